This design comes from an exercise in tuning for small area and a short achievable clock period on the open sky130 flow, not from production work. In this exercise RTL edits were held to simulation tests only and were not proved equivalent to the original. Runs are listed by start time; runs that overlapped did not see each other's results, and the first one shown may already differ from the original design. Not every run is shown, and edits may drop behaviour that the tests do not exercise. In runs 5 to 7 the design's own scripts or RTL, not TritonCTS, make the clock network. The clock port is modelled as an ideal driver, which makes a skipped or thinned clock tree look cheaper than it is; a real chip needs a root buffer or a tree. Power and IR drop assume default switching activity.

<file path="flow/config.mk">
export PLATFORM = sky130hd
export DESIGN_NAME = top
export DESIGN_NICKNAME = top
export VERILOG_FILES = /design/flow/design.v
export SDC_FILE = /design/flow/constraint.sdc
export NUM_CORES = 8
export LEC_CHECK = 0
export CAP_MARGIN = 20
export CORE_MARGIN = 2
export CORE_UTILIZATION = 40
export SETUP_SLACK_MARGIN = 4.0
export SLEW_MARGIN = 20
</file>
<file path="flow/constraint.sdc">
create_clock -name core_clock -period 10.0 [get_ports {hz100}]
set_input_delay 2.0000 -clock core_clock [delete_from_list [all_inputs] [get_ports {hz100}]]
set_output_delay 2.0000 -clock core_clock [all_outputs]
set_load 0.01 [all_outputs]
</file>
<file path="flow/design.v">
`default_nettype none
module top (
  input  logic hz100, reset,
  input  logic [20:0] pb,
  output logic [7:0] ss7, ss6, ss5, ss4, ss3, ss2, ss1, ss0,
  output logic red, green
);
  logic [3:0] shift;
  logic hzX;
  always_ff @(posedge hz100, posedge reset)
    if (reset)
      shift <= 4'b1;
    else
      shift <= {shift[2:0], shift[3]};
  assign hzX = shift[2];
  lunarlander #(16'h800, 16'h4500, 16'h0, 16'h5) ll (
    .hz100(hz100), .clk(hzX), .rst(reset), .in(pb[19:0]), .crash(red), .land(green),
    .ss({ss7, ss6, ss5, ss4, ss3, ss2, ss1, ss0})
  );
endmodule
module lunarlander #(
  parameter FUEL=16'h800,
  parameter ALTITUDE=16'h4500,
  parameter VELOCITY=16'h0,
  parameter THRUST=16'h5,
  parameter GRAVITY=16'h5
  )(
  input logic hz100, clk, rst,    
  input logic [19:0] in,
  output logic [63:0] ss,
  output logic crash, land
);
  logic [15:0] alt, vel, fuel, thrust, newalt, newvel, newfuel, manualthrust;
  bcdaddsub4 bas4(.a(alt), .b(vel), .op(1'b0), .s(newalt)); 
  logic [15:0] intval;
  bcdaddsub4 subtract(.a(vel), .b(GRAVITY), .op(1'b1), .s(intval));
  bcdaddsub4 add(.a(intval), .b(thrust), .op(1'b0), .s(newvel));
  bcdaddsub4 new_fuel(.a(fuel), .b(thrust), .op(1'b1), .s(newfuel));
  logic [4:0] keycode;
  logic strobe;
  scankey sk1 (.clk(hz100), .rst(rst), .in(in[19:0]), .strobe(strobe), .out(keycode));
  always_ff @(posedge hz100,  posedge rst)
    if (rst == 1'b1)
      manualthrust <= THRUST;
    else if (strobe)
      manualthrust <= {11'b0, keycode};
  typedef enum logic [2:0] {INIT=0, CALC=1, SET=2, CHK=3, HLT=4} flight_t;
  logic [2:0] flight;
  logic nland, ncrash;
  always_ff @ (posedge hz100, posedge rst) begin
    if(rst) begin
      flight <= INIT;
      crash <= 1'b0;
      land <= 1'b0;
      ncrash <= 1'b0;
      nland <= 1'b0;
      fuel <= FUEL;
      alt <= ALTITUDE;
      vel <= VELOCITY;
      thrust <= THRUST;
    end
    else if (clk) begin
      case(flight)
        INIT: flight <= CALC;
        CALC: flight <= SET;
        SET: begin begin if (newfuel[15] == 1)
                    fuel <= 0; 
                   else
                    fuel <= newfuel; 
                   alt <= newalt; 
                   vel <= newvel; end
                   if(newfuel <= 0 || fuel == 0)
                      thrust <= 0;
                   else 
                    thrust <= manualthrust;
                   flight <= CHK; end
        CHK: begin if ((newalt[15] == 1) && (thrust <= 5) && (newvel > 16'h9970)) begin
                    nland <= 1;
                    flight <= HLT; end
                    else if (newalt[15] == 1) begin
                      ncrash <= 1;
                      flight <= HLT; end
                    else 
                      flight <= CALC; end
        HLT: begin land <= nland; crash <= ncrash; alt <= 0; vel <= 0; end
      endcase
    end    
  end
  logic [23:0] lookupmsg [3:0];
  logic [1:0] sel;
  logic [15:0] val;
  always_comb begin
    lookupmsg[0] = 24'b011101110011100001111000;   
    lookupmsg[1] = 24'b001111100111100100111000;   
    lookupmsg[2] = 24'b011011110111011101101101;   
    lookupmsg[3] = 24'b011110000111011001010000;   
    case(sel)
      0: val = alt;
      1: val = vel;
      2: val = fuel;
      3: val = thrust;
    endcase
  end
  logic [63:0] valdisp;
  display_32_bit show_val (.in({16'b0, val}), .out(valdisp));
  always_comb begin
    ss = {lookupmsg[sel], 8'b0, valdisp[31:0]};
  end
  always_ff @(posedge hz100, posedge rst)
    if(rst)
       sel <= 0;
    else if (strobe) begin
      case (keycode)
        5'b10000: sel <= 3;
        5'b10001: sel <= 2;
        5'b10010: sel <= 1;
        5'b10011: sel <= 0;
      endcase
    end
endmodule
module bcdaddsub4 (input logic [15:0] a, b, input logic op, output logic [15:0]s);
    logic [3:0]out1, out2, out3, out4;
    logic [15:0]cin, bNew;
    bcd9comp1 cmp1(.in(b[3:0]), .out(out1));
    bcd9comp1 cmp2(.in(b[7:4]), .out(out2));
    bcd9comp1 cmp3(.in(b[11:8]), .out(out3));
    bcd9comp1 cmp4(.in(b[15:12]), .out(out4));
    assign cin = {out4, out3, out2, out1};
    assign bNew = op == 1 ? cin : b;
    bcdadd4 ba1(.a(a), .b(bNew), .ci(op), .co(), .s(s));
endmodule
module bcdadd4 (input logic [15:0] a, b, input logic ci, output logic co,output logic [15:0]s);
    logic co1, co2, co3;
    bcdadd1 ba1(.a(a[ 3: 0]), .b(b[ 3: 0]), .ci(ci ), .co(co1), .s(s[ 3: 0]));
    bcdadd1 ba2(.a(a[ 7: 4]), .b(b[ 7: 4]), .ci(co1), .co(co2), .s(s[ 7: 4]));
    bcdadd1 ba3(.a(a[11: 8]), .b(b[11: 8]), .ci(co2), .co(co3), .s(s[11: 8]));
    bcdadd1 ba4(.a(a[15:12]), .b(b[15:12]), .ci(co3), .co(co ), .s(s[15:12]));
endmodule
module bcd9comp1(input logic [3:0]in, output logic [3:0]out);
  always_comb
    case(in)
      4'b0000: out = 4'b1001;
      4'b0001: out = 4'b1000;
      4'b0010: out = 4'b0111;
      4'b0011: out = 4'b0110;
      4'b0100: out = 4'b0101;
      4'b0101: out = 4'b0100;
      4'b0110: out = 4'b0011;
      4'b0111: out = 4'b0010;
      4'b1000: out = 4'b0001;
      4'b1001: out = 4'b0000;
      default: out = 4'b0000;
    endcase
endmodule
module bcdadd1 (input logic [3:0]a, b, input logic ci, output logic co, output logic [3:0]s);
  logic [3:0]z, bNew;
  logic cout;
  fa4 f1(.a(a), .b(b), .ci(ci), .s(z), .co(cout));
  assign co = cout | z[3] & z[2] | z[3] & z[1];
  assign bNew = {1'b0, co, co, 1'b0};
  fa4 add(.a(bNew), .b(z), .ci(1'b0), .s(s), .co());
endmodule
module fa4(input logic [3:0]a, b, input logic ci, output logic [3:0] s, output logic co);
  logic co1, co2, co3;
  fa f1(.a(a[0]), .b(b[0]), .ci(ci), .s(s[0]), .co(co1));
  fa f2(.a(a[1]), .b(b[1]), .ci(co1), .s(s[1]), .co(co2));
  fa f3(.a(a[2]), .b(b[2]), .ci(co2), .s(s[2]), .co(co3));
  fa f4(.a(a[3]), .b(b[3]), .ci(co3), .s(s[3]), .co(co));
endmodule
module fa (input logic a, b, ci, output logic s, co);
  assign s = a ^ b ^ ci;
  assign co = a &b | a&ci | b&ci;
endmodule
module scankey(input logic clk, input logic rst, input logic [19:0] in, output logic [4:0] out, output logic strobe);
  assign out[0] = in[1] | in[3] | in[5] | in[7] | in[9]  | in[11] | in[13] | in[15] | in[17] | in[19];
  assign out[1] = in[2] | in[3] | in[6] | in[7] | in[10] | in[11] | in[14] | in[15] | in[18] | in[19];
  assign out[2] = in[4] | in[5] | in[6] | in[7] | in[12] | in[13] | in[14] | in[15];
  assign out[3] = in[8] | in[9] | in[10] | in[11] | in[12] | in[13] | in[14] | in[15];
  assign out[4] = in[16] | in[17] | in[18] | in[19];
  logic delay0, delay1;
  logic [3:0] next_out;
  always_ff @ (posedge clk, posedge rst) begin
    if(rst) begin
    delay0 <= 0;
    delay1 <= 0;
    end
    else begin
    delay0 <= |in[19:0];
    delay1 <= delay0;
    end
  end
  assign strobe = delay0 & ~delay1;    
endmodule
module display_32_bit (input logic [31:0] in, output logic [63:0] out);
  ssdec s0(.out(out[6:0]), .in(in[3:0]), .enable(1'b1));
  ssdec s1(.out(out[14:8]), .in(in[7:4]), .enable(|in[31:4]));
  ssdec s2(.out(out[22:16]), .in(in[11:8]), .enable(|in[31:8]));
  ssdec s3(.out(out[30:24]), .in(in[15:12]), .enable(|in[31:12]));
  ssdec s4(.out(out[38:32]), .in(in[19:16]), .enable(|in[31:16]));
  ssdec s5(.out(out[46:40]), .in(in[23:20]), .enable(|in[31:20]));
  ssdec s6(.out(out[54:48]), .in(in[27:24]), .enable(|in[31:24]));
  ssdec s7(.out(out[62:56]), .in(in[31:28]), .enable(|in[31:28]));
  assign out[7] = 0;
  assign out[15] = 0;
  assign out[23] = 0;
  assign out[31] = 0;
  assign out[39] = 0;
  assign out[47] = 0;
  assign out[55] = 0;
  assign out[63] = 0;
endmodule
module ssdec (input logic [3:0]in, output logic [6:0] out, input logic enable);
    logic [6:0] SEG7 [15:0];
    assign SEG7[4'h0] = enable == 1 ? 7'b0111111: 7'b0000000; 
    assign SEG7[4'h1] = enable == 1 ? 7'b0000110: 7'b0000000; 
    assign SEG7[4'h2] = enable == 1 ? 7'b1011011: 7'b0000000; 
    assign SEG7[4'h3] = enable == 1 ? 7'b1001111: 7'b0000000; 
    assign SEG7[4'h4] = enable == 1 ? 7'b1100110: 7'b0000000; 
    assign SEG7[4'h5] = enable == 1 ? 7'b1101101: 7'b0000000; 
    assign SEG7[4'h6] = enable == 1 ? 7'b1111101: 7'b0000000; 
    assign SEG7[4'h7] = enable == 1 ? 7'b0000111: 7'b0000000; 
    assign SEG7[4'h8] = enable == 1 ? 7'b1111111: 7'b0000000; 
    assign SEG7[4'h9] = enable == 1 ? 7'b1100111: 7'b0000000; 
    assign SEG7[4'ha] = enable == 1 ? 7'b1110111: 7'b0000000; 
    assign SEG7[4'hb] = enable == 1 ? 7'b1111100: 7'b0000000; 
    assign SEG7[4'hc] = enable == 1 ? 7'b0111001: 7'b0000000; 
    assign SEG7[4'hd] = enable == 1 ? 7'b1011110: 7'b0000000; 
    assign SEG7[4'he] = enable == 1 ? 7'b1111001: 7'b0000000; 
    assign SEG7[4'hf] = enable == 1 ? 7'b1110001: 7'b0000000; 
    assign {out[6:0]} = SEG7[in];
endmodule
</file>
<file path="flow/run.sh">
#!/bin/bash
# synth_recipe.tcl (not shown) runs the flow's synth.tcl, then flattens the netlist and writes it again
# the make line also repeats each setting of config.mk as NAME=value (left out here)
make -C /OpenROAD-flow-scripts/flow DESIGN_CONFIG=/design/flow/config.mk WORK_HOME=/design/flow/orfs CLKGATE_MAP_FILE= SYNTH_SCRIPT=/design/flow/synth_recipe.tcl finish
</file>
==> impl_metrics.csv, run 1 <==
group,metric,value,unit
drt,dr_wl_met3,943,um
global_route,gr-total-overflow,0,
timing,hold_viol,0,
timing,finalCritPeriodShare,0.778,
placement,dp_hpwl,11600,um
die,io_pins,89,
min_path,hold_path_class,"flip-flop to flip-flop",
layout,nNetsFinal,996,
timing,clock_skew,0.00579,ns
clocking,htreeDepth,3,
drt,drt_first_pass_iters,5,
layout,drive_gt1_frac,0.287,
synth,synthCells,751,
timing,relSlewSlack,0.364,
placement,gp_congestion,0.819,
setup_path,cp.required,10.22,ns
timing,drv_slew,0,
clocking,cts_buffer_depth,2,
setup_path,path_buf_inv,10,
die,start_util,0.413,
layout,antennaDiodeCount,0,
global_route,grt_pass1_wl,27900,um
drt,first_iter_violations,402,
drt,wirelength_met1,7920,um
drt,postRouteAntennaNets,0,
setup_path,cp_top_family,"adder cells",
clocking,clk_latency,0.33,ns
timing,tightest_slew,0.954,ns
setup_path,crit_top_cell,"fa_2",
drt,wl,18200,um
die,core,0.0160,mm2
timing,fin_crit,7.78,ns
run_status,status,"finished clean",
clocking,cts_buffers,9,
flow_run,timing.max_cap.violations,0,
timing,clock.fmax,128,MHz
synth,synth_flop_cell,"dfrtp_1",
clocking,hold_buffers,0,
synth,yosysSeqAreaShare,0.275,
setup_path,cpMaxStageDelayCell,"fa_1",
synth,yosysTopAreaCell,"dfrtp_1",
setup_path,critPathKind,"flip-flop to flip-flop",
setup_path,cp_slowest_stage_delay,0.55,ns
die,fp.dieW,132,um
die,die_area,0.0175,mm2
drt,met2_length,8900,um
layout,fillers,1355,
drt,wl_per_cell,16.7,um
synth,synth_area,0.00660,mm2
layout,layout_commonest_cell,"nand2_1",
timing,setup_viol,0,
clocking,cts_root_buffer,"clkbuf_16",
synth,avgSynthCellArea,8.79,um2
timing,setup_tns,0,ns
clocking,path_clk_slew,0.06,ns
placement,io_buffers,68,
setup_path,path_max_fanout,3,
global_route,grt_max_degree,73,
layout,final_cell_mix,"70 x nand2_1, 69 x inv_1, 68 x clkdlybuf4s50_1, 68 x buf_4, 60 x dfrtp_1",
drt,drc_errors,0,
clocking,clock_sinks,72,
synth,synth.top_cell.area_share,0.239,
drt,top_layer,"met4",
synth,synth-edff-count,0,
die,rows,46,
die,die_y,132,um
global_route,grt_pass1_vias,5806,
setup_path,worstPathArrival,8.00,ns
global_route,antenna_found_initial,0,
synth,synth-seq-cells,72,
timing,rsz0062_at_grt,"true",
drt,vias,5874,
setup_path,start_kind,"flip-flop",
synth,yosys_warnings,7,
synth,synthTopCellsByArea,"dfrtp_1 24%, ha_1 15%, fa_1 7.0%",
synth,synthArstFlopShare,1.00,
setup_path,end_kind,"flip-flop",
drt,via_per_inst,5.39,
layout,syn_to_final_growth,38.6,%
clocking,cts_tree,"built",
synth,ys_types,56,
global_route,grt_usage,0.196,
path summary, 6_finish.rpt:
| path | start | to | slack, ns | cells after the start |
|---|---|---|---|---|
| setup / recovery | ll.alt[0] | ll.flight[2] | 2.22 | 35 |
| hold / removal | shift[1] | shift[2] | 0.35 | 0 |
| setup reg to reg | ll.alt[0] | ll.flight[2] | 2.22 | 35 |
| hold reg to reg | shift[1] | shift[2] | 0.35 | 0 |
| max in group asynchronous | reset | ll.vel[0] | 7.05 | 3 |
| min in group asynchronous | reset | ll.fuel[14] | 2.29 | 3 |
sequential cells by signal, summed over array words and instances, names as in the netlist:
signal	flops
ll.alt	16
ll.vel	16
ll.fuel	15
ll.manualthrust	5
ll.thrust	5
shift	4
ll.flight	3
ll.sel	2
ll.crash	1
ll.land	1
ll.ncrash	1
ll.nland	1
ll.sk1.delay0	1
ll.sk1.delay1	1
timing repair:
item                                    4_1_cts  5_1_grt
resized for setup                            76       65
cloned                                        1        0
endpoints found under the hold margin         0        0
pin swaps                                    43       53
setup buffers                                46       23
endpoints found under the setup margin       37       41
stage by stage:
step	hold slack (ns)	cell area [um2]	cells	util	worst slack, ns
3_3_place_gp	0.336	7490	1004	0.468	2.08
4_1_cts	0.349	8590	1067	0.537	2.35
6_report	0.351	9150	1090	0.572	2.22
5_1_grt	0.358	9150	1090	0.572	1.90
3_5_place_dp	0.339	7490	1004	0.468	1.86
2_1_floorplan	0.331	6850	768	-	2.53
per-layer routing:
metal / global-route usage / vias to the layer above
met3: 0.0280 / 27
met1: 0.251 / 2841
met2: 0.337 / 207
met4: 0.0723 / 0
met5: 0 / -
li1: - / 2799
layout make-up:
class                           count  area (um2)  area share
Clock inverter                      6         115      0.0126
Sequential cell                    72        1820       0.199
Inverter                           96         363      0.0397
Timing Repair Buffer              144        1280       0.140
Multi-Input combinational cell    546        5060       0.554
Tap cell                          216         270      0.0295
Clock buffer                       10         239      0.0261
worst reg2reg max path: cells and delay by family, from the launching register on:
family,cells,cell delay [ns]
XOR/XNOR,1,0.26
flip-flops,1,0.36
AO/OA/AOI/OAI,5,0.91
AND/OR/NAND/NOR,2,0.26
buffers and inverters,10,0.64
adder cells (fa/ha/maj),17,5.25
logic make-up after synthesis:
| group | share of synthesized area |
|---|---|
| multiplexers | 0.0245 |
| flip-flops | 0.275 |
| buffers and inverters | 0.108 |
| adder cells (fa/ha/maj) | 0.223 |
| other | 0.00114 |
| XOR/XNOR | 0.0517 |
| AND/OR/NAND/NOR | 0.133 |
| AO/OA/AOI/OAI | 0.184 |
synth_stat cells (all sizes together), types with 5 or more instances:
cell	number
inv	96
ha	81
nand2	72
o21ai	66
dfrtp	63
buf	43
nor2	43
a21oi	23
fa	23
xnor2	23
a22o	22
nor4	16
xor2	16
a22oi	11
clkbuf	11
a211oi	9
dfstp	9
mux2	9
nand2b	9
or3	9
o21a	8
o31ai	8
a31oi	7
nand3	7
nor3	7
a21o	6
mux2i	6
o22ai	6
a222oi	5
Power of run 1 is not shown: the default activity estimate is doubtful for this run.
==> run 2, diff against run 1 <==
==> flow/design.v (replaced) <==
`default_nettype none
module top (
  input  logic hz100, reset,
  input  logic [20:0] pb,
  output logic [7:0] ss7, ss6, ss5, ss4, ss3, ss2, ss1, ss0,
  output logic red, green
);
  function automatic logic [4:0] dadd(input logic [3:0] a, input logic [3:0] b, input logic ci);
    logic [4:0] c;
    logic [3:0] z, s;
    logic co;
    c[0] = ci;
    for (int i = 0; i < 4; i++) begin
      z[i] = a[i] ^ b[i] ^ c[i];
      c[i+1] = (a[i] & b[i]) | (a[i] & c[i]) | (b[i] & c[i]);
    end
    co = c[4] | (z[3] & z[2]) | (z[3] & z[1]);
    s[0] = z[0];
    s[1] = z[1] ^ co;
    s[2] = z[2] ^ (co & ~z[1]);
    s[3] = z[3] ^ (co & (z[2] | z[1]));
    dadd = {co, s};
  endfunction
  function automatic logic [6:0] seg(input logic [3:0] d);
    case (d)
      4'h0: seg = 7'h3F; 4'h1: seg = 7'h06; 4'h2: seg = 7'h5B; 4'h3: seg = 7'h4F;
      4'h4: seg = 7'h66; 4'h5: seg = 7'h6D; 4'h6: seg = 7'h7D; 4'h7: seg = 7'h07;
      4'h8: seg = 7'h7F; 4'h9: seg = 7'h67; 4'hA: seg = 7'h77; 4'hB: seg = 7'h7C;
      4'hC: seg = 7'h39; 4'hD: seg = 7'h5E; 4'hE: seg = 7'h79; default: seg = 7'h71;
    endcase
  endfunction
  function automatic logic [6:0] segd(input logic [3:0] x);
    logic D, C, B, A;
    {D, C, B, A} = x;
    segd[0] = D | B | ~(C ^ A);
    segd[1] = ~C | ~(B ^ A);
    segd[2] = C | ~B | A;
    segd[3] = (~C & ~A) | (B & ~A) | (~C & B) | (C & ~B & A);
    segd[4] = ~A & (~C | B);
    segd[5] = D | (~B & ~A) | (C & ~B) | (C & ~A);
    segd[6] = D | (B ^ C) | (C & ~A);
  endfunction
  logic [1:0] ph;
  always_ff @(posedge hz100, posedge reset)
    if (reset) ph <= 2'b00;
    else       ph <= {ph[0], ~ph[1]};
  wire step = ph[1] & ph[0];
  wire [19:0] in = pb[19:0];
  wire [4:0] keycode;
  assign keycode[0] = in[1] | in[3] | in[5] | in[7] | in[9]  | in[11] | in[13] | in[15] | in[17] | in[19];
  assign keycode[1] = in[2] | in[3] | in[6] | in[7] | in[10] | in[11] | in[14] | in[15] | in[18] | in[19];
  assign keycode[2] = in[4] | in[5] | in[6] | in[7] | in[12] | in[13] | in[14] | in[15];
  assign keycode[3] = in[8] | in[9] | in[10] | in[11] | in[12] | in[13] | in[14] | in[15];
  assign keycode[4] = in[16] | in[17] | in[18] | in[19];
  logic d0, d1;
  always_ff @(posedge hz100, posedge reset)
    if (reset) begin d0 <= 1'b0; d1 <= 1'b0; end
    else begin d0 <= |in; d1 <= d0; end
  wire strobe = d0 & ~d1;
  logic [4:0] mt;    
  logic [1:0] sel;
  always_ff @(posedge hz100, posedge reset)
    if (reset) begin
      mt <= 5'd5;
      sel <= 2'd0;
    end else if (strobe) begin
      mt <= keycode;
      if (keycode[4:2] == 3'b100) sel <= ~keycode[1:0];
    end
  localparam logic [2:0] INIT = 3'd0, CALC = 3'd1, SET = 3'd2, CHK = 3'd3,
                         HLTL = 3'd4, HLTC = 3'd5, LAND = 3'd6, CRSH = 3'd7;
  logic [2:0] flight;
  logic [14:0] alt;       
  logic [11:0] vel;       
  logic vneg;             
  logic [11:0] fuel;      
  logic [4:0] thrust;     
  wire [4:0] a0 = dadd(alt[3:0], vel[3:0], 1'b0);
  wire [4:0] a1 = dadd(alt[7:4], vel[7:4], a0[4]);
  wire [4:0] a2 = dadd(alt[11:8], vel[11:8], a1[4]);
  wire alt15 = vneg ? (alt[14:12] == 3'd0 && !a2[4]) : (alt[14:12] == 3'd7 && a2[4]);
  wire [2:0] a3 = alt[14:12] + {2'b0, a2[4]} - {2'b0, vneg};    
  wire [14:0] newalt = {a3, a2[3:0], a1[3:0], a0[3:0]};
  wire [4:0] i0 = dadd(vel[3:0], 4'd4, 1'b1);
  wire [4:0] i1 = dadd(vel[7:4], 4'd9, i0[4]);
  wire [4:0] i2 = dadd(vel[11:8], 4'd9, i1[4]);
  wire [4:0] n0 = dadd(i0[3:0], thrust[3:0], 1'b0);
  wire [4:0] n1 = dadd(i1[3:0], {3'b0, thrust[4]}, n0[4]);
  wire [4:0] n2 = dadd(i2[3:0], 4'd0, n1[4]);
  wire newvneg = vneg ? !(i2[4] && n2[4]) : !(i2[4] || n2[4]);
  wire [11:0] newvel = {n2[3:0], n1[3:0], n0[3:0]};
  wire [3:0] td0 = (thrust[3] && (thrust[2] || thrust[1])) ? 4'd9 : thrust[3:0];
  wire [4:0] f0 = dadd(fuel[3:0], 4'd9 - td0, 1'b1);
  wire [4:0] f1 = dadd(fuel[7:4], {3'b100, !thrust[4]}, f0[4]);
  wire [4:0] f2 = dadd(fuel[11:8], 4'd9, f1[4]);
  wire fuelneg = !f2[4];                                    
  wire fuelhit = fuel[11:8] == 4'd0 && fuel[7:4] == {3'b0, thrust[4]} && fuel[3:0] == td0;   
  wire fuelzero = fuel == 12'd0;
  wire [11:0] newfuel = {f2[3:0], f1[3:0], f0[3:0]};
  wire landok = thrust <= 5'd5 && newvneg && n2[3:0] == 4'd9 &&
                (n1[3:0] > 4'd7 || (n1[3:0] == 4'd7 && n0[3:0] != 4'd0));
  always_ff @(posedge hz100, posedge reset)
    if (reset) begin
      flight <= INIT;
      alt <= 15'h4500;
      vel <= 12'h0;
      vneg <= 1'b0;
      fuel <= 12'h800;
      thrust <= 5'd5;
    end else if (step) begin
      case (flight)
        INIT: flight <= CALC;
        CALC: flight <= SET;
        SET: begin
          fuel <= fuelneg ? 12'd0 : newfuel;
          alt <= newalt;
          vel <= newvel;
          vneg <= newvneg;
          thrust <= (fuelhit || fuelzero) ? 5'd0 : mt;
          flight <= CHK;
        end
        CHK: begin
          if (alt15)
            flight <= landok ? HLTL : HLTC;
          else
            flight <= CALC;
        end
        HLTL, HLTC: begin
          flight <= (flight == HLTL) ? LAND : CRSH;
          alt <= 15'd0;
          vel <= 12'd0;
          vneg <= 1'b0;
        end
        default: ;
      endcase
    end
  assign green = flight == LAND;
  assign red = flight == CRSH;
  wire s0 = sel == 2'd0, s1 = sel == 2'd1, s2 = sel == 2'd2, s3 = sel == 2'd3;
  wire [3:0] v3 = s0 ? {1'b0, alt[14:12]} : (s1 ? {vneg, 2'b0, vneg} : 4'd0);
  wire [3:0] v2 = s0 ? alt[11:8] : s1 ? vel[11:8] : s2 ? fuel[11:8] : 4'd0;
  wire [3:0] v1 = s0 ? alt[7:4] : s1 ? vel[7:4] : s2 ? fuel[7:4] : {3'b0, thrust[4]};
  wire [3:0] v0 = s0 ? alt[3:0] : s1 ? vel[3:0] : s2 ? fuel[3:0] : thrust[3:0];
  wire en3 = v3 != 4'd0;
  wire en2 = en3 || v2 != 4'd0;
  wire en1 = en2 || v1 != 4'd0;
  always_comb begin
    case (sel)
      2'd0: {ss7, ss6, ss5} = 24'h773878;
      2'd1: {ss7, ss6, ss5} = 24'h3E7938;
      2'd2: {ss7, ss6, ss5} = 24'h6F776D;
      default: {ss7, ss6, ss5} = 24'h787650;
    endcase
    ss4 = 8'h00;
    ss3 = {1'b0, en3 ? segd(v3) : 7'h00};
    ss2 = {1'b0, en2 ? segd(v2) : 7'h00};
    ss1 = {1'b0, en1 ? segd(v1) : 7'h00};
    ss0 = {1'b0, seg(v0)};
  end
endmodule
==> impl_metrics.csv, run 2 <==
group,metric,value,unit
run_status,status,"finished clean",
clocking,cts_root_buffer,"clkbuf_16",
clocking,hold_buffers,0,
layout,largest-register,"alt",
placement,place_area,0.00622,mm2
synth,synth-seq-cells,59,
layout,layout_commonest_cell,"inv_1",
placement,io_buffers,68,
drt,vias,4459,
timing,setup_viol,0,
setup_path,cp.required,10.26,ns
min_path,hold_path_class,"flip-flop to flip-flop",
die,die_area,0.0148,mm2
layout,largest_reg_flops,15,
setup_path,end_kind,"flip-flop",
layout,biggestRegsByFlops,"alt x15, fuel x12, vel x12",
timing,setup_tns,0,ns
synth,yosysMostFrequentCell,"inv_1",
min_path,whs_endpoint,"d1",
drt,wl_per_cell,13.9,um
layout,syn_to_final_growth,25.0,%
timing,hold_viol,0,
placement,dp.cells,838,
placement,dp_hpwl,8990,um
setup_path,cp_slowest_stage_delay,0.50,ns
timing,fin_ws,3.55,ns
setup_path,path_max_fanout,2,
synth,synth_flop_cell,"dfrtp_1",
clocking,cts_tree,"built",
min_path,hold_start,"d0",
layout,drive_gt1_frac,0.148,
clocking,clk_latency,0.34,ns
synth,synthTopCellsByArea,"dfrtp_1 23%, ha_1 17%, fa_1 7.3%",
setup_path,rr_startpoint,"vel[0]",
global_route,gr-total-overflow,0,
setup_path,critPathKind,"flip-flop to flip-flop",
die,core,0.0133,mm2
timing,fin_crit,6.45,ns
layout,nNetsFinal,817,
setup_path,start_kind,"flip-flop",
drt,drc_errors,0,
synth,yosysTopAreaCell,"dfrtp_1",
flow_run,timing.max_cap.violations,0,
timing,tightest_slew,0.775,ns
setup_path,r2r-end,"alt[14]",
synth,synth_area,0.00552,mm2
global_route,grt_max_degree,60,
die,start_util,0.413,
clocking,clock_sinks,59,
synth,synthCells,620,
setup_path,worstPathArrival,6.71,ns
drt,first_iter_violations,168,
global_route,grt_pass1_vias,4392,
global_route,grt_pass1_wl,20600,um
clocking,path_clk_slew,0.06,ns
setup_path,ff2ff_path_depth,29,
die,fp.dieW,121,um
clocking,cts_buffers,9,
synth,synth-edff-count,0,
layout,final_area,0.00690,mm2
setup_path,regToRegSetupSlack,3.55,ns
timing,relSlewSlack,0.483,
timing,rsz0062_at_grt,"true",
die,io_pins,89,
layout,antennaDiodeCount,0,
placement,gp_congestion,0.790,
synth,synth_commonest_cells,"92 x inv_1, 77 x ha_1, 57 x nand2_1",
layout,final_cell_mix,"88 x inv_1, 68 x clkdlybuf4s50_1, 67 x ha_1",
clocking,cts_buffer_depth,2,
synth,avgSynthCellArea,8.90,um2
drt,drt_first_pass_iters,4,
setup_path,cpMaxStageDelayCell,"fa_1",
placement,dp_slack,3.19,ns
timing,drv_slew,0,
drt,wl,12200,um
die,die_y,121,um
global_route,antenna_found_initial,0,
synth,yosys_warnings,1,
clocking,htreeDepth,3,
drt,via_per_inst,5.08,
min_path,hold_path_depth,0,
drt,postRouteAntennaNets,0,
die,rows,42,
synth,ys_types,56,
synth,synth.top_cell.area_share,0.231,
synth,yosysSeqAreaShare,0.269,
timing,clock_skew,0.00563,ns
setup_path,crit_top_cell,"fa_2",
layout,fin_cells,878,
global_route,grt_usage,0.175,
synth,synthArstFlopShare,1.00,
timing,finalCritPeriodShare,0.645,
timing,clock.fmax,155,MHz
-- run 2: worst max-delay path: cells and delay by family, from the launching register on --
| kind | cells | cell delay, ns |
|---|---|---|
| fa+ha+maj | 15 | 4.70 |
| compound gates | 5 | 0.72 |
| buf+inv | 7 | 0.39 |
| flops | 1 | 0.36 |
| xor+xnor | 1 | 0.15 |
| simple gates | 1 | 0.06 |
-- run 2: logic make-up (layout without fill, tap and decap cells) --
family / after synthesis / after routing / share of synthesized area
buffers and inverters: 139 / 204 / 0.121
AO/OA/AOI/OAI: 132 / 132 / 0.152
AND/OR/NAND/NOR: 161 / 161 / 0.157
flip-flops: 59 / 59 / 0.269
other: 2 / 19 / 0.00136
XOR/XNOR: 17 / 17 / 0.0270
multiplexers: 12 / 12 / 0.0229
adder cells (fa/ha/maj): 98 / 98 / 0.249
-- run 2: layer usage --
| layer | up-vias | GRT usage | wire length, um |
|---|---|---|---|
| li1 | 2219 | - | - |
| met1 | 2146 | 0.231 | 5640 |
| met2 | 87 | 0.294 | 5990 |
| met3 | 7 | 0.0301 | 482 |
| met4 | 0 | 0.0481 | 125 |
| met5 | - | 0 | 0 |
-- run 2: final cells by class --
class,count,area [um2]
Fill cell,1255,6450
Clock buffer,9,225
Sequential cell,59,1490
Clock inverter,7,146
Inverter,92,345
Timing Repair Buffer,96,895
Tap cell,176,220
Multi-Input combinational cell,439,3580
-- run 2: repair_timing --
action	4_1_cts	5_1_grt
buffers inserted	18	6
endpoints found under the setup margin	13	15
cloned	0	0
pin swaps	12	14
endpoints found under the hold margin	0	0
gates resized for setup	13	11
-- run 2: how the worst max path moves through the flow --
stage / from / end / cells past startpoint
6_report: vel[0] / alt[14] / 29
2_1_floorplan: vel[0] / alt[14] / 29
3_3_place_gp: vel[0] / alt[14] / 29
4_1_cts: vel[0] / alt[14] / 29
3_5_place_dp: vel[0] / alt[14] / 29
5_1_grt: alt[0] / alt[14] / 29
-- run 2: through the flow --
| step | utilization | hold slack, ns |
|---|---|---|
| after floorplan | - | 0.355 |
| after global placement | 0.466 | 0.363 |
| after detailed placement | 0.466 | 0.374 |
| after CTS | 0.510 | 0.387 |
| after global routing | 0.517 | 0.399 |
| final | 0.517 | 0.381 |
Power of run 2 is not shown: the default activity estimate is doubtful for this run.
==> run 3, diff against run 2 <==
--- a/flow/design.v
+++ b/flow/design.v
@@ -20,25 +20,6 @@
     s[2] = z[2] ^ (co & ~z[1]);
     s[3] = z[3] ^ (co & (z[2] | z[1]));
     dadd = {co, s};
-  endfunction
-  function automatic logic [6:0] seg(input logic [3:0] d);
-    case (d)
-      4'h0: seg = 7'h3F; 4'h1: seg = 7'h06; 4'h2: seg = 7'h5B; 4'h3: seg = 7'h4F;
-      4'h4: seg = 7'h66; 4'h5: seg = 7'h6D; 4'h6: seg = 7'h7D; 4'h7: seg = 7'h07;
-      4'h8: seg = 7'h7F; 4'h9: seg = 7'h67; 4'hA: seg = 7'h77; 4'hB: seg = 7'h7C;
-      4'hC: seg = 7'h39; 4'hD: seg = 7'h5E; 4'hE: seg = 7'h79; default: seg = 7'h71;
-    endcase
-  endfunction
-  function automatic logic [6:0] segd(input logic [3:0] x);
-    logic D, C, B, A;
-    {D, C, B, A} = x;
-    segd[0] = D | B | ~(C ^ A);
-    segd[1] = ~C | ~(B ^ A);
-    segd[2] = C | ~B | A;
-    segd[3] = (~C & ~A) | (B & ~A) | (~C & B) | (C & ~B & A);
-    segd[4] = ~A & (~C | B);
-    segd[5] = D | (~B & ~A) | (C & ~B) | (C & ~A);
-    segd[6] = D | (B ^ C) | (C & ~A);
   endfunction
   logic [1:0] ph;
   always_ff @(posedge hz100, posedge reset)
@@ -75,28 +56,45 @@
   logic vneg;             
   logic [11:0] fuel;      
   logic [4:0] thrust;     
+  logic ac1, ac2, ac3;
   wire [4:0] a0 = dadd(alt[3:0], vel[3:0], 1'b0);
-  wire [4:0] a1 = dadd(alt[7:4], vel[7:4], a0[4]);
-  wire [4:0] a2 = dadd(alt[11:8], vel[11:8], a1[4]);
-  wire alt15 = vneg ? (alt[14:12] == 3'd0 && !a2[4]) : (alt[14:12] == 3'd7 && a2[4]);
-  wire [2:0] a3 = alt[14:12] + {2'b0, a2[4]} - {2'b0, vneg};    
+  wire [4:0] a1 = dadd(alt[7:4], vel[7:4], ac1);
+  wire [4:0] a2 = dadd(alt[11:8], vel[11:8], ac2);
+  wire alt15 = vneg ? (alt[14:12] == 3'd0 && !ac3) : (alt[14:12] == 3'd7 && ac3);
+  wire [2:0] a3 = alt[14:12] + {2'b0, ac3} - {2'b0, vneg};    
   wire [14:0] newalt = {a3, a2[3:0], a1[3:0], a0[3:0]};
-  wire [4:0] i0 = dadd(vel[3:0], 4'd4, 1'b1);
-  wire [4:0] i1 = dadd(vel[7:4], 4'd9, i0[4]);
-  wire [4:0] i2 = dadd(vel[11:8], 4'd9, i1[4]);
-  wire [4:0] n0 = dadd(i0[3:0], thrust[3:0], 1'b0);
-  wire [4:0] n1 = dadd(i1[3:0], {3'b0, thrust[4]}, n0[4]);
-  wire [4:0] n2 = dadd(i2[3:0], 4'd0, n1[4]);
-  wire newvneg = vneg ? !(i2[4] && n2[4]) : !(i2[4] || n2[4]);
+  wire vb0 = vel[3:0] >= 4'd5;
+  wire vb1 = vel[7:4] != 4'd0 || vb0;
+  wire vb2 = vel[11:8] != 4'd0 || vb1;
+  wire [3:0] i0 = dadd(vel[3:0], 4'd4, 1'b1);
+  wire [3:0] i1 = dadd(vel[7:4], 4'd9, vb0);
+  wire [3:0] i2 = dadd(vel[11:8], 4'd9, vb1);
+  logic vc0, vc1;
+  wire [4:0] n0 = dadd(i0, thrust[3:0], 1'b0);
+  wire [4:0] n1 = dadd(i1, {3'b0, thrust[4]}, vc0);
+  wire [4:0] n2 = dadd(i2, 4'd0, vc1);
+  wire newvneg = vneg ? !(vb2 && n2[4]) : !(vb2 || n2[4]);
   wire [11:0] newvel = {n2[3:0], n1[3:0], n0[3:0]};
+  always_ff @(posedge hz100) begin
+    ac1 <= a0[4];
+    ac2 <= a1[4];
+    ac3 <= a2[4];
+    vc0 <= n0[4];
+    vc1 <= n1[4];
+  end
   wire [3:0] td0 = (thrust[3] && (thrust[2] || thrust[1])) ? 4'd9 : thrust[3:0];
+  logic fc1, fc2;
   wire [4:0] f0 = dadd(fuel[3:0], 4'd9 - td0, 1'b1);
-  wire [4:0] f1 = dadd(fuel[7:4], {3'b100, !thrust[4]}, f0[4]);
-  wire [4:0] f2 = dadd(fuel[11:8], 4'd9, f1[4]);
-  wire fuelneg = !f2[4];                                    
-  wire fuelhit = fuel[11:8] == 4'd0 && fuel[7:4] == {3'b0, thrust[4]} && fuel[3:0] == td0;   
-  wire fuelzero = fuel == 12'd0;
+  wire [4:0] f1 = dadd(fuel[7:4], {3'b100, !thrust[4]}, fc1);
+  wire [4:0] f2 = dadd(fuel[11:8], 4'd9, fc2);
   wire [11:0] newfuel = {f2[3:0], f1[3:0], f0[3:0]};
+  logic fempty, tcut;
+  always_ff @(posedge hz100) begin
+    fc1 <= f0[4];
+    fc2 <= f1[4];
+    fempty <= !f2[4];
+    tcut <= (f2[4] && newfuel == 12'd0) || fuel == 12'd0;
+  end
   wire landok = thrust <= 5'd5 && newvneg && n2[3:0] == 4'd9 &&
                 (n1[3:0] > 4'd7 || (n1[3:0] == 4'd7 && n0[3:0] != 4'd0));
   always_ff @(posedge hz100, posedge reset)
@@ -112,11 +110,11 @@
         INIT: flight <= CALC;
         CALC: flight <= SET;
         SET: begin
-          fuel <= fuelneg ? 12'd0 : newfuel;
+          fuel <= fempty ? 12'd0 : newfuel;
           alt <= newalt;
           vel <= newvel;
           vneg <= newvneg;
-          thrust <= (fuelhit || fuelzero) ? 5'd0 : mt;
+          thrust <= tcut ? 5'd0 : mt;
           flight <= CHK;
         end
         CHK: begin
@@ -136,14 +134,46 @@
     end
   assign green = flight == LAND;
   assign red = flight == CRSH;
-  wire s0 = sel == 2'd0, s1 = sel == 2'd1, s2 = sel == 2'd2, s3 = sel == 2'd3;
+  display show (.sel(sel), .alt(alt), .vel(vel), .vneg(vneg), .fuel(fuel), .thrust(thrust),
+    .ss7(ss7), .ss6(ss6), .ss5(ss5), .ss4(ss4), .ss3(ss3), .ss2(ss2), .ss1(ss1), .ss0(ss0));
+endmodule
+module display (
+  input  logic [1:0] sel,
+  input  logic [14:0] alt,
+  input  logic [11:0] vel,
+  input  logic vneg,
+  input  logic [11:0] fuel,
+  input  logic [4:0] thrust,
+  output logic [7:0] ss7, ss6, ss5, ss4, ss3, ss2, ss1, ss0
+);
+  function automatic logic [6:0] seg(input logic [3:0] d);
+    case (d)
+      4'h0: seg = 7'h3F; 4'h1: seg = 7'h06; 4'h2: seg = 7'h5B; 4'h3: seg = 7'h4F;
+      4'h4: seg = 7'h66; 4'h5: seg = 7'h6D; 4'h6: seg = 7'h7D; 4'h7: seg = 7'h07;
+      4'h8: seg = 7'h7F; 4'h9: seg = 7'h67; 4'hA: seg = 7'h77; 4'hB: seg = 7'h7C;
+      4'hC: seg = 7'h39; 4'hD: seg = 7'h5E; 4'hE: seg = 7'h79; default: seg = 7'h71;
+    endcase
+  endfunction
+  function automatic logic [6:0] segd(input logic [3:0] x);
+    logic D, C, B, A;
+    {D, C, B, A} = x;
+    segd[0] = D | B | ~(C ^ A);
+    segd[1] = ~C | ~(B ^ A);
+    segd[2] = C | ~B | A;
+    segd[3] = (~C & ~A) | (B & ~A) | (~C & B) | (C & ~B & A);
+    segd[4] = ~A & (~C | B);
+    segd[5] = D | (~B & ~A) | (C & ~B) | (C & ~A);
+    segd[6] = D | (B ^ C) | (C & ~A);
+  endfunction
+  wire s0 = sel == 2'd0, s1 = sel == 2'd1, s2 = sel == 2'd2;
   wire [3:0] v3 = s0 ? {1'b0, alt[14:12]} : (s1 ? {vneg, 2'b0, vneg} : 4'd0);
   wire [3:0] v2 = s0 ? alt[11:8] : s1 ? vel[11:8] : s2 ? fuel[11:8] : 4'd0;
   wire [3:0] v1 = s0 ? alt[7:4] : s1 ? vel[7:4] : s2 ? fuel[7:4] : {3'b0, thrust[4]};
   wire [3:0] v0 = s0 ? alt[3:0] : s1 ? vel[3:0] : s2 ? fuel[3:0] : thrust[3:0];
-  wire en3 = v3 != 4'd0;
-  wire en2 = en3 || v2 != 4'd0;
-  wire en1 = en2 || v1 != 4'd0;
+  wire alt3nz = alt[14:12] != 3'd0;
+  wire en3 = (s0 && alt3nz) || (s1 && vneg);
+  wire en2 = (s0 && (alt3nz || alt[11:8] != 4'd0)) || (s1 && (vneg || vel[11:8] != 4'd0)) ||
+             (s2 && fuel[11:8] != 4'd0);
   always_comb begin
     case (sel)
       2'd0: {ss7, ss6, ss5} = 24'h773878;
@@ -152,9 +182,9 @@
       default: {ss7, ss6, ss5} = 24'h787650;
     endcase
     ss4 = 8'h00;
-    ss3 = {1'b0, en3 ? segd(v3) : 7'h00};
-    ss2 = {1'b0, en2 ? segd(v2) : 7'h00};
-    ss1 = {1'b0, en1 ? segd(v1) : 7'h00};
+    ss3 = {1'b0, (v3 != 4'd0) ? segd(v3) : 7'h00};
+    ss2 = {1'b0, (en3 || v2 != 4'd0) ? segd(v2) : 7'h00};
+    ss1 = {1'b0, (en2 || v1 != 4'd0) ? segd(v1) : 7'h00};
     ss0 = {1'b0, seg(v0)};
   end
 endmodule
==> flow/flow/run.sh (new file) <==
#!/bin/bash
# Own layout flow: the standard layout (standard.sh) with these changes:
#  * synthesis (flow/synth_top.tcl): the display module is mapped by ABC with
#    ORFS's delay script, the rest with flow/area.abc for area, and the adder
#    extraction step is skipped (ADDER_MAP_FILE cleared); registers are the
#    standard synthesis's own;
#  * SYNTH_HIERARCHICAL=1 so that the display module reaches ABC on its own;
#  * buf_2 port buffers;
#  * repair_timing aims at 6.5 ns of setup slack.
# make's output goes to own_flow.log here; ORFS keeps each tool's log under orfs/logs.
set -euo pipefail
W=$(pwd)
export OWN_ABC_SCRIPT=$W/flow/area.abc
export OWN_ABC_D=1000
export OWN_DISP_MAP=speed
export BUFFER_PORTS_ARGS="-buffer_cell sky130_fd_sc_hd__buf_2"
EXTRA="ADDER_MAP_FILE= SYNTH_HIERARCHICAL=1 SETUP_SLACK_MARGIN=6.5"
sed -e "s#SYNTH_SCRIPT=[^ ]*#SYNTH_SCRIPT=$W/flow/synth_top.tcl#" \
    -e "s#\"\${@:-finish}\"#$EXTRA \"\${@:-finish}\"#" standard.sh > own_standard.sh
bash own_standard.sh > own_flow.log 2>&1
==> flow/flow/area.abc (new file) <==
strash
&get -n
&st
&dch -f
&nf -R 1000
&put
==> flow/flow/synth_top.tcl (new file) <==
proc synth {args} { yosys synth -nofsm -noshare {*}$args }
proc abc {args} {
  set i [lsearch -exact $args -script]
  set j [lsearch -exact $args -D]
  if {$j >= 0} { set args [lreplace $args $j [expr {$j + 1}]] }
  set fast $args
  if {$::env(OWN_DISP_MAP) eq "speed"} {
    lappend fast -D $::env(OWN_ABC_D)
  } else {
    lset fast [expr {$i + 1}] $::env(OWN_ABC_SCRIPT)
  }
  yosys abc {*}$fast display
  set slow $args
  lset slow [expr {$i + 1}] $::env(OWN_ABC_SCRIPT)
  yosys abc {*}$slow top
}
source $::env(SCRIPTS_DIR)/synth.tcl
# left out here: clear keep_hierarchy, flatten, clean up, hide names made inside functions, write 1_2_yosys.v
==> flow/standard.sh (new file) <==
#!/bin/bash
# synth_recipe.tcl (not shown) runs the flow's synth.tcl, then flattens the netlist and writes it again
# the make line also repeats each setting of config.mk as NAME=value (left out here)
make -C /OpenROAD-flow-scripts/flow DESIGN_CONFIG=/design/flow/config.mk WORK_HOME=/design/flow/orfs CLKGATE_MAP_FILE= SYNTH_SCRIPT=/design/flow/synth_recipe.tcl "${@:-finish}"
removed: flow/run.sh
==> impl_metrics.csv, run 3 <==
group,metric,value,unit
run_status,status,"finished clean",
clocking,htreeDepth,3,
placement,gp_congestion,0.810,
synth,synth-edff-count,0,
die,start_util,0.405,
clocking,cts_buffers,9,
synth,synthMuxAreaShare,0.0420,
setup_path,cp_slowest_stage_delay,0.61,ns
global_route,antenna_found_initial,0,
timing,relSlewSlack,0.473,
layout,largest_reg_flops,15,
global_route,grt_pass1_wl,21200,um
synth,synthCells,610,
timing,holdWs,0.371,ns
setup_path,crit_end,"ss0[0]",
synth,synth_commonest_cells,"93 x nand2_1, 52 x nor2_1, 51 x dfrtp_1",
die,rows,41,
setup_path,worstPathArrival,2.20,ns
global_route,grt_max_degree,60,
setup_path,ff2ff_path_depth,15,
timing,drv_slew,0,
layout,final_cell_mix,"89 x nand2_1, 68 x buf_2, 46 x nor2_1",
layout,final_area,0.00648,mm2
drt,wl_per_cell,15.3,um
clocking,path_clk_slew,0.05,ns
synth,yosys.area_share.simple,0.230,
setup_path,path_cells,"buf_6, mux4_2, nand2b_4, nor2_2, a21oi_1, o22a_1, buf_2",
synth,synth-seq-cells,68,
setup_path,end_kind,"primary output",
die,die_y,117,um
drt,drt_first_pass_iters,4,
clocking,cts_tree,"built",
drt,vias,4706,
placement,io_buffers,68,
drt,via_per_inst,5.31,
timing,setup_viol,0,
placement,dp.cells,833,
setup_path,crit_path_start,"sel[0]",
synth,synthAdderAreaFrac,0.0237,
clocking,cts_buffer_depth,2,
synth,synth.top_cell.area_share,0.252,
timing,hold_viol,0,
clocking,clk_latency,0.33,ns
global_route,grt_usage,0.199,
setup_path,cpMaxStageDelayCell,"mux4_2",
timing,fin_crit,4.20,ns
synth,ys_types,70,
clocking,cts_root_buffer,"clkbuf_16",
flow_run,timing.max_cap.violations,0,
timing,setup_tns,0,ns
layout,fin_cells,886,
layout,drive_gt1_frac,0.305,
synth,synthTopCellsByArea,"dfrtp_1 25%, xnor2_1 7.1%, nand2_1 6.9%",
layout,biggestRegsByFlops,"alt x15, fuel x12, vel x12",
clocking,clock_sinks,68,
setup_path,path_max_fanout,6,
drt,drc_errors,0,
die,fp.dieW,117,um
setup_path,r2r-end,"flight[0]",
timing,rsz0062_at_grt,"true",
layout,largest-register,"alt",
drt,first_iter_violations,262,
layout,syn_to_final_growth,27.9,%
drt,wl,13600,um
layout,antennaDiodeCount,0,
layout,nNetsFinal,732,
synth,synthXorXnorAreaFrac,0.117,
setup_path,critPathKind,"flip-flop to primary output",
synth,synth_flop_cell,"dfrtp_1",
global_route,grt_pass1_vias,4351,
setup_path,start_kind,"flip-flop",
die,io_pins,89,
synth,avgSynthCellArea,8.31,um2
die,die_area,0.0136,mm2
setup_path,regToRegSetupSlack,6.35,ns
timing,clock_skew,0.00661,ns
synth,yosysSeqAreaShare,0.329,
synth,synth_top_family_by_area,"simple AND/OR/NAND/NOR gates",
global_route,gr-total-overflow,0,
synth,yosysTopAreaCell,"dfrtp_1",
die,core,0.0125,mm2
drt,postRouteAntennaNets,0,
setup_path,cp.required,8.00,ns
placement,dp_hpwl,8880,um
setup_path,rr_startpoint,"vel[1]",
synth,yosys_warnings,8,
timing,clock.fmax,238,MHz
timing,tightest_slew,0.790,ns
synth,yosysMostFrequentCell,"nand2_1",
timing,finalCritPeriodShare,0.420,
min_path,hold_path_class,"flip-flop to flip-flop",
synth,synthArstFlopShare,0.868,
synth,synth_compound_area_frac,0.189,
synth,synth_area,0.00507,mm2
placement,place_area,0.00547,mm2
layout,layout_commonest_cell,"nand2_1",
==> run 3: cell count changes after synthesis, sizes merged, moves of 18 or more <==
cell   before  now
ha         77    0
xnor2       8   41
nand2      57   94
nor2       31   52
inv        92    5
xor2        9   27
fa         20    0
==> run 3: layout make-up <==
class	count	area, um2
fillers	1183	6030
multi-input cells	505	3460
flip-flops and latches	68	1680
repair buffers	110	758
clock buffers	12	256
well taps	172	215
inverters	15	61.3
clock inverters	4	47.5
==> run 3: worst min-delay path by stage <==
stage,startpoint,slack [ns],cells after the start,to
after floorplan,d0,0.35,0,d1
after global placement,d0,0.36,0,d1
after detailed placement,d0,0.37,0,d1
after CTS,d0,0.37,0,d1
after global routing,d0,0.39,0,d1
final,d0,0.37,0,d1
==> run 3: critical path: cells and delay by family, from the launching register on <==
kind / cells / cell delay [ns]
multiplexers: 1 / 0.61
buffers and inverters: 2 / 0.27
AND/OR/NAND/NOR: 2 / 0.30
flip-flops: 1 / 0.47
AO/OA/AOI/OAI: 2 / 0.21
==> run 3: repair_timing <==
item	CTS	global route
hold buffers	0	0
pin swaps	14	13
endpoints found under the setup margin	43	37
buffers inserted	29	7
gates cloned	1	0
gates resized for setup	58	33
==> run 3: kinds of logic (layout without fill, tap and decap cells) <==
group           Yosys count  count (layout)
compound gates          149             149
xor+xnor                 68              68
fa+ha+maj                12              12
buf+inv                  54             141
flops                    68              68
mux                      14              14
other cells               2              19
simple gates            243             243
==> run 3: per-stage QoR <==
step	setup slack, ns	utilization
after CTS	5.84	0.502
after global placement	5.31	0.437
after floorplan	6.20	-
after global routing	5.75	0.518
final	5.80	0.518
after detailed placement	5.25	0.437
==> run 3: routing by layer <==
layer  vias to the layer above  part of all wire  global-route usage
li1                       2323                 -                   -
met2                       111              0.50               0.352
met1                      2251              0.44               0.257
met3                        21             0.041              0.0239
met4                         0             0.016              0.0588
met5                         -                 0                   0
==> run 3: per-module statistics from Yosys (local to each module, per instance) <==
module   flops+latches  area [um2]  copies in the design  cells inside
display              0        1170                     1           167
top                 68        3900                     1           443
Power of run 3 is not shown: the default activity estimate is doubtful for this run.
==> run 4, diff against run 3 <==
==> flow/design.v (replaced) <==
`default_nettype none
module top (
  input  logic hz100, reset,
  input  logic [20:0] pb,
  output logic [7:0] ss7, ss6, ss5, ss4, ss3, ss2, ss1, ss0,
  output logic red, green
);
  function automatic logic [4:0] dadd(input logic [3:0] a, input logic [3:0] b, input logic ci);
    logic [4:0] c;
    logic [3:0] z, s;
    logic co;
    c[0] = ci;
    for (int i = 0; i < 4; i++) begin
      z[i] = a[i] ^ b[i] ^ c[i];
      c[i+1] = (a[i] & b[i]) | (a[i] & c[i]) | (b[i] & c[i]);
    end
    co = c[4] | (z[3] & z[2]) | (z[3] & z[1]);
    s[0] = z[0];
    s[1] = z[1] ^ co;
    s[2] = z[2] ^ (co & ~z[1]);
    s[3] = z[3] ^ (co & (z[2] | z[1]));
    dadd = {co, s};
  endfunction
  logic [1:0] ph;
  always_ff @(posedge hz100, posedge reset)
    if (reset) ph <= 2'b00;
    else       ph <= {ph[0], ~ph[1]};
  wire step = ph[1] & ph[0];
  logic d0, d1;
  logic [4:0] mt;    
  logic [1:0] sel;   
  localparam logic [2:0] INIT = 3'd0, CALC = 3'd1, SET = 3'd2, CHK = 3'd3,
                         HLTL = 3'd4, HLTC = 3'd5, LAND = 3'd6, CRSH = 3'd7;
  logic [2:0] flight;
  logic [14:0] alt;       
  logic [11:0] vel;       
  logic vneg;             
  logic [11:0] fuel;      
  logic [4:0] thrust;     
  logic ac1, ac2, ac3;
  wire [4:0] a0 = dadd(alt[3:0], vel[3:0], 1'b0);
  wire [4:0] a1 = dadd(alt[7:4], vel[7:4], ac1);
  wire [4:0] a2 = dadd(alt[11:8], vel[11:8], ac2);
  wire alt15 = vneg ? (alt[14:12] == 3'd0 && !ac3) : (alt[14:12] == 3'd7 && ac3);
  wire [2:0] a3 = alt[14:12] + {2'b0, ac3} - {2'b0, vneg};    
  wire [14:0] newalt = {a3, a2[3:0], a1[3:0], a0[3:0]};
  logic vb0, vb1, vb2;
  always_ff @(posedge hz100) begin
    vb0 <= vel[3:0] >= 4'd5;
    vb1 <= vel[7:4] != 4'd0 || vel[3:0] >= 4'd5;
    vb2 <= vel[11:4] != 8'd0 || vel[3:0] >= 4'd5;
  end
  wire [3:0] i0 = dadd(vel[3:0], 4'd4, 1'b1);
  wire [3:0] i1 = dadd(vel[7:4], 4'd9, vb0);
  wire [3:0] i2 = dadd(vel[11:8], 4'd9, vb1);
  logic vc0, vc1;
  wire [4:0] n0 = dadd(i0, thrust[3:0], 1'b0);
  wire [4:0] n1 = dadd(i1, {3'b0, thrust[4]}, vc0);
  wire [4:0] n2 = dadd(i2, 4'd0, vc1);
  wire newvneg = vneg ? !(vb2 && n2[4]) : !(vb2 || n2[4]);
  wire [11:0] newvel = {n2[3:0], n1[3:0], n0[3:0]};
  always_ff @(posedge hz100) begin
    ac1 <= a0[4];
    ac2 <= a1[4];
    ac3 <= a2[4];
    vc0 <= n0[4];
    vc1 <= n1[4];
  end
  wire [3:0] td0 = (thrust[3] && (thrust[2] || thrust[1])) ? 4'd9 : thrust[3:0];
  logic fc1, fc2;
  wire [4:0] f0 = dadd(fuel[3:0], 4'd9 - td0, 1'b1);
  wire [4:0] f1 = dadd(fuel[7:4], {3'b100, !thrust[4]}, fc1);
  wire [4:0] f2 = dadd(fuel[11:8], 4'd9, fc2);
  wire [11:0] newfuel = {f2[3:0], f1[3:0], f0[3:0]};
  logic fempty, tcut;
  always_ff @(posedge hz100) begin
    fc1 <= f0[4];
    fc2 <= f1[4];
    fempty <= !f2[4];
    tcut <= (f2[4] && newfuel == 12'd0) || fuel == 12'd0;
  end
  wire landnow = thrust <= 5'd5 && newvneg && n2[3:0] == 4'd9 &&
                (n1[3:0] > 4'd7 || (n1[3:0] == 4'd7 && n0[3:0] != 4'd0));
  logic landok;
  always_ff @(posedge hz100) landok <= landnow;
  wire set_e = step && flight == SET;
  wire hlt_e = step && (flight == HLTL || flight == HLTC);
  logic [2:0] flight_n;
  always_comb begin
    flight_n = flight;
    if (step)
      case (flight)
        INIT: flight_n = CALC;
        CALC: flight_n = SET;
        SET:  flight_n = CHK;
        CHK:  flight_n = alt15 ? (landok ? HLTL : HLTC) : CALC;
        HLTL: flight_n = LAND;
        HLTC: flight_n = CRSH;
        default: ;
      endcase
  end
  logic [14:0] alt_n;
  logic [11:0] vel_n;
  logic vneg_n;
  logic [11:0] fuel_n;
  logic [4:0] thrust_n;
  logic d0_n;
  logic [4:0] mt_n;
  logic [1:0] sel_n;
  logic [15:0] val_n;
  logic en3_n, en2_n, en1_n;
  pick next (.pb(pb), .d0(d0), .d1(d1), .mt(mt), .sel(sel),
    .set_e(set_e), .hlt_e(hlt_e), .fempty(fempty), .tcut(tcut),
    .alt(alt), .newalt(newalt), .vel(vel), .newvel(newvel), .vneg(vneg), .newvneg(newvneg),
    .fuel(fuel), .newfuel(newfuel), .thrust(thrust),
    .d0_n(d0_n), .mt_n(mt_n), .sel_n(sel_n),
    .alt_n(alt_n), .vel_n(vel_n), .vneg_n(vneg_n), .fuel_n(fuel_n), .thrust_n(thrust_n),
    .val_n(val_n), .en3_n(en3_n), .en2_n(en2_n), .en1_n(en1_n));
  always_ff @(posedge hz100, posedge reset)
    if (reset) begin
      d0 <= 1'b0;
      d1 <= 1'b0;
      mt <= 5'd5;
      sel <= 2'd0;
    end else begin
      d0 <= d0_n;
      d1 <= d0;
      mt <= mt_n;
      sel <= sel_n;
    end
  always_ff @(posedge hz100, posedge reset)
    if (reset) begin
      flight <= INIT;
      alt <= 15'h4500;
      vel <= 12'h0;
      vneg <= 1'b0;
      fuel <= 12'h800;
      thrust <= 5'd5;
    end else begin
      flight <= flight_n;
      alt <= alt_n;
      vel <= vel_n;
      vneg <= vneg_n;
      fuel <= fuel_n;
      thrust <= thrust_n;
    end
  assign green = flight == LAND;
  assign red = flight == CRSH;
  logic [15:0] val;
  logic en3, en2, en1;
  always_ff @(posedge hz100, posedge reset)
    if (reset) begin
      val <= 16'h4500;
      en3 <= 1'b1;
      en2 <= 1'b1;
      en1 <= 1'b1;
    end else begin
      val <= val_n;
      en3 <= en3_n;
      en2 <= en2_n;
      en1 <= en1_n;
    end
  display show (.sel(sel), .val(val), .en3(en3), .en2(en2), .en1(en1),
    .ss7(ss7), .ss6(ss6), .ss5(ss5), .ss4(ss4), .ss3(ss3), .ss2(ss2), .ss1(ss1), .ss0(ss0));
endmodule
module display (
  input  logic [1:0] sel,
  input  logic [15:0] val,
  input  logic en3, en2, en1,
  output logic [7:0] ss7, ss6, ss5, ss4, ss3, ss2, ss1, ss0
);
  function automatic logic [6:0] seg(input logic [3:0] d);
    case (d)
      4'h0: seg = 7'h3F; 4'h1: seg = 7'h06; 4'h2: seg = 7'h5B; 4'h3: seg = 7'h4F;
      4'h4: seg = 7'h66; 4'h5: seg = 7'h6D; 4'h6: seg = 7'h7D; 4'h7: seg = 7'h07;
      4'h8: seg = 7'h7F; 4'h9: seg = 7'h67; 4'hA: seg = 7'h77; 4'hB: seg = 7'h7C;
      4'hC: seg = 7'h39; 4'hD: seg = 7'h5E; 4'hE: seg = 7'h79; default: seg = 7'h71;
    endcase
  endfunction
  function automatic logic [6:0] segd(input logic [3:0] x);
    logic D, C, B, A;
    {D, C, B, A} = x;
    segd[0] = D | B | ~(C ^ A);
    segd[1] = ~C | ~(B ^ A);
    segd[2] = C | ~B | A;
    segd[3] = (~C & ~A) | (B & ~A) | (~C & B) | (C & ~B & A);
    segd[4] = ~A & (~C | B);
    segd[5] = D | (~B & ~A) | (C & ~B) | (C & ~A);
    segd[6] = D | (B ^ C) | (C & ~A);
  endfunction
  always_comb begin
    case (sel)
      2'd0: {ss7, ss6, ss5} = 24'h773878;
      2'd1: {ss7, ss6, ss5} = 24'h3E7938;
      2'd2: {ss7, ss6, ss5} = 24'h6F776D;
      default: {ss7, ss6, ss5} = 24'h787650;
    endcase
    ss4 = 8'h00;
    ss3 = {1'b0, en3 ? segd(val[15:12]) : 7'h00};
    ss2 = {1'b0, en2 ? segd(val[11:8]) : 7'h00};
    ss1 = {1'b0, en1 ? segd(val[7:4]) : 7'h00};
    ss0 = {1'b0, seg(val[3:0])};
  end
endmodule
module pick (
  input  logic [20:0] pb,
  input  logic d0, d1,
  input  logic [4:0] mt,
  input  logic [1:0] sel,
  input  logic set_e, hlt_e, fempty, tcut,
  input  logic [14:0] alt, newalt,
  input  logic [11:0] vel, newvel,
  input  logic vneg, newvneg,
  input  logic [11:0] fuel, newfuel,
  input  logic [4:0] thrust,
  output logic d0_n,
  output logic [4:0] mt_n,
  output logic [1:0] sel_n,
  output logic [14:0] alt_n,
  output logic [11:0] vel_n,
  output logic vneg_n,
  output logic [11:0] fuel_n,
  output logic [4:0] thrust_n,
  output logic [15:0] val_n,
  output logic en3_n, en2_n, en1_n
);
  wire [19:0] in = pb[19:0];
  wire [4:0] keycode;
  assign keycode[0] = in[1] | in[3] | in[5] | in[7] | in[9]  | in[11] | in[13] | in[15] | in[17] | in[19];
  assign keycode[1] = in[2] | in[3] | in[6] | in[7] | in[10] | in[11] | in[14] | in[15] | in[18] | in[19];
  assign keycode[2] = in[4] | in[5] | in[6] | in[7] | in[12] | in[13] | in[14] | in[15];
  assign keycode[3] = in[8] | in[9] | in[10] | in[11] | in[12] | in[13] | in[14] | in[15];
  assign keycode[4] = in[16] | in[17] | in[18] | in[19];
  assign d0_n = |in;
  wire strobe = d0 & ~d1;
  assign mt_n = strobe ? keycode : mt;
  wire sel_ld = strobe && keycode[4:2] == 3'b100;
  assign sel_n = sel_ld ? ~keycode[1:0] : sel;
  assign alt_n    = set_e ? newalt : (hlt_e ? 15'd0 : alt);
  assign vel_n    = set_e ? newvel : (hlt_e ? 12'd0 : vel);
  assign vneg_n   = set_e ? newvneg : (hlt_e ? 1'b0 : vneg);
  assign fuel_n   = set_e ? (fempty ? 12'd0 : newfuel) : fuel;
  assign thrust_n = set_e ? (tcut ? 5'd0 : mt) : thrust;
  wire [15:0] altv = {1'b0, alt_n};
  wire [15:0] velv = {vneg_n, 2'b0, vneg_n, vel_n};
  wire [15:0] fuelv = {4'd0, fuel_n};
  wire [15:0] thrv = {11'd0, thrust_n};
  wire [2:0] alte = {alt_n[14:12] != 3'd0, alt_n[14:8] != 7'd0, alt_n[14:4] != 11'd0};
  wire [2:0] vele = {vneg_n, vneg_n || vel_n[11:8] != 4'd0, vneg_n || vel_n[11:4] != 8'd0};
  wire [2:0] fuele = {1'b0, fuel_n[11:8] != 4'd0, fuel_n[11:4] != 8'd0};
  wire [2:0] thre = {2'b0, thrust_n[4]};
  always_comb
    case (sel_n)
      2'd0: {val_n, en3_n, en2_n, en1_n} = {altv, alte};
      2'd1: {val_n, en3_n, en2_n, en1_n} = {velv, vele};
      2'd2: {val_n, en3_n, en2_n, en1_n} = {fuelv, fuele};
      default: {val_n, en3_n, en2_n, en1_n} = {thrv, thre};
    endcase
endmodule
==> flow/flow/run.sh (replaced) <==
#!/bin/bash
# Own layout flow: the standard layout (standard.sh) with these changes:
#  * synthesis (flow/synth_top.tcl) maps each module with its own ABC script
#    (OWN_MAP below): the display and the next-value logic (pick) for speed,
#    the rest for area; the adder extraction step is skipped (ADDER_MAP_FILE
#    cleared); the registers are the standard synthesis's own;
#  * SYNTH_HIERARCHICAL=1 so that each module reaches ABC on its own;
#  * buf_2 port buffers;
#  * repair_timing aims at 6.6 ns of setup slack.
# make's output goes to own_flow.log here; ORFS keeps each tool's log under orfs/logs.
set -euo pipefail
W=$(pwd)
export OWN_FLOW_DIR=$W/flow
export OWN_MAP="display:fast2.abc pick:fast3.abc top:area"
export BUFFER_PORTS_ARGS="-buffer_cell sky130_fd_sc_hd__buf_2"
EXTRA="ADDER_MAP_FILE= SYNTH_HIERARCHICAL=1 SETUP_SLACK_MARGIN=6.6"
sed -e "s#SYNTH_SCRIPT=[^ ]*#SYNTH_SCRIPT=$W/flow/synth_top.tcl#" \
    -e "s#\"\${@:-finish}\"#$EXTRA \"\${@:-finish}\"#" standard.sh > own_standard.sh
bash own_standard.sh > own_flow.log 2>&1
==> flow/flow/fast2.abc (new file) <==
strash
map
topo
buffer -c
upsize -c
dnsize -c
==> flow/flow/fast3.abc (new file) <==
strash
dch
map
topo
buffer -c
upsize -c
dnsize -c
==> flow/flow/synth_top.tcl (replaced) <==
proc synth {args} { yosys synth -nofsm -noshare {*}$args }
proc abc {args} {
  # OWN_MAP: a list of module:script, script being "speed" (ORFS's
  # abc_speed.script), "area" (flow/area.abc) or a file name in flow/
  set i [lsearch -exact $args -script]
  set j [lsearch -exact $args -D]
  if {$j >= 0} { set args [lreplace $args $j [expr {$j + 1}]] }
  foreach spec $::env(OWN_MAP) {
    lassign [split $spec :] m how
    switch -- $how {
      speed { set script $::env(SCRIPTS_DIR)/abc_speed.script }
      area { set script $::env(OWN_FLOW_DIR)/area.abc }
      default { set script $::env(OWN_FLOW_DIR)/$how }
    }
    set a $args
    lset a [expr {$i + 1}] $script
    yosys abc {*}$a $m
  }
}
source $::env(SCRIPTS_DIR)/synth.tcl
# left out here: clear keep_hierarchy, flatten, clean up, hide names made inside functions, write 1_2_yosys.v
==> impl_metrics.csv, run 4 <==
group,metric,value,unit
run_status,status,"finished clean",
timing,finalCritPeriodShare,0.343,
layout,syn_to_final_growth,16.7,%
min_path,hold_path_depth,0,
synth,yosys_warnings,9,
setup_path,cpMaxStageDelayCell,"dfstp_2",
clocking,path_clk_slew,0.06,ns
pwr,swShare,0.207,
pwr,p_comb_frac,0.026,
timing,tightest_slew,0.717,ns
timing,rsz0062_at_grt,"true",
synth,synth_area,0.00600,mm2
placement,gp_congestion,0.849,
clocking,clk_latency,0.35,ns
drt,via_per_inst,5.47,
synth,synth_flop_cell,"dfrtp_1",
layout,biggestRegsByFlops,"val x16, alt x15",
pwr,p_sw,0.000154,W
setup_path,cp.required,8.00,ns
synth,synth.top_cell.area_share,0.267,
timing,clock.fmax,291,MHz
timing,drv_slew,0,
timing,clock_skew,0.00457,ns
synth,yosysMostFrequentCell,"nand2_1",
placement,io_buffers,68,
setup_path,cp_top_family,"flip-flops",
placement,dp.cells,971,
pwr,powerDensity,107,mW/mm2
global_route,grt_usage,0.183,
clocking,cts_root_buffer,"clkbuf_16",
pwr,power,0.000746,W
layout,final_cell_mix,"86 x nand2_1, 68 x buf_2, 63 x nand3_1",
die,rows,44,
pwr,peakVddDrop,74.1,uV
pwr,p_leak,3.21,nW
synth,yosysSeqAreaShare,0.372,
drt,wl_per_cell,14.7,um
setup_path,cp_slowest_stage_delay,0.64,ns
synth,synthCells,743,
placement,dp_hpwl,10700,um
die,die_y,126,um
die,die_area,0.0160,mm2
synth,synth-seq-cells,91,
drt,wl,14800,um
min_path,whs_endpoint,"ph[1]",
die,fp.dieW,126,um
synth,synth_commonest_cells,"98 x nand2_1, 66 x nand3_1, 66 x nor2_1",
setup_path,r2r-end,"landok",
timing,setup_viol,0,
setup_path,start_kind,"flip-flop",
global_route,gr-total-overflow,0,
layout,drive_gt1_frac,0.233,
setup_path,regToRegSetupSlack,6.67,ns
clocking,clock_sinks,91,
setup_path,ff2ff_path_depth,13,
layout,layout_commonest_cell,"nand2_1",
synth,yosysTopAreaCell,"dfrtp_1",
setup_path,rr_startpoint,"vel[1]",
global_route,antenna_found_initial,0,
layout,fillers,1396,
clocking,cts_tree,"built",
drt,first_iter_violations,261,
global_route,grt_max_degree,79,
layout,fin_cells,1003,
clocking,htreeDepth,3,
synth,synthTopCellsByArea,"dfrtp_1 27%, xnor2_1 6.9%, dfstp_2 6.1%",
synth,synth-edff-count,0,
setup_path,path_buf_inv,1,
placement,place_area,0.00634,mm2
min_path,hold_path_class,"flip-flop to flip-flop",
layout,antennaDiodeCount,0,
drt,vias,5491,
timing,relSlewSlack,0.522,
timing,holdWs,0.380,ns
timing,setup_tns,0,ns
synth,synthArstFlopShare,0.857,
clocking,cts_buffers,9,
synth,avgSynthCellArea,8.08,um2
setup_path,end_kind,"primary output",
drt,drc_errors,0,
die,start_util,0.411,
global_route,grt_pass1_vias,5173,
setup_path,worstPathArrival,1.43,ns
die,io_pins,89,
synth,ys_types,58,
layout,largest-register,"val",
setup_path,critPathKind,"flip-flop to primary output",
layout,nNetsFinal,837,
die,core,0.0146,mm2
global_route,grt_pass1_wl,24100,um
pwr,clock_power_share,0.481,
layout,final_area,0.00700,mm2
pwr,power_frac_seq,0.493,
pwr,p_int,0.000591,W
timing,hold_viol,0,
setup_path,path_cells,"nand2_2, a41oi_2, buf_2",
clocking,cts_buffer_depth,2,
drt,postRouteAntennaNets,0,
setup_path,path_max_fanout,6,
layout,largest_reg_flops,16,
min_path,hold_start,"ph[0]",
flow_run,timing.max_cap.violations,0,
drt,drt_first_pass_iters,5,
timing,fin_crit,3.43,ns
==> run 4: changes by cell type in the layout (fill, tap and decap cells not counted), sizes merged, moves of 13 or more <==
cell,previous run,this run
nand4,5,26
nor2,52,69
inv,6,50
nand3,10,66
a21oi,43,24
buf,110,86
nand2,94,108
dfrtp,51,64
==> run 4: worst reg2reg max path: cells and delay by family (launching register included) <==
family	cells	cell delay, ns
adder cells (fa/ha/maj)	1	0.35
flip-flops	1	0.44
XOR/XNOR	3	0.48
AND/OR/NAND/NOR	4	0.99
AO/OA/AOI/OAI	5	0.96
==> run 4: worst max-delay path by stage <==
stage,from,to,slack (ns),cells after the start
6_report,val[14],ss3[5],6.57,3
5_1_grt,val[0],ss0[4],6.48,4
4_1_cts,val[1],ss0[3],6.57,6
3_5_place_dp,vel[0],landok,6.17,13
3_3_place_gp,vel[0],landok,6.26,13
2_1_floorplan,vel[0],landok,6.62,13
==> run 4: per-stage QoR <==
stage / utilization / worst slack [ns]
floorplan: - / 6.62
CTS: 0.460 / 6.57
finish: 0.480 / 6.57
detailed placement: 0.434 / 6.17
global placement: 0.434 / 6.26
global route: 0.480 / 6.48
==> run 4: repair_timing <==
item,in CTS,in global routing
pin swaps,3,12
buffers inserted,3,12
hold buffers,0,0
cloned,0,1
endpoints found under the setup margin,12,46
gates resized for setup,12,51
==> run 4: per-module statistics from Yosys (local to each module, per instance) <==
module / flip-flops and latches / cells inside
display: 0 / 144
top: 91 / 345
pick: 0 / 254
==> run 4: power groups by stage <==
stage / Clock, W / Sequential (W) / Combinational (W)
2_1_floorplan: 0 / 0.000375 / 0.0000161
3_3_place_gp: 0 / 0.000375 / 0.0000185
3_5_place_dp: 0 / 0.000375 / 0.0000193
4_1_cts: 0.000364 / 0.000368 / 0.0000193
5_1_grt: 0.000380 / 0.000367 / 0.0000224
6_report: 0.000359 / 0.000368 / 0.0000191
==> run 4: final cells by class <==
type / count / area [um2] / share of cell area
clock buffer: 13 / 240 / 0.0343
clock inverter: 3 / 65.1 / 0.00929
inverter: 58 / 223 / 0.0318
multi-input combinational: 568 / 3520 / 0.503
sequential: 91 / 2240 / 0.320
tap: 184 / 230 / 0.0329
timing repair buffer: 86 / 483 / 0.0690
==> run 4: routing by layer <==
layer | wire [um] | GRT usage | part of all wire
met5 | 0 | 0 | 0
met4 | 455 | 0.0840 | 0.031
met3 | 493 | 0.0249 | 0.033
met2 | 7380 | 0.313 | 0.50
met1 | 6450 | 0.229 | 0.44
==> run 4: logic make-up (layout without fill, tap and decap cells) <==
logic type	Yosys count	count (layout)	synth area share
other	2	19	0.00125
and+or+nand+nor	316	317	0.254
AOI/OAI and AO/OA	155	155	0.169
DFF	91	91	0.372
xor gates and xnor gates	68	68	0.0992
adders and majority gates	9	9	0.0150
buffers and inverters	102	160	0.0903
==> run 5, diff against run 4 <==
--- a/flow/design.v
+++ b/flow/design.v
@@ -77,12 +77,16 @@
     fc1 <= f0[4];
     fc2 <= f1[4];
     fempty <= !f2[4];
-    tcut <= (f2[4] && newfuel == 12'd0) || fuel == 12'd0;
-  end
-  wire landnow = thrust <= 5'd5 && newvneg && n2[3:0] == 4'd9 &&
-                (n1[3:0] > 4'd7 || (n1[3:0] == 4'd7 && n0[3:0] != 4'd0));
-  logic landok;
-  always_ff @(posedge hz100) landok <= landnow;
+    tcut <= (fuel[11:8] == 4'd0 && fuel[7:4] == {3'b0, thrust[4]} && fuel[3:0] == td0) || fuel == 12'd0;
+  end
+  wire landhi = thrust <= 5'd5 && newvneg && n2[3:0] == 4'd9;
+  wire landlo = n1[3:0] > 4'd7 || (n1[3:0] == 4'd7 && n0[3:0] != 4'd0);
+  logic landok_hi, landok_lo;
+  always_ff @(posedge hz100) begin
+    landok_hi <= landhi;
+    landok_lo <= landlo;
+  end
+  wire landok = landok_hi && landok_lo;
   wire set_e = step && flight == SET;
   wire hlt_e = step && (flight == HLTL || flight == HLTC);
   logic [2:0] flight_n;
@@ -108,14 +112,16 @@
   logic [4:0] mt_n;
   logic [1:0] sel_n;
   logic [15:0] val_n;
-  logic en3_n, en2_n, en1_n;
+  logic en2_n, en1_n;
+  assign alt_n    = set_e ? newalt : (hlt_e ? 15'd0 : alt);
+  assign vel_n    = set_e ? newvel : (hlt_e ? 12'd0 : vel);
+  assign vneg_n   = set_e ? newvneg : (hlt_e ? 1'b0 : vneg);
+  assign fuel_n   = set_e ? (fempty ? 12'd0 : newfuel) : fuel;
+  assign thrust_n = set_e ? (tcut ? 5'd0 : mt) : thrust;
   pick next (.pb(pb), .d0(d0), .d1(d1), .mt(mt), .sel(sel),
-    .set_e(set_e), .hlt_e(hlt_e), .fempty(fempty), .tcut(tcut),
-    .alt(alt), .newalt(newalt), .vel(vel), .newvel(newvel), .vneg(vneg), .newvneg(newvneg),
-    .fuel(fuel), .newfuel(newfuel), .thrust(thrust),
+    .alt_n(alt_n), .vel_n(vel_n), .vneg_n(vneg_n), .fuel_n(fuel_n), .thrust_n(thrust_n),
     .d0_n(d0_n), .mt_n(mt_n), .sel_n(sel_n),
-    .alt_n(alt_n), .vel_n(vel_n), .vneg_n(vneg_n), .fuel_n(fuel_n), .thrust_n(thrust_n),
-    .val_n(val_n), .en3_n(en3_n), .en2_n(en2_n), .en1_n(en1_n));
+    .val_n(val_n), .en2_n(en2_n), .en1_n(en1_n));
   always_ff @(posedge hz100, posedge reset)
     if (reset) begin
       d0 <= 1'b0;
@@ -147,26 +153,24 @@
   assign green = flight == LAND;
   assign red = flight == CRSH;
   logic [15:0] val;
-  logic en3, en2, en1;
+  logic en2, en1;
   always_ff @(posedge hz100, posedge reset)
     if (reset) begin
       val <= 16'h4500;
-      en3 <= 1'b1;
       en2 <= 1'b1;
       en1 <= 1'b1;
     end else begin
       val <= val_n;
-      en3 <= en3_n;
       en2 <= en2_n;
       en1 <= en1_n;
     end
-  display show (.sel(sel), .val(val), .en3(en3), .en2(en2), .en1(en1),
+  display show (.sel(sel), .val(val), .en2(en2), .en1(en1),
     .ss7(ss7), .ss6(ss6), .ss5(ss5), .ss4(ss4), .ss3(ss3), .ss2(ss2), .ss1(ss1), .ss0(ss0));
 endmodule
 module display (
   input  logic [1:0] sel,
   input  logic [15:0] val,
-  input  logic en3, en2, en1,
+  input  logic en2, en1,
   output logic [7:0] ss7, ss6, ss5, ss4, ss3, ss2, ss1, ss0
 );
   function automatic logic [6:0] seg(input logic [3:0] d);
@@ -188,6 +192,9 @@
     segd[5] = D | (~B & ~A) | (C & ~B) | (C & ~A);
     segd[6] = D | (B ^ C) | (C & ~A);
   endfunction
+  function automatic logic [6:0] segz(input logic [3:0] x);
+    segz = (x == 4'd0) ? 7'h00 : segd(x);
+  endfunction
   always_comb begin
     case (sel)
       2'd0: {ss7, ss6, ss5} = 24'h773878;
@@ -196,7 +203,7 @@
       default: {ss7, ss6, ss5} = 24'h787650;
     endcase
     ss4 = 8'h00;
-    ss3 = {1'b0, en3 ? segd(val[15:12]) : 7'h00};
+    ss3 = {1'b0, segz(val[15:12])};
     ss2 = {1'b0, en2 ? segd(val[11:8]) : 7'h00};
     ss1 = {1'b0, en1 ? segd(val[7:4]) : 7'h00};
     ss0 = {1'b0, seg(val[3:0])};
@@ -207,22 +214,16 @@
   input  logic d0, d1,
   input  logic [4:0] mt,
   input  logic [1:0] sel,
-  input  logic set_e, hlt_e, fempty, tcut,
-  input  logic [14:0] alt, newalt,
-  input  logic [11:0] vel, newvel,
-  input  logic vneg, newvneg,
-  input  logic [11:0] fuel, newfuel,
-  input  logic [4:0] thrust,
+  input  logic [14:0] alt_n,
+  input  logic [11:0] vel_n,
+  input  logic vneg_n,
+  input  logic [11:0] fuel_n,
+  input  logic [4:0] thrust_n,
   output logic d0_n,
   output logic [4:0] mt_n,
   output logic [1:0] sel_n,
-  output logic [14:0] alt_n,
-  output logic [11:0] vel_n,
-  output logic vneg_n,
-  output logic [11:0] fuel_n,
-  output logic [4:0] thrust_n,
   output logic [15:0] val_n,
-  output logic en3_n, en2_n, en1_n
+  output logic en2_n, en1_n
 );
   wire [19:0] in = pb[19:0];
   wire [4:0] keycode;
@@ -236,24 +237,19 @@
   assign mt_n = strobe ? keycode : mt;
   wire sel_ld = strobe && keycode[4:2] == 3'b100;
   assign sel_n = sel_ld ? ~keycode[1:0] : sel;
-  assign alt_n    = set_e ? newalt : (hlt_e ? 15'd0 : alt);
-  assign vel_n    = set_e ? newvel : (hlt_e ? 12'd0 : vel);
-  assign vneg_n   = set_e ? newvneg : (hlt_e ? 1'b0 : vneg);
-  assign fuel_n   = set_e ? (fempty ? 12'd0 : newfuel) : fuel;
-  assign thrust_n = set_e ? (tcut ? 5'd0 : mt) : thrust;
   wire [15:0] altv = {1'b0, alt_n};
   wire [15:0] velv = {vneg_n, 2'b0, vneg_n, vel_n};
   wire [15:0] fuelv = {4'd0, fuel_n};
   wire [15:0] thrv = {11'd0, thrust_n};
-  wire [2:0] alte = {alt_n[14:12] != 3'd0, alt_n[14:8] != 7'd0, alt_n[14:4] != 11'd0};
-  wire [2:0] vele = {vneg_n, vneg_n || vel_n[11:8] != 4'd0, vneg_n || vel_n[11:4] != 8'd0};
-  wire [2:0] fuele = {1'b0, fuel_n[11:8] != 4'd0, fuel_n[11:4] != 8'd0};
-  wire [2:0] thre = {2'b0, thrust_n[4]};
+  wire [1:0] alte = {alt_n[14:8] != 7'd0, alt_n[14:4] != 11'd0};
+  wire [1:0] vele = {vneg_n || vel_n[11:8] != 4'd0, vneg_n || vel_n[11:4] != 8'd0};
+  wire [1:0] fuele = {fuel_n[11:8] != 4'd0, fuel_n[11:4] != 8'd0};
+  wire [1:0] thre = {1'b0, thrust_n[4]};
   always_comb
     case (sel_n)
-      2'd0: {val_n, en3_n, en2_n, en1_n} = {altv, alte};
-      2'd1: {val_n, en3_n, en2_n, en1_n} = {velv, vele};
-      2'd2: {val_n, en3_n, en2_n, en1_n} = {fuelv, fuele};
-      default: {val_n, en3_n, en2_n, en1_n} = {thrv, thre};
+      2'd0: {val_n, en2_n, en1_n} = {altv, alte};
+      2'd1: {val_n, en2_n, en1_n} = {velv, vele};
+      2'd2: {val_n, en2_n, en1_n} = {fuelv, fuele};
+      default: {val_n, en2_n, en1_n} = {thrv, thre};
     endcase
 endmodule
==> flow/flow/run.sh (replaced) <==
#!/bin/bash
# Own layout flow: the standard layout (standard.sh) with these changes:
#  * synthesis (flow/synth_top.tcl) maps each module with its own ABC script
#    (OWN_MAP): the display and the keypad/display-select logic (pick) for
#    speed, the rest for area; the adder extraction step is skipped
#    (ADDER_MAP_FILE cleared); the registers are the standard synthesis's own;
#  * SYNTH_HIERARCHICAL=1 so that each module reaches ABC on its own;
#  * buf_2 port buffers;
#  * clock tree (flow/own_cts.tcl, ORFS's PRE_CTS_TCL hook): the clock port
#    drives four clkbuf_16, each driving the registers of one quarter of the
#    core, in place of TritonCTS's tree;
#  * repair_timing aims at 6.6 ns of setup slack.
# make's output goes to own_flow.log here; ORFS keeps each tool's log under orfs/logs.
set -euo pipefail
W=$(pwd)
export OWN_FLOW_DIR=$W/flow
export OWN_MAP="${OWN_MAP:-display:fast2.abc pick:fast5.abc top:area}"
export BUFFER_PORTS_ARGS="-buffer_cell ${OWN_PORTBUF:-sky130_fd_sc_hd__buf_2}"
export PRE_CTS_TCL=$W/flow/own_cts.tcl
export OWN_CTS_GROUPS=${OWN_CTS_GROUPS:-4}
export OWN_CTS_BUF=${OWN_CTS_BUF:-sky130_fd_sc_hd__clkbuf_16}
EXTRA="ADDER_MAP_FILE= SYNTH_HIERARCHICAL=1 SETUP_SLACK_MARGIN=${OWN_MARGIN:-6.6}"
sed -e "s#SYNTH_SCRIPT=[^ ]*#SYNTH_SCRIPT=$W/flow/synth_top.tcl#" \
    -e "s#\"\${@:-finish}\"#$EXTRA \"\${@:-finish}\"#" standard.sh > own_standard.sh
bash own_standard.sh > own_flow.log 2>&1
==> flow/flow/fast5.abc (new file) <==
strash
dch
map
topo
==> flow/flow/own_cts.tcl (new file) <==
# Own clock tree (PRE_CTS_TCL hook of ORFS's cts step): the clock port drives
# OWN_CTS_GROUPS buffers (OWN_CTS_BUF), each driving the clock pins of one
# group of registers, the groups split by position; TritonCTS is skipped.
set block [ord::get_db_block]
set db [ord::get_db]
set clk_net [[$block findBTerm hz100] getNet]
set sinks {}
foreach it [$clk_net getITerms] {
  set box [[$it getInst] getBBox]
  lappend sinks [list $it [expr {([$box xMin] + [$box xMax]) / 2}] [expr {([$box yMin] + [$box yMax]) / 2}]]
}
proc own_split {items n axis} {
  # split items into n groups of near-equal size along x (axis 1) or y (axis 2)
  set items [lsort -integer -index $axis $items]
  set len [llength $items]
  set out {}
  for {set k 0} {$k < $n} {incr k} {
    lappend out [lrange $items [expr {$k * $len / $n}] [expr {($k + 1) * $len / $n - 1}]]
  }
  return $out
}
set ng $::env(OWN_CTS_GROUPS)
if {$ng == 4} {
  set groups {}
  foreach half [own_split $sinks 2 1] { lappend groups {*}[own_split $half 2 2] }
} else {
  set groups [own_split $sinks $ng 1]
}
set master [$db findMaster $::env(OWN_CTS_BUF)]
set g 0
foreach grp $groups {
  set buf [odb::dbInst_create $block $master owncts_buf$g]
  set net [odb::dbNet_create $block owncts_clk$g]
  $net setSigType CLOCK
  [$buf findITerm A] connect $clk_net
  [$buf findITerm X] connect $net
  set sx 0; set sy 0
  foreach s $grp {
    set it [lindex $s 0]
    $it disconnect
    $it connect $net
    incr sx [lindex $s 1]; incr sy [lindex $s 2]
  }
  set n [llength $grp]
  $buf setLocation [expr {$sx / $n}] [expr {$sy / $n}]
  $buf setPlacementStatus PLACED
  puts "own CTS: buffer owncts_buf$g drives $n clock pins"
  incr g
}
global_connect
proc clock_tree_synthesis {args} {
  puts "own CTS: clock_tree_synthesis skipped"
  set_propagated_clock [all_clocks]
}
==> impl_metrics.csv, run 5 <==
group,metric,value,unit
run_status,status,"finished clean",
synth,avgSynthCellArea,8.10,um2
timing,finalCritPeriodShare,0.331,
clocking,path_clk_slew,0.09,ns
drt,first_iter_violations,348,
layout,nNetsFinal,810,
die,start_util,0.411,
drt,wl,14200,um
layout,drive_gt1_frac,0.178,
synth,synth_flop_cell,"dfrtp_1",
setup_path,cp_slowest_stage_delay,0.42,ns
layout,largest_reg_flops,16,
timing,relSlewSlack,0.520,
clocking,hold_buffers,0,
min_path,hold_path_depth,0,
die,fp.dieW,124,um
drt,wl_per_cell,14.7,um
layout,fin_cells,965,
synth,yosysTopAreaCell,"dfrtp_1",
timing,setup_tns,0,ns
setup_path,cp.required,10.01,ns
synth,synthCells,710,
setup_path,end_kind,"flip-flop",
synth,synth_commonest_cells,"86 x nand2_1, 67 x a21oi_1, 67 x nor2_1",
timing,holdWs,0.380,ns
global_route,antenna_found_initial,0,
timing,clock.fmax,302,MHz
global_route,grt_max_degree,78,
setup_path,path_cells,"buf_2, nor2_1, nand3_1, o2111ai_1, nand2_8, nand3_1, nand4_1",
flow_run,timing.max_cap.violations,0,
synth,synth-seq-cells,91,
timing,setup_viol,0,
synth,ys_types,58,
drt,via_per_inst,5.48,
synth,yosysMostFrequentCell,"nand2_1",
die,io_pins,89,
placement,io_buffers,68,
synth,synth_area,0.00575,mm2
placement,dp.cells,951,
setup_path,cpMaxStageDelayCell,"o2111ai_1",
layout,antennaDiodeCount,0,
clocking,clk_latency,0.16,ns
layout,syn_to_final_growth,13.1,%
synth,synthArstFlopShare,0.846,
drt,postRouteAntennaNets,0,
drt,vias,5292,
die,rows,43,
synth,synth-edff-count,0,
global_route,grt_pass1_vias,4841,
synth,yosysSeqAreaShare,0.387,
setup_path,worstPathArrival,3.32,ns
setup_path,crit_top_cell,"nand3_1",
layout,fillers,1408,
layout,biggestRegsByFlops,"val x16, alt x15",
layout,final_area,0.00651,mm2
pwr,powerDensity,85.5,mW/mm2
placement,place_area,0.00621,mm2
layout,regArea,0.00223,mm2
drt,drc_errors,0,
layout,largest-register,"val",
timing,tightest_slew,0.720,ns
min_path,hold_path_class,"flip-flop to flip-flop",
setup_path,start_kind,"primary input",
global_route,grt_pass1_wl,22900,um
pwr,peakVddDrop,77.3,uV
layout,final_cell_mix,"78 x nand2_1, 68 x buf_2, 65 x a21oi_1",
timing,drv_slew,0,
setup_path,path_max_fanout,32,
layout,layout_commonest_cell,"nand2_1",
global_route,grt_usage,0.181,
die,core,0.0140,mm2
placement,dp_hpwl,10400,um
drt,wirelength_met1,6130,um
timing,hold_viol,0,
timing,fin_crit,3.31,ns
drt,dr_wl_met3,620,um
die,die_area,0.0154,mm2
synth,synth.top_cell.area_share,0.279,
layout,multiInputGateArea,0.00337,mm2
placement,gp_congestion,0.797,
drt,top_layer,"met4",
global_route,gr-total-overflow,0,
drt,met2_length,7250,um
synth,synthTopCellsByArea,"dfrtp_1 28%, xnor2_1 7.3%, dfstp_2 5.9%",
setup_path,ff2ff_path_depth,15,
pwr,p_leak,2.74,nW
synth,yosys_warnings,9,
timing,clock_skew,0.00680,ns
pwr,power,0.000556,W
timing,rsz0062_at_grt,"true",
die,die_y,124,um
drt,drt_first_pass_iters,5,
setup_path,critPathKind,"primary input to flip-flop",
==> run 5: changes by cell type after synthesis, sizes merged, moves of 5 or more <==
cell and delta:
a22oi -11, o21ai -11, a21oi +45, nand2 -18, nor3 +5, inv -27, buf -13, clkinv +7
a22o -12
==> run 5: layout make-up <==
cell class / instances / area share
Multi-Input combinational cell: 571 / 0.518
Timing Repair Buffer: 81 / 0.0679
Inverter: 38 / 0.0219
Tap cell: 180 / 0.0346
Buffer: 4 / 0.0154
Sequential cell: 91 / 0.342
==> run 5: repair_timing <==
| item | in CTS | in global routing |
|---|---|---|
| pin swaps | 5 | 3 |
| setup endpoints to repair | 22 | 28 |
| resized for setup | 15 | 17 |
| cloned | 1 | 0 |
| buffers inserted | 6 | 3 |
==> run 5: path summary, 6_finish.rpt <==
path / from / endpoint / slack, ns
hold reg to reg: d0 / d1 / 0.38
min in group asynchronous: reset / fuel[10] / 2.01
hold / removal: d0 / d1 / 0.38
setup / recovery: pb[7] / val[3] / 6.69
setup reg to reg: vel[8] / en1 / 6.76
max in group asynchronous: reset / vel[0] / 7.44
==> run 5: routing by layer <==
layer / global-route usage / up-vias
li1: - / 2639
met1: 0.230 / 2522
met2: 0.343 / 118
met3: 0.0128 / 13
met4: 0.0253 / 0
met5: 0 / -
==> run 5: logic make-up after synthesis <==
logic type                 Yosys count  share of synthesized area
AOI/OAI and AO/OA                  168                      0.173
xor gates and xnor gates            69                      0.105
adders and majority gates           11                     0.0191
buffers and inverters               66                     0.0614
DFF                                 91                      0.387
other                                2                    0.00131
and+or+nand+nor                    303                      0.253
==> run 5: power breakdown <==
group          internal, W  leakage, nW  total (W)  switching (W)
Combinational   0.00000492         1.60  0.0000199      0.0000150
Sequential        0.000367         1.10   0.000367   0.0000000809
Clock            0.0000734       0.0493   0.000169      0.0000954
Total             0.000446         2.74   0.000556       0.000110
==> run 5: through the flow <==
stage / setup slack [ns] / util
after global routing: 6.60 / 0.465
final: 6.69 / 0.465
after detailed placement: 6.09 / 0.444
after floorplan: 6.65 / -
after global placement: 6.09 / 0.444
after CTS: 6.61 / 0.459
==> run 5: worst max-delay path: cells and delay by family <==
family	cells	cell delay, ns
and+or+nand+nor	5	0.76
AOI/OAI and AO/OA	1	0.42
buffers and inverters	1	0.14
==> run 5: modules after synthesis (local to each module, per instance) <==
module | copies in the design | flip-flops and latches | area (um2) | cells
top | 1 | 91 | 4250 | 426
display | 1 | 0 | 778 | 142
pick | 1 | 0 | 718 | 142
==> run 6, diff against run 5 <==
--- a/flow/flow/run.sh
+++ b/flow/flow/run.sh
@@ -9,6 +9,7 @@
 #  * clock tree (flow/own_cts.tcl, ORFS's PRE_CTS_TCL hook): the clock port
 #    drives four clkbuf_16, each driving the registers of one quarter of the
 #    core, in place of TritonCTS's tree;
+#  * one tie cell per constant value (SKIP_REPAIR_TIE_FANOUT=1);
 #  * repair_timing aims at 6.6 ns of setup slack.
 # make's output goes to own_flow.log here; ORFS keeps each tool's log under orfs/logs.
 set -euo pipefail
@@ -19,7 +20,7 @@
 export PRE_CTS_TCL=$W/flow/own_cts.tcl
 export OWN_CTS_GROUPS=${OWN_CTS_GROUPS:-4}
 export OWN_CTS_BUF=${OWN_CTS_BUF:-sky130_fd_sc_hd__clkbuf_16}
-EXTRA="ADDER_MAP_FILE= SYNTH_HIERARCHICAL=1 SETUP_SLACK_MARGIN=${OWN_MARGIN:-6.6}"
+EXTRA="ADDER_MAP_FILE= SYNTH_HIERARCHICAL=1 SKIP_REPAIR_TIE_FANOUT=1 SETUP_SLACK_MARGIN=${OWN_MARGIN:-6.6} ${OWN_EXTRA:-}"
 sed -e "s#SYNTH_SCRIPT=[^ ]*#SYNTH_SCRIPT=$W/flow/synth_top.tcl#" \
     -e "s#\"\${@:-finish}\"#$EXTRA \"\${@:-finish}\"#" standard.sh > own_standard.sh
 bash own_standard.sh > own_flow.log 2>&1
==> flow/flow/synth_top.tcl (replaced) <==
proc synth {args} { yosys synth -nofsm -noshare {*}$args }
proc abc {args} {
  set i [lsearch -exact $args -script]
  set j [lsearch -exact $args -D]
  if {$j >= 0} { set args [lreplace $args $j [expr {$j + 1}]] }
  foreach spec $::env(OWN_MAP) {
    lassign [split $spec :] m how
    set fa [string match *+fa $how]
    set how [string map {+fa {}} $how]
    switch -- $how {
      speed { set script $::env(SCRIPTS_DIR)/abc_speed.script }
      area { set script $::env(OWN_FLOW_DIR)/area.abc }
      default { set script $::env(OWN_FLOW_DIR)/$how }
    }
    if {$fa} {
      yosys extract_fa -fa $m
      yosys techmap -map $::env(PLATFORM_DIR)/cells_adders_hd.v $m
      yosys techmap $m
      yosys opt -fast -purge $m
    }
    set a $args
    lset a [expr {$i + 1}] $script
    yosys abc {*}$a $m
  }
}
source $::env(SCRIPTS_DIR)/synth.tcl
# left out here: clear keep_hierarchy, flatten, clean up, hide names made inside functions, write 1_2_yosys.v
removed: flow/flow/fast3.abc
==> impl_metrics.csv, run 6 <==
group,metric,value,unit
run_status,status,"finished clean",
die,rows,43,
clocking,path_clk_slew,0.09,ns
global_route,gr-total-overflow,0,
global_route,grt_usage,0.188,
setup_path,path_cells,"buf_2, nor2_1, nand2_1, nor2_1, o2111ai_4, nand2_8, nand4_1, nand4_1",
min_path,hold_start,"d0",
layout,largest_reg_flops,16,
synth,synth.top_cell.area_share,0.279,
die,start_util,0.411,
placement,dp.cells,934,
drt,postRouteAntennaNets,0,
setup_path,rr_startpoint,"vel[0]",
setup_path,path_buf_inv,1,
layout,syn_to_final_growth,13.7,%
clocking,clk_latency,0.16,ns
drt,via_per_inst,5.72,
placement,dp_hpwl,10700,um
setup_path,worstPathArrival,3.47,ns
timing,holdWs,0.376,ns
die,die_y,124,um
timing,setup_tns,0,ns
synth,synth-edff-count,0,
layout,biggestRegsByFlops,"val x16, alt x15",
synth,yosysTopAreaCell,"dfrtp_1",
setup_path,end_kind,"flip-flop",
setup_path,cp.required,10.09,ns
synth,synth_flop_cell,"dfrtp_1",
placement,gp_congestion,0.833,
placement,dp_slack,6.09,ns
pwr,peakVddDrop,74.2,uV
global_route,antenna_found_initial,0,
layout,drive_gt1_frac,0.193,
layout,final_cell_mix,"78 x nand2_1, 68 x buf_2, 65 x a21oi_1, 65 x nor2_1, 64 x nand3_1",
synth,synthCells,710,
synth,synth-seq-cells,91,
timing,hold_viol,0,
timing,rsz0062_at_grt,"true",
layout,antennaDiodeCount,0,
setup_path,critPathKind,"primary input to flip-flop",
synth,synthArstFlopShare,0.846,
pwr,p_leak,2.73,nW
die,die_area,0.0154,mm2
synth,synthTopCellsByArea,"dfrtp_1 28%, xnor2_1 7.3%, dfstp_2 5.9%",
timing,drv_slew,0,
pwr,powerDensity,85.3,mW/mm2
min_path,hold_path_class,"flip-flop to flip-flop",
layout,largest-register,"val",
synth,yosysMostFrequentCell,"nand2_1",
setup_path,cp_slowest_stage_delay,0.31,ns
timing,clock.fmax,296,MHz
layout,fin_cells,954,
global_route,grt_max_degree,78,
drt,drt_first_pass_iters,5,
timing,setup_viol,0,
die,core,0.0140,mm2
timing,fin_crit,3.38,ns
setup_path,regToRegSetupSlack,6.75,ns
drt,first_iter_violations,339,
setup_path,path_max_fanout,16,
synth,yosysSeqAreaShare,0.387,
global_route,grt_pass1_vias,5038,
synth,yosys_warnings,9,
global_route,grt_pass1_wl,23900,um
die,fp.dieW,124,um
flow_run,timing.max_cap.violations,0,
timing,finalCritPeriodShare,0.338,
placement,io_buffers,68,
synth,ys_types,58,
timing,relSlewSlack,0.512,
synth,synth_area,0.00575,mm2
drt,wl,15200,um
timing,tightest_slew,0.733,ns
min_path,whs_endpoint,"d1",
timing,clock_skew,0.00632,ns
drt,wl_per_cell,15.9,um
setup_path,cp_top_family,"simple AND/OR/NAND/NOR gates",
setup_path,start_kind,"primary input",
setup_path,r2r-end,"val[2]",
setup_path,cpMaxStageDelayCell,"o2111ai_4",
layout,nNetsFinal,799,
drt,vias,5453,
synth,avgSynthCellArea,8.10,um2
pwr,power,0.000557,W
layout,layout_commonest_cell,"nand2_1",
synth,synth_commonest_cells,"86 x nand2_1, 67 x a21oi_1, 67 x nor2_1",
min_path,hold_path_depth,0,
setup_path,ff2ff_path_depth,13,
timing,fin_ws,6.62,ns
die,io_pins,89,
drt,drc_errors,0,
## run 6: cell counts after synthesis
No cell type changed its count.
## run 6: repair_timing
action / 4_1_cts / 5_1_grt
pin swaps: 4 / 8
hold buffers: 0 / 0
cloned: 0 / 3
setup buffers: 4 / 9
resized for setup: 17 / 22
endpoints found under the setup margin: 23 / 27
## run 6: worst max-delay path by stage
stage | start | end | slack (ns) | depth (start not counted)
floorplan | pb[6] | val[4] | 6.65 | 6
global placement | pb[6] | val[3] | 6.11 | 7
detailed placement | pb[6] | val[0] | 6.09 | 7
CTS | pb[19] | val[3] | 6.61 | 8
global route | pb[10] | val[1] | 6.49 | 8
finish | pb[10] | val[3] | 6.62 | 8
## run 6: layout make-up
| cell class | count | area [um2] |
|---|---|---|
| Timing Repair Buffer | 85 | 472 |
| Buffer | 4 | 100 |
| Fill cell | 1401 | 7450 |
| Multi-Input combinational cell | 556 | 3370 |
| Tap cell | 180 | 225 |
| Sequential cell | 91 | 2230 |
| Inverter | 38 | 143 |
## run 6: per-layer routing
metal | part of all wire | up-vias | track usage
met5 | 0 | - | 0
met4 | 0.0098 | 0 | 0.0330
met3 | 0.051 | 15 | 0.0151
met2 | 0.51 | 169 | 0.349
met1 | 0.43 | 2629 | 0.242
li1 | - | 2640 | -
## run 6: cells by family after synthesis
logic type,count (synthesis),synth area share
flip-flops,91,0.387
buffers and inverters,66,0.0614
AND/OR/NAND/NOR,303,0.253
adder cells (fa/ha/maj),11,0.0191
AO/OA/AOI/OAI,168,0.173
XOR/XNOR,69,0.105
other,2,0.00131
## run 6: where the power goes
part           internal (W)  total [W]  switching, W
Sequential         0.000367   0.000367   0.000000107
Clock             0.0000734   0.000170     0.0000964
Combinational    0.00000489  0.0000201     0.0000152
Total              0.000446   0.000557      0.000112
## run 6: worst register-to-register path, delay by kind of cell (launching register included)
family | cells | cell delay [ns]
xor+xnor | 1 | 0.14
fa+ha+maj | 3 | 1.19
simple gates | 5 | 0.81
compound gates | 4 | 0.54
flops | 1 | 0.46
## run 6: modules after synthesis, one instance, submodules excluded
module,flops+latches,cells,area (um2),times used
display,0,142,778,1
top,91,426,4250,1
pick,0,142,718,1
## run 6: metrics by stage
stage          cell area [um2]   util
6_report                  6540  0.467
3_3_place_gp              6150  0.439
2_1_floorplan             5760      -
5_1_grt                   6540  0.467
4_1_cts                   6340  0.453
3_5_place_dp              6150  0.439
==> run 7, diff against run 6 <==
--- a/flow/design.v
+++ b/flow/design.v
@@ -51,20 +51,23 @@
     vb2 <= vel[11:4] != 8'd0 || vel[3:0] >= 4'd5;
   end
   wire [3:0] i0 = dadd(vel[3:0], 4'd4, 1'b1);
-  wire [3:0] i1 = dadd(vel[7:4], 4'd9, vb0);
-  wire [3:0] i2 = dadd(vel[11:8], 4'd9, vb1);
   logic vc0, vc1;
   wire [4:0] n0 = dadd(i0, thrust[3:0], 1'b0);
-  wire [4:0] n1 = dadd(i1, {3'b0, thrust[4]}, vc0);
-  wire [4:0] n2 = dadd(i2, 4'd0, vc1);
-  wire newvneg = vneg ? !(vb2 && n2[4]) : !(vb2 || n2[4]);
-  wire [11:0] newvel = {n2[3:0], n1[3:0], n0[3:0]};
+  wire [3:0] i1 = vb0 ? vel[7:4] : (vel[7:4] == 4'd0 ? 4'd9 : vel[7:4] - 4'd1);
+  wire [4:0] s1 = {1'b0, i1} + {4'b0, thrust[4]} + {4'b0, vc0};
+  wire n1c = s1 >= 5'd10;
+  wire [3:0] n1 = n1c ? s1[3:0] - 4'd10 : s1[3:0];
+  wire [3:0] i2 = vb1 ? vel[11:8] : (vel[11:8] == 4'd0 ? 4'd9 : vel[11:8] - 4'd1);
+  wire n2c = vc1 && i2 == 4'd9;
+  wire [3:0] n2 = vc1 ? (i2 == 4'd9 ? 4'd0 : i2 + 4'd1) : i2;
+  wire newvneg = vneg ? !(vb2 && n2c) : !(vb2 || n2c);
+  wire [11:0] newvel = {n2, n1, n0[3:0]};
   always_ff @(posedge hz100) begin
     ac1 <= a0[4];
     ac2 <= a1[4];
     ac3 <= a2[4];
     vc0 <= n0[4];
-    vc1 <= n1[4];
+    vc1 <= n1c;
   end
   wire [3:0] td0 = (thrust[3] && (thrust[2] || thrust[1])) ? 4'd9 : thrust[3:0];
   logic fc1, fc2;
@@ -79,8 +82,8 @@
     fempty <= !f2[4];
     tcut <= (fuel[11:8] == 4'd0 && fuel[7:4] == {3'b0, thrust[4]} && fuel[3:0] == td0) || fuel == 12'd0;
   end
-  wire landhi = thrust <= 5'd5 && newvneg && n2[3:0] == 4'd9;
-  wire landlo = n1[3:0] > 4'd7 || (n1[3:0] == 4'd7 && n0[3:0] != 4'd0);
+  wire landhi = thrust <= 5'd5 && newvneg && n2 == 4'd9;
+  wire landlo = n1 > 4'd7 || (n1 == 4'd7 && n0[3:0] != 4'd0);
   logic landok_hi, landok_lo;
   always_ff @(posedge hz100) begin
     landok_hi <= landhi;
==> flow/flow/fast3.abc (new file) <==
strash
dch
map
topo
buffer -c
upsize -c
dnsize -c
==> impl_metrics.csv, run 7 <==
group,metric,value,unit
layout,largest_reg_flops,16,
layout,nNetsFinal,808,
setup_path,rr_startpoint,"vel[0]",
global_route,gr-total-overflow,0,
flow_run,timing.max_cap.violations,0,
pwr,clock_power_share,0.305,
setup_path,end_kind,"primary output",
synth,synth.top_cell.area_share,0.277,
setup_path,critPathKind,"flip-flop to primary output",
synth,yosys_warnings,9,
die,io_pins,89,
die,rows,43,
run_status,status,"finished clean",
die,die_area,0.0154,mm2
layout,fin_cells,963,
synth,synthCells,722,
die,core,0.0140,mm2
pwr,power_frac_seq,0.661,
global_route,grt_pass1_vias,5100,
layout,layout_commonest_cell,"nand2_1",
setup_path,path_max_fanout,3,
drt,drt_first_pass_iters,4,
timing,relSlewSlack,0.313,
timing,tightest_slew,1.03,ns
placement,io_buffers,68,
global_route,grt_max_degree,78,
die,die_y,124,um
layout,final_cell_mix,"87 x nand2_1, 70 x nand3_1, 68 x buf_2",
clocking,path_clk_slew,0.09,ns
drt,vias,5450,
synth,yosysMostFrequentCell,"nand2_1",
clocking,clk_latency,0.16,ns
setup_path,cp.required,8.00,ns
global_route,antenna_found_initial,0,
setup_path,regToRegSetupSlack,6.77,ns
timing,drv_slew,0,
layout,final_area,0.00656,mm2
placement,dp_slack,6.06,ns
drt,first_iter_violations,328,
timing,finalCritPeriodShare,0.332,
placement,dp_hpwl,10500,um
timing,clock_skew,0.00567,ns
synth,synth-edff-count,0,
synth,synthTopCellsByArea,"dfrtp_1 28%, xnor2_1 6.7%, nand2_1 6.1%",
die,start_util,0.413,
pwr,swShare,0.199,
pwr,peakVddDrop,70.9,uV
placement,gp_congestion,0.849,
min_path,hold_path_depth,0,
pwr,p_leak,2.80,nW
global_route,grt_usage,0.176,
timing,fin_crit,3.32,ns
timing,clock.fmax,301,MHz
timing,hold_viol,0,
pwr,p_int,0.000445,W
setup_path,worstPathArrival,1.32,ns
synth,synth_commonest_cells,"94 x nand2_1, 70 x nand3_1, 64 x dfrtp_1",
synth,yosysSeqAreaShare,0.384,
global_route,grt_pass1_wl,23700,um
layout,drive_gt1_frac,0.189,
min_path,hold_path_class,"flip-flop to flip-flop",
pwr,p_comb_frac,0.034,
drt,drc_errors,0,
timing,rsz0062_at_grt,"false",
clocking,hold_buffers,0,
pwr,power,0.000556,W
synth,synth_flop_cell,"dfrtp_1",
timing,setup_viol,0,
layout,syn_to_final_growth,13.4,%
setup_path,ff2ff_path_depth,12,
synth,synth_area,0.00578,mm2
synth,synth-seq-cells,91,
layout,fillers,1390,
drt,via_per_inst,5.66,
pwr,p_sw,0.000110,W
synth,avgSynthCellArea,8.01,um2
die,fp.dieW,124,um
synth,ys_types,56,
pwr,powerDensity,84.8,mW/mm2
timing,fin_ws,6.68,ns
drt,postRouteAntennaNets,0,
timing,setup_tns,0,ns
drt,wl,14500,um
placement,place_area,0.00618,mm2
setup_path,r2r-end,"val[1]",
drt,wl_per_cell,15.1,um
min_path,hold_start,"d0",
synth,yosysTopAreaCell,"dfrtp_1",
synth,synthArstFlopShare,0.846,
layout,antennaDiodeCount,0,
placement,dp.cells,945,
min_path,whs_endpoint,"d1",
layout,biggestRegsByFlops,"val x16, alt x15",
setup_path,start_kind,"flip-flop",
layout,largest-register,"val",
## run 7: cell types whose count changed after synthesis, moves of 4 or more
| cell | delta |
|---|---|
| o21ai_0 | +11 |
| xnor2_1 | -4 |
| nand3b_1 | +4 |
| a21oi_1 | -15 |
| nand2_1 | +8 |
| nand3_1 | +6 |
| nor2_1 | -7 |
## run 7: power groups by stage
stage	combinational (W)	clock [W]	sequential [W]
global route	0.0000218	0.000187	0.000367
detailed placement	0.0000181	0	0.000375
CTS	0.0000184	0.000173	0.000367
global placement	0.0000178	0	0.000375
finish	0.0000191	0.000169	0.000367
floorplan	0.0000157	0	0.000375
## run 7: layer usage
metal  track usage  wire (um)  share of wire
met5             0          0              0
met4        0.0469        395          0.027
met3        0.0155        738          0.051
met2         0.318       7110           0.49
met1         0.226       6270           0.43
## run 7: worst max path at each step
stage	from	endpoint	cells past startpoint
finish	val[14]	ss3[5]	4
global placement	pb[6]	val[4]	7
detailed placement	pb[6]	val[4]	7
floorplan	pb[6]	val[4]	6
CTS	vel[8]	en1	17
global route	pb[6]	val[0]	8
## run 7: area by class of cell
cell class | count | area, um2 | share of cell area
Buffer | 4 | 100 | 0.0153
Inverter | 42 | 158 | 0.0240
Multi-Input combinational cell | 562 | 3390 | 0.517
Sequential cell | 91 | 2230 | 0.340
Tap cell | 180 | 225 | 0.0343
Timing Repair Buffer | 84 | 460 | 0.0702
## run 7: cells by family (layout without fill, tap and decap cells)
| logic type | Yosys count | after routing | share of synthesized area |
|---|---|---|---|
| AND/OR/NAND/NOR | 319 | 320 | 0.267 |
| flip-flops | 91 | 91 | 0.384 |
| other | 2 | 2 | 0.00130 |
| AO/OA/AOI/OAI | 164 | 164 | 0.168 |
| adder cells (fa/ha/maj) | 8 | 8 | 0.0138 |
| buffers and inverters | 70 | 130 | 0.0632 |
| XOR/XNOR | 68 | 68 | 0.103 |
## run 7: per-stage QoR
step	util	hold WS, ns
3_3_place_gp	0.442	0.353
4_1_cts	0.456	0.387
2_1_floorplan	-	0.346
6_report	0.469	0.381
5_1_grt	0.469	0.399
3_5_place_dp	0.442	0.365
## run 7: worst max-delay path, cell delays in order, from the launching register on
cell,delay [ns]
dfstp_2,0.57
buf_4,0.13
nand2_1,0.08
a41oi_1,0.22
buf_2,0.16
## run 7: timing repair
item / in CTS / in global routing
pin swaps: 4 / 2
cloned: 0 / 1
setup buffers: 6 / 7
resized for setup: 15 / 27
setup endpoints to repair: 23 / 23
## run 7: Yosys stat by module (local to each module, per instance)
module | times used | flip-flops and latches | cells inside
display | 1 | 0 | 142
pick | 1 | 0 | 142
top | 1 | 91 | 438

-- afterwards: timing with drivers on the ports --
The results above use ideal ports. As a check the final layouts listed here were re-extracted and re-timed, cells and wires unchanged. Step 1 sets driving cells, clkbuf_16 on the clock port and buf_2 on the other inputs (assumed; they add their load-dependent delay and slew). Step 2 adds t to the input delays and takes it off the output delays; t is the mean of the earliest and latest rising clock arrival at the registers after step 1. Input paths then give back, and output paths get back, about the clock's delay inside the block. Three values: no drivers, after step 1, after step 2; two values: the first two.
| run | t (ns) | setup slack, ns | worst slew at a driven data input, ns |
|---|---|---|---|
| run 1 | 0.369 | 2.216 / 2.216 / 2.216 | 0.03 |
| run 2 | 0.370 | 3.550 / 3.550 / 3.550 | 0.04 |
| run 3 | 0.364 | 5.802 / 5.765 / 6.129 | 0.03 |
| run 4 | 0.380 | 6.568 / 6.531 / 6.407 | 0.03 |
| run 5 | 0.242 | 6.689 / 6.601 / 6.517 | 0.03 |
| run 6 | 0.239 | 6.624 / 6.584 / 6.451 | 0.03 |
| run 7 | 0.239 | 6.678 / 6.593 / 6.528 | 0.03 |
After both steps setup and hold are still met in every run listed. For run 6, which loses most, drivers alone change the setup slack by -0.040 ns; drivers and shift together by -0.173 ns.
